What follows belongs to an exercise in optimizing a design on an open flow for small area, a short achievable clock period and few clock cycles; a production flow would make more cautious choices. RTL that was checked went through simulation tests only; none was proved equivalent to the original. Runs are listed by start time; runs that overlapped did not see each other's results, and the first one shown may already differ from the original design. Some runs may be left out. An edit can pass the tests and still lose a function that they never use. Function not checked in run 1: the RTL went through the layout flow alone. Power is estimated from default activity; no workload was simulated.

==> flow/design.v <==
module cache(
    clk,
    proc_reset,
    proc_read,
    proc_write,
    proc_addr,
    proc_rdata,
    proc_wdata,
    proc_stall,
    mem_read,
    mem_write,
    mem_addr,
    mem_rdata,
    mem_wdata,
    mem_ready
);
    input          clk;
    input          proc_reset;
    input          proc_read, proc_write;
    input   [29:0] proc_addr;
    input   [31:0] proc_wdata;
    output         proc_stall;
    output [31:0]  proc_rdata;
    input  [127:0] mem_rdata;
    input          mem_ready;
    output         mem_read, mem_write;
    output [27:0]  mem_addr;
    output [127:0] mem_wdata;
    integer i;
    reg [127:0] data  [0:7];
    reg [24:0]  tag   [0:7];
    reg [7:0]   valid, dirty;
    reg [29:0]  addr_r;
    reg         wr_r;
    reg [31:0]  wdata_r;
    reg         cap;       
    reg         stall_r;
    reg         whit_r;    
    reg         mrd, mwr;  
    reg         mbusy;     
    reg         rdfl;      
    reg [31:0]  rdata_r;
    reg [127:0] mwdata_r;
    reg [27:0]  maddr_r;
    assign proc_stall = stall_r;
    assign proc_rdata = rdata_r;
    assign mem_read   = mrd;
    assign mem_write  = mwr;
    assign mem_addr   = maddr_r;
    assign mem_wdata  = mwdata_r;
    wire [2:0]  idx_in = proc_addr[4:2];
    wire [1:0]  off_in = proc_addr[1:0];
    wire        req_in = proc_read | proc_write;
    reg  [7:0]  match;
    always @(*) for (i = 0; i < 8; i = i + 1) match[i] = valid[i] & (tag[i] == proc_addr[29:5]);
    wire        hit_in = match[idx_in];
    wire [127:0] blk_in = data[idx_in];
    reg  [31:0] word_in;
    always @(*) case (off_in)
        2'd0: word_in = blk_in[31:0];
        2'd1: word_in = blk_in[63:32];
        2'd2: word_in = blk_in[95:64];
        default: word_in = blk_in[127:96];
    endcase
    wire [2:0]  idx_r = addr_r[4:2];
    wire [1:0]  off_r = addr_r[1:0];
    reg  [31:0] word_mem;
    always @(*) case (off_r)
        2'd0: word_mem = mem_rdata[31:0];
        2'd1: word_mem = mem_rdata[63:32];
        2'd2: word_mem = mem_rdata[95:64];
        default: word_mem = mem_rdata[127:96];
    endcase
    wire taken = !mbusy & !mem_ready & (mrd | mwr);
    wire fill  = rdfl & mem_ready;
    reg [127:0] wbus;
    always @(*) for (i = 0; i < 4; i = i + 1)
        wbus[32*i +: 32] = (rdfl & !(wr_r & off_r == i)) ? mem_rdata[32*i +: 32] : wdata_r;
    always @(posedge clk) begin
        addr_r  <= proc_addr;
        wr_r    <= proc_write;
        wdata_r <= proc_wdata;
        rdata_r <= rdfl ? word_mem : word_in;
        mwdata_r <= data[idx_r];
        if (cap)
            maddr_r <= proc_addr[29:2];
        else if (!(mrd & !taken))
            maddr_r <= {tag[idx_r], idx_r};
        whit_r <= cap & proc_write & hit_in;
    end
    always @(posedge clk) begin
        if (proc_reset) begin
            cap     <= 1'b1;
            stall_r <= 1'b1;
            mrd     <= 1'b0;
            mwr     <= 1'b0;
            mbusy   <= 1'b0;
            rdfl    <= 1'b0;
        end else begin
            cap <= !stall_r;
            if (cap)
                stall_r <= req_in & !hit_in;
            else if (!stall_r)
                stall_r <= 1'b1;
            else if (fill)
                stall_r <= 1'b0;
            mrd <= (cap & req_in & !hit_in) | (mrd & !taken);
            mwr <= (fill & dirty[idx_r]) | (mwr & !taken);
            if (mem_ready)
                mbusy <= 1'b0;
            else if (taken)
                mbusy <= 1'b1;
            if (mem_ready)
                rdfl <= 1'b0;
            else if (taken & mrd)
                rdfl <= 1'b1;
        end
    end
    always @(posedge clk) begin
        for (i = 0; i < 8; i = i + 1) begin
            if (idx_r == i) begin
                if (fill) begin
                    data[i] <= wbus;
                    tag[i]  <= addr_r[29:5];
                end else if (whit_r) begin
                    case (off_r)
                        2'd0: data[i][31:0]   <= wdata_r;
                        2'd1: data[i][63:32]  <= wdata_r;
                        2'd2: data[i][95:64]  <= wdata_r;
                        default: data[i][127:96] <= wdata_r;
                    endcase
                end
            end
        end
    end
    always @(posedge clk) begin
        if (proc_reset) begin
            valid <= 8'd0;
            dirty <= 8'd0;
        end else begin
            for (i = 0; i < 8; i = i + 1) begin
                if (idx_r == i) begin
                    if (fill) begin
                        valid[i] <= 1'b1;
                        dirty[i] <= wr_r;
                    end else if (whit_r)
                        dirty[i] <= 1'b1;
                end
            end
        end
    end
endmodule
==> flow/run.sh <==
#!/bin/bash
# synth_recipe.tcl (not shown) runs the flow's synth.tcl, then flattens the netlist and writes it again
# the make line also repeats each setting of config.mk as NAME=value (left out here)
make -C /OpenROAD-flow-scripts/flow DESIGN_CONFIG=/design/flow/config.mk WORK_HOME=/design/flow/orfs CLKGATE_MAP_FILE= SYNTH_SCRIPT=/design/flow/synth_recipe.tcl finish
==> flow/config.mk <==
export PLATFORM = sky130hd
export DESIGN_NAME = cache
export DESIGN_NICKNAME = cache
export VERILOG_FILES = /design/flow/design.v
export SDC_FILE = /design/flow/constraint.sdc
export NUM_CORES = 4
export LEC_CHECK = 0
export CAP_MARGIN = 20
export CORE_MARGIN = 2
export CORE_UTILIZATION = 40
export SLEW_MARGIN = 20
==> flow/constraint.sdc <==
create_clock -name core_clock -period 10.0 [get_ports {clk}]
set_input_delay 2.0000 -clock core_clock [delete_from_list [all_inputs] [get_ports {clk}]]
set_output_delay 2.0000 -clock core_clock [all_outputs]
set_load 0.01 [all_outputs]
==> run summary, run 1 <==
The flow ran to the end and the layout has no timing, DRC or antenna violations. The final wirelength came out at 280000 µm. The first-iteration detailed-routing DRC count is 8598.

The share of the synthesized area in compound gates (AO/OA/AOI/OAI) is 0.150. In this run the cell area of the synthesized design comes to 65900 µm². STA classifies the critical path endpoint as a flop.

Between clock sinks in the finished design, the worst skew comes to 42.7 ps. The number of clock buffers inserted by TritonCTS is 163. Setup repair after global routing left no endpoint under its margin. The average via count per standard cell is 6.66. The last weighted congestion value of the routability-driven placer is 0.933.

After routing, the total negative slack on setup checks comes to 0 ps. After synthesis, the cell types taking the most area are edfxtp_1 57%, dfxtp_1 7.5%, mux2_2 4.2%. The number of top-level design ports came out at 386. The number of nets in the final layout is 5331. The total of buffers placed on input and output ports is 385.

The worst-case headroom to the max-slew limit came out at 0.116. The number of synthesized flops with an enable pin is 1252. The number of fill cells in the layout is 14390. Relative to the synthesized area, the layout overhead comes to 17.8%. The static leakage power came out at 25.6 nW. Clock tree synthesis selected as its root buffer the cell clkbuf_16. The dominant combinational cell family by area after synthesis is compound AO/OA/AOI/OAI gates.

The length of routed met3 wiring came out at 42200 µm. The shortest clock period the worst path allows after layout is 5380 ps. The critical path contains buffers and inverters numbering 3 combined.

The count of nets left with antenna violations after detail routing is 0. The hold-critical path depth came out at 1. After layout, the worst setup slack is 4620 ps. The die area is 168000 µm². The count of standard-cell rows came out at 149. The number of buffers inserted by hold repair at cts came out at 0.

The library cell occupying the most area in the post-synthesis netlist is edfxtp_1. The number of gates on the worst path with buffers counted came out at 10. The max-slew violation count came to 0. The adder-cell area share of the yosys netlist came out at 0.

The worst-case hold slack came out at 426 ps. The clock input transition at the sequential cells of the worst setup and hold paths is 60 ps. The required time reported for the critical path endpoint came out at 10760 ps. Of the total synthesized cell area, the portion taken by AND, OR, NAND and NOR gates is 0.0491.

The share of the Yosys chip area taken by registers is 0.645. Each instance of the synthesized netlist takes up on average 13.6 µm². The maximum cell stage delay along the critical path is 930 ps. The worst-skew pair later-pin latency came out at 830 ps. Static timing analysis puts the maximum clock frequency at 0.186 GHz. At the pin with the least slew margin, the transition time is 1310 ps.

The number of cells traversed by the worst register-to-register path is 6. The vertical die dimension is 410 µm. For this configuration, the core starts out at a cell density of 0.401.

The data arrival time at the worst-slack endpoint came out at 6140 ps. The worst-case vdd ir drop came out at 0.000194 V. The number of nets handed over by synthesis was 5048. The quantity of gates resized following cts came out at 0. The footprint of the flip-flops and latches came out at 42500 µm². The H-tree generated during clock tree synthesis spans 4 levels.

The share of cells above drive strength 1 is 0.149. Detailed placement ended at an HPWL of 176000 µm. The clock drives 1498 sinks.

The via total after detailed routing came out at 49759. The via count of the first global-routing pass came out at 46748. The multi-input combinational cells in the finished layout cover a total of 21900 µm². The share of synthesized area in the top cell type comes to 0.570. Dividing the detail-routed wire length by the instance count gives 37.6 µm. The post-placement cell area came out at 72400 µm². Setup violations remaining at the end of the flow were counted as 0. In this run the deepest clock path goes through 3 buffers.

The most frequently used flop master after synthesis is edfxtp_1. The worst hold path belongs to the class flop to flop. The xor and xnor fraction of the mapped netlist area came out at 0.0260. The initial antenna violation count is 34. The number of warnings issued by yosys is 3.

In this run, distinct cell masters in the synthesized netlist total 68. In the global route stage, overall resource usage came out at 0.324. After synthesis the netlist holds a flip-flop and latch count of 1498. The classification of the worst setup path is input pin to flop. The top fanout value on the critical path came out at 55. The highest-delay cell along the critical path is buf_4. The final non-filler cell area came out at 77700 µm². In the detailed route, the total length drawn on met2 is 118000 µm. In this run the post-CTS setup repair buffer count came out at 0.

The total congestion overflow came out at 0. The most common cell in the synthesized netlist is edfxtp_1. The worst-case setup slack after placement came out at 4100 ps. The share of synthesized area spent on multiplexers is 0.0999. Power spread over the standard cell area amounts to 188 nW/µm². TritonCTS built the clock tree. The die boundary width came out at 410 µm. The first-pass GRT wire length came out at 381000 µm. The wire length on met1 came out at 105000 µm.

The cell family contributing the most delay on the critical path is compound AO/OA/AOI/OAI gates. The final count of hold timing violations came out at 0. The first-pass iteration count of the detailed router came out at 9. Walking the worst path, the cells encountered are clkbuf_8 -> buf_4 -> nor2b_4 -> buf_4 -> a22o_1 -> a221oi_1 -> a211oi_1 -> a21oi_1 -> a211o_1 -> a21oi_1.

The DRC violation count after routing came out at 0. Ranked by instance count, the synthesized netlist is headed by 1252 x edfxtp_1, 368 x nor2_1, 260 x a21oi_1, 255 x o21ai_0, 247 x mux2_2. The post-synthesis instance total is 4853. The maximum number of pins on one net before global-route repair came out at 128. The share of flip-flops with an asynchronous set or reset after synthesis is 0. The top routing layer in use is met5. Of the available clock period, the critical path in the final layout requires 0.538. The total core area is 164000 µm². The max-capacitance violation count came out at 0. The overall power of the completed layout came out at 14.6 mW. The worst setup path is launched from an input pin.
==> registers in the layout, summed over array words and instances (netlist names) <==
signal    cells
data       1024
tag         200
mwdata_r    128
rdata_r      32
wdata_r      32
addr_r       30
maddr_r      28
dirty         8
valid         8
cap           1
mbusy         1
mrd           1
mwr           1
rdfl          1
stall_r       1
whit_r        1
wr_r          1
==> kinds of logic (layout without fill, tap and decap cells) <==
kind of cell    after synthesis  after routing
other cells                   0             10
flops                      1498           1498
xor+xnor                    196            196
mux                         542            542
compound gates             1418           1418
buf+inv                     457            872
simple gates                742            742
==> report_power, final <==
| group | switching (mW) | leakage (nW) | internal [mW] | total (mW) |
|---|---|---|---|---|
| logic | 1.02 | 9.68 | 0.553 | 1.57 |
| registers | 0.113 | 13.4 | 6.90 | 7.02 |
| clock network | 2.56 | 2.59 | 3.47 | 6.04 |
==> path summary, 6_finish.rpt <==
path                                     to    startpoint  slack, ps
worst min-delay path                    cap       stall_r        430
worst max-delay path            rdata_r[10]  proc_addr[3]       4620
worst min register to register          cap       stall_r        430
worst max register to register  data[7][37]     addr_r[2]       5220
==> final cells by class <==
type,instances,share of cell area
well taps,2189,0.0353
multi-input cells,2898,0.282
diodes,10,0.000322
clock buffers,227,0.0601
inverters,54,0.00264
repair buffers,521,0.0636
clock inverters,70,0.00820
flip-flops and latches,1498,0.547
==> metal layers <==
layer / up-vias / track usage
met3: 798 / 0.118
met5: - / 0
li1: 19690 / -
met4: 10 / 0.159
met1: 24845 / 0.436
met2: 4416 / 0.461
==> cells in the final DEF, fill, tap and decap left out, types with 31 or more instances in the layout <==
cell	Yosys	routed
a211oi_1	75	75
a21oi_1	260	260
a221o_1	33	33
a221oi_1	171	171
a22o_1	100	100
a22oi_1	218	218
a31oi_1	50	45
buf_4	24	132
clkbuf_1	208	40
clkbuf_16	0	173
clkdlybuf4s50_1	0	380
dfxtp_1	246	239
edfxtp_1	1252	1252
inv_1	52	48
mux2_2	247	247
mux2i_1	227	227
mux4_2	68	68
nand2_1	185	183
nor2_1	368	315
nor2_4	0	41
nor2b_1	42	36
o21ai_0	255	254
o22ai_1	57	57
o32a_1	31	31
xnor2_1	102	102
xor2_1	94	94
==> through the flow <==
stage / instances / utilization
floorplan: 4853 / -
global placement: 7160 / 0.440
detailed placement: 7160 / 0.440
CTS: 7457 / 0.472
global route: 7459 / 0.472
finish: 7467 / 0.473
==> run 2: changes to the inputs <==
==> flow/design.v (replaced) <==
module cache(
    clk,
    proc_reset,
    proc_read,
    proc_write,
    proc_addr,
    proc_rdata,
    proc_wdata,
    proc_stall,
    mem_read,
    mem_write,
    mem_addr,
    mem_rdata,
    mem_wdata,
    mem_ready
);
    input          clk;
    input          proc_reset;
    input          proc_read, proc_write;
    input   [29:0] proc_addr;
    input   [31:0] proc_wdata;
    output         proc_stall;
    output [31:0]  proc_rdata;
    input  [127:0] mem_rdata;
    input          mem_ready;
    output         mem_read, mem_write;
    output [27:0]  mem_addr;
    output [127:0] mem_wdata;
    integer i;
    reg [127:0] data  [0:7];
    reg [24:0]  tag   [0:7];
    reg [7:0]   valid, dirty;
    reg         cap;       
    reg         stall_r;
    reg         whit_r;    
    reg         mrd, mwr;  
    reg         mbusy;     
    reg         rdfl;      
    reg [31:0]  rdata_r;
    reg [127:0] mwdata_r;
    reg [27:0]  maddr_r;
    reg [7:0]   sel_r;     
    reg [3:0]   offd_r;    
    reg         wr_r;
    assign proc_stall = stall_r;
    assign proc_rdata = rdata_r;
    assign mem_read   = mrd;
    assign mem_write  = mwr;
    assign mem_addr   = maddr_r;
    assign mem_wdata  = mwdata_r;
    wire [2:0]  idx = proc_addr[4:2];
    wire [1:0]  off = proc_addr[1:0];
    wire        req = proc_read | proc_write;
    wire [127:0] blk = data[idx];
    reg  [7:0]  match;
    always @(*) for (i = 0; i < 8; i = i + 1) match[i] = valid[i] & (tag[i] == proc_addr[29:5]);
    wire        hit = |(match & (8'd1 << idx));
    reg  [31:0] word_blk, word_mem;
    always @(*) begin
        case (off)
            2'd0: begin word_blk = blk[31:0];   word_mem = mem_rdata[31:0];   end
            2'd1: begin word_blk = blk[63:32];  word_mem = mem_rdata[63:32];  end
            2'd2: begin word_blk = blk[95:64];  word_mem = mem_rdata[95:64];  end
            default: begin word_blk = blk[127:96]; word_mem = mem_rdata[127:96]; end
        endcase
    end
    reg  [24:0] tag_old;
    reg         dirty_old;
    always @(*) begin
        tag_old = 25'd0;
        dirty_old = 1'b0;
        for (i = 0; i < 8; i = i + 1) begin
            tag_old = tag_old | (tag[i] & {25{sel_r[i]}});
            dirty_old = dirty_old | (dirty[i] & sel_r[i]);
        end
    end
    wire taken = !mbusy & !mem_ready & (mrd | mwr);
    wire fill  = rdfl & mem_ready;
    reg [127:0] wbus;
    always @(*) for (i = 0; i < 4; i = i + 1)
        wbus[32*i +: 32] = (rdfl & !(wr_r & offd_r[i])) ? mem_rdata[32*i +: 32] : proc_wdata;
    always @(posedge clk) begin
        rdata_r  <= rdfl ? word_mem : word_blk;
        mwdata_r <= blk;
        maddr_r  <= rdfl ? {tag_old, idx} : proc_addr[29:2];
        sel_r    <= 8'd1 << idx;
        offd_r   <= 4'd1 << off;
        wr_r     <= proc_write;
    end
    always @(posedge clk) begin
        if (proc_reset) begin
            cap     <= 1'b1;
            stall_r <= 1'b1;
            whit_r  <= 1'b0;
            mrd     <= 1'b0;
            mwr     <= 1'b0;
            mbusy   <= 1'b0;
            rdfl    <= 1'b0;
        end else begin
            cap    <= !stall_r;
            whit_r <= cap & proc_write & hit;
            if (cap)
                stall_r <= req & !hit;
            else if (!stall_r)
                stall_r <= 1'b1;
            else if (fill)
                stall_r <= 1'b0;
            mrd <= (cap & req & !hit) | (mrd & !taken);
            mwr <= (fill & dirty_old) | (mwr & !taken);
            if (mem_ready)
                mbusy <= 1'b0;
            else if (taken)
                mbusy <= 1'b1;
            if (mem_ready)
                rdfl <= 1'b0;
            else if (taken & mrd)
                rdfl <= 1'b1;
        end
    end
    always @(posedge clk) begin
        for (i = 0; i < 8; i = i + 1) begin
            if (sel_r[i] & (fill | (whit_r & offd_r[0]))) data[i][31:0]   <= wbus[31:0];
            if (sel_r[i] & (fill | (whit_r & offd_r[1]))) data[i][63:32]  <= wbus[63:32];
            if (sel_r[i] & (fill | (whit_r & offd_r[2]))) data[i][95:64]  <= wbus[95:64];
            if (sel_r[i] & (fill | (whit_r & offd_r[3]))) data[i][127:96] <= wbus[127:96];
            if (sel_r[i] & fill) tag[i] <= proc_addr[29:5];
        end
    end
    always @(posedge clk) begin
        if (proc_reset) begin
            valid <= 8'd0;
            dirty <= 8'd0;
        end else begin
            for (i = 0; i < 8; i = i + 1) begin
                if (sel_r[i] & fill) begin
                    valid[i] <= 1'b1;
                    dirty[i] <= wr_r;
                end else if (sel_r[i] & whit_r)
                    dirty[i] <= 1'b1;
            end
        end
    end
endmodule
==> flow/flow/run.sh (new file) <==
#!/bin/bash
# The standard ORFS layout (standard.sh), with timing repair asked to
# leave extra setup slack and the ports buffered with buf_2.
set -euo pipefail
export SETUP_SLACK_MARGIN=6.6
export BUFFER_PORTS_ARGS="-buffer_cell sky130_fd_sc_hd__buf_2"
bash standard.sh > standard.log 2>&1
==> flow/standard.sh (new file) <==
#!/bin/bash
# synth_recipe.tcl (not shown) runs the flow's synth.tcl, then flattens the netlist and writes it again
# the make line also repeats each setting of config.mk as NAME=value (left out here)
make -C /OpenROAD-flow-scripts/flow DESIGN_CONFIG=/design/flow/config.mk WORK_HOME=/design/flow/orfs CLKGATE_MAP_FILE= SYNTH_SCRIPT=/design/flow/synth_recipe.tcl "${@:-finish}"
--- a/flow/config.mk
+++ b/flow/config.mk
@@ -6,6 +6,9 @@
 export NUM_CORES = 4
 export LEC_CHECK = 0
+export ABC_AREA = 1
 export CAP_MARGIN = 20
 export CORE_MARGIN = 2
 export CORE_UTILIZATION = 40
+export CTS_CLUSTER_DIAMETER = 100
+export CTS_CLUSTER_SIZE = 24
 export SLEW_MARGIN = 20
removed: flow/run.sh
==> run 2 against run 1 <==
Register-to-register slack improved by 1300 ps. Cell area shrank 16%. Clock-buffer cell count fell by 111. Die area decreased by 13%. Sequential power fell by 3.7%. Largest power group unchanged.
==> run summary, run 2 <==
The flow ran to the end and the layout has no timing, DRC or antenna violations. The final non-filler cell area came out at 65200 µm². The via total after detailed routing came out at 41552. The worst clock skew came out at 28.3 ps.

Counting instances in the post-synthesis netlist gives the leading cell types as 1388 x nand2_1, 1224 x edfxtp_1, 468 x inv_1, 268 x nor2_1, 224 x dfxtp_1. The first detailed-routing pass took 6 iterations. Leaving out fill and tap cells, the most frequent cell in the layout is nand2_1.

Measured on the finished design, the core utilization comes to 0.460. Power comes to 11.2 mW. The first-iteration detailed-routing DRC count is 6814.

The power density over the cells came out at 171 nW/µm². The largest total area in the synthesized netlist belongs to edfxtp_1. The total overflow left after global routing is 0.

The average instance area after synthesis is 11.7 µm². The largest registers in the layout are data (1024), tag (200), mwdata_r (128). The final wirelength came out at 225000 µm. Final hold analysis gives a worst-case slack of 424 ps. The total of buffers placed on input and output ports is 385. STA puts the critical path data required time at 10380 ps. The tool flagged a number of max-cap violations equal to 0. The share of cells above drive strength 1 is 0.161.

The first-pass GRT wire length is 301000 µm. The synthesized area came out at 57200 µm². The number of nets in the final layout came out at 5467. The average via count per standard cell is 5.75. The clock input transition at the sequential cells of the worst setup and hold paths is 100 ps. The via count of the first global-routing pass is 37907. The proportion of netlist area held by the largest area contributor came out at 0.643. The path with the worst hold slack has its endpoint at cap.

The maximum number of pins on one net before global-route repair came out at 50. The final non-filler cell total is 7221. The setup-violating endpoint count in the final report came out at 0. The number of synthesized flops with an enable pin came out at 1224. Clock tree synthesis found a total of 1448 sinks. The count of standard-cell rows is 138. The smallest clock period supported by the final layout is computed as 3520 ps. The worst-case headroom to the max-slew limit came out at 0.204. Based on the critical path, the design can be clocked at up to 0.284 GHz. Of the available clock period, the critical path in the final layout requires 0.352. The average detailed-routed wire length per instance came out at 31.1 µm. The synthesized netlist contains 46 unique library cells. The startpoint identified for the worst hold timing path is stall_r. The total area inside the core boundary comes to 142000 µm².

The classification of the worst setup path is flop to flop. Setup slack on the worst reg-to-reg path comes out at 6480 ps. The worst register-to-register path ends at data[3][67]. The layout overhead on the synthesized area came out at 14.1%.

The sequential area share after synthesis is 0.722. TritonCTS built the clock tree. Setup repair after global routing could not meet its margin everywhere. The floorplan step set the die height to 382 µm.

When the netlist entered floorplanning its net count stood at 5073. The half-perimeter wire length of the detailed placement result is 139000 µm. The final total negative setup slack came out at 0 ps.

The static leakage power came out at 24.6 nW. The cell sitting at the root of the clock tree is a clkbuf_16. The post-placement cell area is 61600 µm².

The number of top-level design ports came out at 386. The data arrival time at the worst-slack endpoint came out at 3890 ps. The type of destination of the critical path is a flop.

The count of placed standard cells including taps is 7021. The post-synthesis instance total is 4878. The DRC violation count after routing came out at 0. After layout, the worst setup slack is 6480 ps. The number of buffers inserted by hold repair at cts came out at 0. The floorplan step defined a die boundary enclosing 146000 µm². TritonCTS created 72 clock buffers. The number of warnings issued by yosys is 3. The worst register-to-register path begins at rdfl.

For this configuration, the core starts out at a cell density of 0.403. The worst-case vdd ir drop is 0.000132 V. The top fanout value on the critical path is 46. After synthesis the netlist holds a flip-flop and latch count of 1448. For the pin with the worst max-slew slack, the measured transition is 1180 ps. The worst-case setup slack after placement is 4870 ps. In the layout the commonest cells are 1378 x nand2_1, 1224 x edfxtp_1, 462 x inv_1. At the end of routability-driven placement, the weighted congestion stood at 0.944.

The final count of hold timing violations came out at 0. CTS built an H-tree with a depth of 3. The most instantiated library cell after synthesis is nand2_1. The hold-critical path depth is 1.

Clock latency on the worst-skew pair, taken at its later pin, is 720 ps. The count of nets left with antenna violations after detail routing is 0. The number of cells traversed by the worst register-to-register path came out at 4.

The die is 382 µm wide. In the post-synthesis netlist, the biggest area contributors are edfxtp_1 64%, nand2_1 9.1%, dfxtp_1 7.8%. The number of flip-flops under the largest register name is 1024. The category of the worst setup path launch point is a flop. The max-slew violation count is 0. The min-delay analysis places its worst path in the category flop to flop. The most used flip-flop cell after synthesis is edfxtp_1. The maximum clock path buffer count came out at 3. In the global route stage, overall resource usage came out at 0.296. Counting flops per register, the top entry is data.

For this run, asynchronously set or reset flops after synthesis account for 0. The initial antenna violation count is 32.
## run 2: cell type report
class	instances	area [µm²]
fillers	12985	76500
repair inverters	4	35.0
repair buffers	539	3680
diodes	7	17.5
clock buffers	116	2000
well taps	1890	2360
multi-input cells	2724	13700
flip-flops and latches	1448	41300
inverters	483	1930
clock inverters	10	160
## run 2: worst max path at each step
stage | startpoint | end | slack, ps
floorplan | mem_ready | dirty[1] | 6280
global placement | proc_addr[3] | rdata_r[24] | 4910
detailed placement | proc_addr[3] | rdata_r[3] | 4870
CTS | rdfl | data[5][35] | 6530
global route | rdfl | data[3][67] | 6480
finish | rdfl | data[3][67] | 6480
## run 2: repair_timing
| item | in CTS | in global routing |
|---|---|---|
| buffers inserted | 27 | 18 |
| pin swaps | 23 | 18 |
| gates cloned | 15 | 7 |
| gates resized for setup | 165 | 68 |
| setup endpoints to repair | 492 | 284 |
## run 2: critical path, cell delays in order, from the launching register on
cell and delay, ps:
dfxtp_4 340, buf_4 650, nand2_2 660, buf_4 530, o21ai_0 870
## run 2: cells by family (layout without fill, tap and decap cells)
kind of cell,Yosys count,count (layout),synth area share
muxes,36,36,0.00709
AOI/OAI and AO/OA,695,695,0.0750
buffers and inverters,708,1152,0.0493
xor gates and xnor gates,74,74,0.0113
and+or+nand+nor,1917,1919,0.136
DFF,1448,1448,0.722
other,0,7,0
## run 2: metal layers
layer	part of all wire	track usage	vias up	routed length [µm]
met1	0.37	0.406	20325	83500
met4	0.059	0.144	28	13200
li1	-	-	17565	-
met3	0.14	0.0750	508	31100
met2	0.43	0.441	3126	96700
met5	0.00074	0	-	167
## run 2: power by group
| part | switching, mW | internal [mW] | leakage, nW |
|---|---|---|---|
| clock network | 1.99 | 1.42 | 1.03 |
| registers | 0.109 | 6.65 | 12.9 |
| logic | 0.727 | 0.278 | 10.7 |
Testbench counts for the RTL of run 2, summed over its fixed seeds: cycles 158,178.
==> run 3: changes to the inputs <==
--- a/flow/config.mk
+++ b/flow/config.mk
@@ -10,5 +10,5 @@
 export CORE_MARGIN = 2
 export CORE_UTILIZATION = 40
-export CTS_CLUSTER_DIAMETER = 100
-export CTS_CLUSTER_SIZE = 24
+export CTS_CLUSTER_DIAMETER = 60
+export CTS_CLUSTER_SIZE = 20
 export SLEW_MARGIN = 20
==> run 3 against run 2 <==
Worst setup slack got worse by 18 ps. Utilization increased by 1.2 points. Highest routed layer unchanged. Maximum frequency decreased by 0.51%. Critical path type is now input pin to flop. Synthesized cell count unchanged. Still clean on timing, DRC and antenna. Global-route usage about the same. Largest power group unchanged. Non-clock buffer count decreased by 8. Clock skew increased by 30 ps. First-iteration DRC count increased by 1.8%. Sequential share of layout area decreased by 1.5 points. Register-to-register slack about the same. Clock-buffer cell count increased by 15.
==> run summary, run 3 <==
The max-slew violation count came out at 0. Along the worst hold path, the cell count comes to 1. In this run the power density over the cells is 188 nW/µm².

In this run the power spent charging and discharging nets is 3.23 mW. For the pin with the worst max-slew slack, the measured transition is 1240 ps. Across all setup checks in the final design, the least slack found is 6470 ps. The path class of the tightest hold or removal check is flop to flop.

The end of the worst hold path is cap. Leaving out fill and tap cells, the most frequent cell in the layout is nand2_1. The layout overhead on the synthesized area came out at 17.0%. For the final routed database, the setup TNS stands at 0 ps. The last weighted congestion value of the routability-driven placer came out at 0.944. Across the routed clock network, the largest skew measured is 57.9 ps.

In this run, synthesis inferred 1224 flip-flops with an integrated enable. Of the total power, registers draw 0.538. The net count of the finished layout is 5494.

No sink is reached through more buffers than the 3 on the longest clock path. Counting flops per register, the top entry is data. Data on the critical path is required at its endpoint by 10710 ps. The half-perimeter wire length of the detailed placement result is 139000 µm. The flow ran to the end and the layout has no timing, DRC or antenna violations. By count the netlist is led by 1388 x nand2_1, 1224 x edfxtp_1, 468 x inv_1, 268 x nor2_1, 224 x dfxtp_1. The synthesis-stage register bit count came out at 1448.

For this run, the number of Yosys warnings is 3. The via count of the first global-routing pass came out at 38218. The shortest clock period the worst path allows after layout came out at 3530 ps. The proportion of netlist area held by the largest area contributor came out at 0.643. The largest total area in the synthesized netlist belongs to edfxtp_1. The total number of H-tree levels is 3. Measured in cells, the most critical reg-to-reg path has a length of 4. The startpoint of the lowest-slack register-to-register path is rdfl. The minimum setup slack among reg-to-reg paths came out at 6490 ps. The die boundary width came out at 382 µm. The fraction of power spent switching nets is 0.257. TritonCTS built the clock tree.

The worst-skew pair later-pin latency came out at 780 ps. The root buffer cell chosen for the clock tree is clkbuf_16. The number of distinct standard cells referenced by the synthesized netlist came out at 46. The worst pin sits at a relative slew slack of 0.164. The setup path with the least slack is of type input pin to flop. The number of clock buffers inserted by TritonCTS is 109. The static leakage power came out at 25.4 nW. The initial standard-cell utilization of the core came out at 0.403. The final core utilization is 0.472. The first detailed-routing pass took 6 iterations. The global routing usage summed across all routing layers came out at 0.297. The number of top-level design ports is 386. The share of total power dissipated in combinational logic is 0.080. The die covers 146000 µm². After floorplanning, the core was sized to cover 142000 µm². STA classifies the critical path startpoint as an input pin. After clock tree synthesis, the clock-pin slew on the worst setup and hold paths is 80 ps. The count of nets left with antenna violations after detail routing is 0.

Sorting the synthesized cells by area gives the leading types as edfxtp_1 64%, nand2_1 9.1%, dfxtp_1 7.8%. The startpoint identified for the worst hold timing path is stall_r. The share of total power dissipated in the clock network is 0.383. For this run, design rule violations remaining after detail routing come to 0. The first-pass GRT wire length came out at 302000 µm. The maximum number of pins on one net before global-route repair came out at 51.

The final wirelength is 225000 µm. The clock sink count is 1448. The largest registers in the layout are data (1024), tag (200), mwdata_r (128). The total nets after synthesis is 5073. The cell area that synthesis handed to floorplanning was 57200 µm². After global routing the overflow that remains totals 0. The total of buffers placed on input and output ports came out at 385. The average instance area after synthesis is 11.7 µm².

The setup-violating endpoint count in the final report came out at 0. The worst-case setup slack after placement came out at 4870 ps. The worst-case vdd ir drop is 0.000132 V.

The internal portion of total power is 9.34 mW. The capture point of the worst reg-to-reg path is data[4][51]. The final count of hold timing violations was 0.

After detailed routing, the average wire length per cell comes to 30.9 µm. The top cell types in the final layout, fill and taps aside, are 1378 x nand2_1, 1224 x edfxtp_1, 462 x inv_1. The max-capacitance violation count came out at 0. For this run, the leading register cell type out of synthesis is edfxtp_1.

The post-synthesis instance total came out at 4878. The first-iteration detailed-routing DRC count came out at 6939. Yosys instantiated no cell more often than nand2_1. The share of cells above drive strength 1 is 0.178. The top fanout value on the critical path came out at 31. The sequential area share after synthesis came out at 0.722. The number of flip-flops under the largest register name is 1024. STA classifies the critical path endpoint as a flop.

The average via count per standard cell is 5.73. The maximum clock rate came out at 0.283 GHz. The number of buffers inserted by hold repair at cts came out at 0.

From bottom edge to top edge, the die measures 382 µm. For the worst setup path, the data arrival time is 4240 ps. The initial antenna violation count is 28. Setup repair after global routing could not meet its margin everywhere.

The count of standard-cell rows came out at 138. Counting flops with an async set or reset pin after synthesis yields a share of 0. The post-route fraction of the period consumed by the critical path is 0.353. The via total after detailed routing came out at 41788.
## run 3: cell counts after synthesis
Identical to the previous run, type by type.
## run 3: per-stage QoR
| step | std cells | cell area [µm²] | hold WS (ps) | total power [mW] |
|---|---|---|---|---|
| floorplan | 4878 | 57400 | 424 | 7.23 |
| global placement | 7021 | 61600 | 399 | 7.78 |
| detailed placement | 7021 | 61600 | 403 | 7.78 |
| CTS | 7264 | 66500 | 428 | 12.5 |
| global route | 7285 | 66800 | 468 | 12.8 |
| finish | 7291 | 66900 | 417 | 12.6 |
## run 3: cells by family (layout without fill, tap and decap cells)
| family | count (synthesis) | in the layout | synth area share |
|---|---|---|---|
| XOR/XNOR | 74 | 74 | 0.0113 |
| multiplexers | 36 | 36 | 0.00709 |
| other | 0 | 6 | 0 |
| flip-flops | 1448 | 1448 | 0.722 |
| AO/OA/AOI/OAI | 695 | 695 | 0.0750 |
| AND/OR/NAND/NOR | 1917 | 1919 | 0.136 |
| buffers and inverters | 708 | 1223 | 0.0493 |
## run 3: power by group through the flow
stage	logic (mW)	registers (mW)	clock network, mW
after floorplan	0.387	6.85	0
after global placement	0.887	6.89	0
after detailed placement	0.892	6.89	0
after CTS	0.944	6.76	4.82
after global routing	1.04	6.76	5.04
final	0.999	6.76	4.81
## run 3: final cells by class
cell class	instances	area [µm²]
clock inverter	76	965
fill	12828	74900
tap	1890	2360
timing repair buffer	531	3610
multi-input combinational	2724	13600
clock buffer	131	2940
antenna	6	15.0
sequential	1448	41400
timing repair inverter	2	17.5
inverter	483	1920
## run 3: worst max-delay path by stage
| stage | startpoint | to | cells past startpoint |
|---|---|---|---|
| 5_1_grt | proc_addr[0] | rdata_r[25] | 9 |
| 6_report | proc_addr[0] | rdata_r[25] | 9 |
| 3_5_place_dp | proc_addr[3] | rdata_r[3] | 11 |
| 2_1_floorplan | mem_ready | dirty[1] | 5 |
| 3_3_place_gp | proc_addr[3] | rdata_r[24] | 11 |
| 4_1_cts | mwdata_r[10] | mem_wdata[10] | 1 |
## run 3: what timing repair did
item                                    in CTS  in global routing
cloned                                      12                  8
endpoints found under the hold margin        0                  0
endpoints found under the setup margin     505                232
buffers inserted                            24                 13
pin swaps                                   18                 16
gates resized for setup                    192                 55
## run 3: routing by layer
layer	global-route usage	wire length, µm	vias up
li1	-	-	17694
met1	0.409	85100	20511
met2	0.445	97100	3035
met3	0.0727	30400	528
met4	0.133	12300	20
met5	0	126	-
## run 3: worst max-delay path, cell delays in order
cell	delay [ps]
buf_2	90
buf_4	240
nand2_8	290
buf_8	320
buf_4	500
nor2_1	150
nor2_1	330
o21ai_2	170
nand2_1	80
==> run 4: changes to the inputs <==
--- a/flow/design.v
+++ b/flow/design.v
@@ -77,7 +77,5 @@
     wire taken = !mbusy & !mem_ready & (mrd | mwr);
     wire fill  = rdfl & mem_ready;
-    reg [127:0] wbus;
-    always @(*) for (i = 0; i < 4; i = i + 1)
-        wbus[32*i +: 32] = (rdfl & !(wr_r & offd_r[i])) ? mem_rdata[32*i +: 32] : proc_wdata;
+    wire [127:0] wbus = rdfl ? mem_rdata : {4{proc_wdata}};
     always @(posedge clk) begin
         rdata_r  <= rdfl ? word_mem : word_blk;
@@ -99,5 +97,5 @@
         end else begin
             cap    <= !stall_r;
-            whit_r <= cap & proc_write & hit;
+            whit_r <= (cap & proc_write & hit) | (fill & wr_r);
             if (cap)
                 stall_r <= req & !hit;
@@ -135,5 +133,5 @@
                 if (sel_r[i] & fill) begin
                     valid[i] <= 1'b1;
-                    dirty[i] <= wr_r;
+                    dirty[i] <= 1'b0;
                 end else if (sel_r[i] & whit_r)
                     dirty[i] <= 1'b1;
--- a/flow/config.mk
+++ b/flow/config.mk
@@ -10,5 +10,5 @@
 export CORE_MARGIN = 2
 export CORE_UTILIZATION = 40
-export CTS_CLUSTER_DIAMETER = 60
-export CTS_CLUSTER_SIZE = 20
+export CTS_CLUSTER_DIAMETER = 100
+export CTS_CLUSTER_SIZE = 24
 export SLEW_MARGIN = 20
==> run 4 against run 3 <==
Non-clock buffer count shrank 14. Via count up 0.46%. Highest routed layer unchanged. Utilization shrank 1.2 points.
==> run summary, run 4 <==
The buffer type at the clock tree root is clkbuf_16. More flip-flops sit in one register than any other, and that register is data. STA puts the critical path data required time at 10670 ps. The worst-case headroom to the max-slew limit came out at 0.210.

The top fanout value on the critical path is 54. The shortest clock period the worst path allows after layout came out at 3490 ps. The largest registers in the layout are data (1024), tag (200), mwdata_r (128). The die area is 145000 µm².

Counting every net in the synthesized netlist gives 5122. The register with the most flip-flops in the layout has 1024 of them. Compared with the post-synthesis result, the final layout area differs by 14.3%. The data arrival time at the worst-slack endpoint came out at 4160 ps. Among all flip-flop cells after synthesis, the most frequent one is edfxtp_1. Routability-driven placement finished with a final weighted congestion of 0.958. After routing the design area is 65000 µm². The count of nets left with antenna violations after detail routing came out at 0.

The number of placed instances, taps included, is 7055. The number of warnings issued by yosys came out at 3. The clock tree synthesis step divided the H-tree into 3 levels. Synthesis inferred 1448 register bits. Setup repair after global routing could not meet its margin everywhere. The worst hold path belongs to the class flop to flop. The number of top-level design ports came out at 386. The internal portion of total power is 8.39 mW.

The category of the worst setup path launch point is an input pin. At the pin with the least slew margin, the transition time is 1170 ps. The clock sink count came out at 1448. After floorplanning, the core was divided into 138 placement rows. Summed over all layers, the global routing overflow is 0.

The vertical die dimension is 381 µm. The hold-critical path depth came out at 2. The average via count per standard cell came out at 5.78. The clock tree from TritonCTS is done. Clock-pin slew was measured on the worst setup and hold paths at 100 ps. The post-route fraction of the period consumed by the critical path came out at 0.349. Synthesis produced a netlist whose cell count is 4927. The number of buffers inserted by hold repair at cts is 0. The worst setup path is captured at a flop. The worst-skew pair later-pin latency came out at 750 ps.

The number of nets in the final layout is 5503. For this run, the register share of the synthesized area comes to 0.725. The core region is 141000 µm². The post-placement cell area is 61100 µm². Port buffering added 385 buffers. The worst-case vdd ir drop came out at 0.000120 V. Measured along the x axis, the die boundary spans 381 µm. The DRC violation count after routing is 0. In the layout the commonest cells are 1664 x nand2_1, 1224 x edfxtp_1, 399 x inv_1. The maximum clock path buffer count is 3.

In the post-synthesis netlist, the cell with the most instances is nand2_1. The worst setup path is of the input pin to flop kind. The commonest cells after synthesis are 1678 x nand2_1, 1224 x edfxtp_1, 404 x inv_1, 298 x nor2_1, 224 x dfxtp_1. Counting flops with a built-in enable in the synthesized netlist gives 1224. The max-capacitance violation count came out at 0. The final count of hold timing violations is 0. The first global-routing pass estimated 306000 µm of wire. The via count of the first global-routing pass is 37763.

The logic gate share of total power is 0.091. For this design the ratio of total power to cell area is 174 nW/µm². The synthesized area came out at 56900 µm². Setup violations remaining at the end of the flow were counted as 0.

After filler insertion, the fill cell instance count of the layout stands at 12926. The via total after detailed routing is 41981. Summed over all cells, the static leakage comes to 24.5 nW.

The share of total power dissipated in the clock network is 0.310. The first-iteration detailed-routing DRC count came out at 6953. The number of cells traversed by the worst register-to-register path came out at 5.

Static timing analysis puts the maximum clock frequency at 0.286 GHz. In the post-synthesis netlist, the biggest area contributors are edfxtp_1 65%, nand2_1 11%, dfxtp_1 7.9%. Leaving out fill and tap cells, the most frequent cell in the layout is nand2_1. The final total negative setup slack came out at 0 ps. The initial standard-cell utilization of the core is 0.402. The share of total power in sequential cells came out at 0.599. The worst clock skew came out at 64.7 ps. The final non-filler cell total is 7263. Of the post-synthesis cell area, the dominant cell type holds 0.646. The share of cells above drive strength 1 came out at 0.147.

The flow ran to the end and the layout has no timing, DRC or antenna violations. The share of flip-flops with an asynchronous set or reset after synthesis is 0. The synthesized design spends more area on one cell type than any other, namely edfxtp_1. The first-pass iteration count of the detailed router came out at 6. The initial antenna violation count came out at 26. In this run the power spent charging and discharging nets is 2.91 mW.

The number of clock buffers inserted by TritonCTS came out at 73. Dividing the synthesized area by the synthesized cell count gives 11.5 µm². The half-perimeter wire length of the detailed placement result is 144000 µm. Of the total power, the share spent switching nets is 0.257.

The global routing usage summed across all routing layers is 0.304. For this block, the routed nets add up to 235000 µm of wire. The max-slew violation count is 0. The average detailed-routed wire length per instance came out at 32.4 µm. The number of distinct standard cells referenced by the synthesized netlist is 39. Entering global routing, the biggest net connects 109 pins.
==> run 4: cell count changes in the layout (fill, tap and decap cells not counted), moves of 26 or more <==
cell	before	now
clkbuf_16	120	85
nand4_1	139	113
mux2_2	36	0
a21oi_1	181	145
o2111ai_1	8	40
o21ai_1	64	26
nand2_1	1378	1664
o21ai_0	154	80
clkbuf_1	14	47
inv_1	462	399
==> run 4: layer usage <==
layer,up-vias,global-route usage,share of wire
met5,-,0,0.00068
met4,26,0.153,0.064
met3,521,0.0642,0.12
met2,3169,0.484,0.46
met1,20693,0.392,0.36
li1,17572,-,-
==> run 4: worst max-delay path: stages <==
cell	delay (ps)
buf_4	420
nand2_8	310
buf_6	420
o2111ai_2	430
nand2_1	250
nand2_1	130
==> run 4: area by class of cell <==
class	instances	area, µm²	share of cell area
Clock inverter	11	206	0.00318
Sequential cell	1448	41300	0.635
Clock buffer	123	2070	0.0318
Multi-Input combinational cell	2842	13700	0.210
Antenna cell	6	15.0	0.000231
Timing Repair Buffer	517	3570	0.0548
Inverter	419	1740	0.0267
Tap cell	1890	2360	0.0364
Timing Repair inverter	7	76.3	0.00117
==> run 4: power groups by stage <==
stage	clock (mW)	combinational, mW	sequential, mW
2_1_floorplan	0	0.380	6.86
3_3_place_gp	0	0.900	6.90
3_5_place_dp	0	0.910	6.90
4_1_cts	3.52	0.953	6.76
5_1_grt	3.70	1.05	6.77
6_report	3.51	1.02	6.77
==> run 4: path summary, 6_finish.rpt <==
path / startpoint / to / slack [ps]
worst max register to register: rdfl / data[5][126] / 6670
worst min register to register: wr_r / whit_r / 460
worst min-delay path: wr_r / whit_r / 460
worst max-delay path: proc_addr[0] / rdata_r[16] / 6510
==> run 4: per-stage QoR <==
stage	hold slack, ps	power (mW)	worst slack (ps)	util
after CTS	463	11.2	6460	0.454
after global routing	491	11.5	6570	0.460
final	463	11.3	6510	0.460
after global placement	447	7.80	4290	0.432
after floorplan	429	7.24	6390	-
after detailed placement	449	7.81	4250	0.432
==> run 4: timing repair <==
action,4_1_cts,5_1_grt
gates cloned,10,18
resized for setup,146,70
endpoints found under the setup margin,236,161
buffers inserted,7,33
pin swaps,6,17
==> run 4: cells by family (layout without fill, tap and decap cells) <==
logic type             after synthesis  after routing  synth area share
flip-flops                        1448           1448             0.725
other                                0              6                 0
buffers and inverters              639           1077            0.0451
AO/OA/AOI/OAI                      550            550            0.0638
XOR/XNOR                            69             69            0.0106
AND/OR/NAND/NOR                   2221           2223             0.156
Testbench counts for the RTL of run 4, summed over its fixed seeds: cycles 158,178.
==> run 5: changes to the inputs <==
==> flow/flow/run.sh (replaced) <==
#!/bin/bash
# The standard ORFS layout (standard.sh), with timing repair asked to
# leave extra setup slack and the ports buffered with buf_2.
set -euo pipefail
export SETUP_SLACK_MARGIN=6.75
export BUFFER_PORTS_ARGS="-buffer_cell sky130_fd_sc_hd__buf_2"
bash standard.sh > standard.log 2>&1
==> run 5 against run 4 <==
Still clean. Clock skew decreased by 4.6 ps. Critical path depth increased by 5. Clock-buffer cell count decreased by 4. Clock power about the same. Sequential power about the same. Register-to-register slack improved by 30 ps. Cell count increased by 0.59%. Die area unchanged. Synthesized cell count unchanged. Flip-flop and latch count unchanged. Largest cell class unchanged.
==> run summary, run 5 <==
Setup repair after global routing could not meet its margin everywhere. The tightest min-delay check is of the flop to flop type. The post-synthesis instance total came out at 4927.

The maximum cell stage delay along the critical path is 280 ps. The worst-case vdd ir drop came out at 0.000142 V. The die area came out at 145000 µm². The fraction of power spent switching nets is 0.256. The signal on the critical path passes through buf_8 -> nand2_2 -> nor2_4 -> buf_4 -> buf_12 -> a22oi_2 -> nand4_1 -> nand2_1 -> nand4_1 -> nand2_2 -> nand2_1. For this run the aggregate overflow at the end of global routing stands at 0. By instance count, the leading cell after synthesis is nand2_1. The initial standard-cell utilization of the core came out at 0.402. The category of the worst setup path launch point is an input pin. The register with the most flip-flops in the layout has 1024 of them.

From synthesis to final layout, the design area changed by 17.5%. The setup-violating endpoint count in the final report came out at 0. The count of buffer and inverter cells on the critical path is 3.

The highest-delay cell along the critical path is nand4_1. The share of total power in sequential cells is 0.596. Of all nets on the critical path, the largest fanout is 38.

The post-layout worst setup margin came out at 6650 ps. For this run, the detailed router's first-pass iteration total came to 6. In this run, CTS created clock tree buffers numbering 74. Once layout is complete, the utilization of the core stands at 0.473. The data arrival time at the worst-slack endpoint came out at 3990 ps. The top routing layer in use is met5. The post-route fraction of the period consumed by the critical path came out at 0.335. The most used flip-flop cell after synthesis is edfxtp_1. The floorplan step defined a core boundary enclosing 141000 µm². The flow ran to the end and the layout has no timing, DRC or antenna violations.

The register ranked first by flip-flop count is data. After detailed placement, the total cell area comes to 61400 µm². Between clock sinks in the finished design, the worst skew comes to 60.0 ps.

After legalization and detailed placement, the total HPWL measured 145000 µm. Wires add up to 239000 µm. For this design, the CTS-stage hold fixing added 0 buffers. The synthesized area is 56900 µm². TritonCTS built the clock tree.

At the pin with the least slew margin, the transition time is 1160 ps. In the final layout, the registers with the most flip-flops are data (1024), tag (200), mwdata_r (128). The die boundary width is 381 µm. Leaving out fill and tap cells, the most frequent cell in the layout is nand2_1. The maximum clock path buffer count is 3.

The via count of the first global-routing pass came out at 37907. In this run the power density over the cells is 170 nW/µm². Across the run, the number of max-cap violations was 0. After the first detailed-routing iteration, the DRC count stood at 6618.

The total nets after synthesis came out at 5122. The number of top-level design ports is 386. The worst-case hold slack came out at 437 ps.

The total of buffers placed on input and output ports came out at 385. The buffer type at the clock tree root is clkbuf_16. In the layout the commonest cells are 1660 x nand2_1, 1224 x edfxtp_1, 399 x inv_1.

The commonest cells after synthesis are 1678 x nand2_1, 1224 x edfxtp_1, 404 x inv_1, 298 x nor2_1, 224 x dfxtp_1. After synthesis the netlist holds a flip-flop and latch count of 1448. The logic gate share of total power came out at 0.095.

Summed over all instances, the cell type with the most area after synthesis is edfxtp_1. The final count of hold timing violations came to 0. The max-slew violation count is 0. Summed over all nets, the switching power comes to 2.91 mW. The count of nets left with antenna violations after detail routing is 0. The number of distinct standard cells referenced by the synthesized netlist came out at 39. Among cell families on the critical path, the largest total delay comes from simple AND/OR/NAND/NOR gates. The average instance area after synthesis came out at 11.5 µm². The proportion of netlist area held by the largest area contributor came out at 0.646. Counting flops with a built-in enable in the synthesized netlist gives 1224.

The maximum clock rate came out at 0.299 GHz. The worst-case headroom to the max-slew limit came out at 0.219. The portion of total power attributed to the clock network came out at 0.309.

The total number of H-tree levels is 3. STA classifies the critical path endpoint as a flop. The via total after detailed routing is 42164.

The final non-filler cell area came out at 66800 µm². The wire length on met1 came out at 86200 µm. The clock input transition at the sequential cells of the worst setup and hold paths is 110 ps. For this run, design rule violations remaining after detail routing come to 0. The average detailed-routed wire length per instance is 32.7 µm. The maximum number of pins on one net before global-route repair is 62. The last weighted congestion value of the routability-driven placer came out at 0.984. The initialized floorplan defines 138 standard-cell rows. The worst-skew pair later-pin latency came out at 730 ps. For this run, the post-layout net count is 5549.

The share of the Yosys chip area taken by registers is 0.725. Detailed routing placed a total of 104000 µm of wire on met2. The global routing usage summed across all routing layers is 0.316. The first-pass GRT wire length came out at 315000 µm. The vertical die dimension came out at 381 µm.

The initial antenna violation count came out at 20. The average via count per standard cell is 5.77. The analysis attributes to cell leakage a power of 25.2 nW. The internal portion of total power came out at 8.48 mW. The length of routed met3 wiring came out at 31400 µm. The number of fill cells in the layout is 12712. The tree built by TritonCTS fans out to 1448 sinks. Of all flip-flops after synthesis, the portion carrying an async set or reset was 0.

The worst-case setup slack after placement is 4350 ps. After layout, the minimum clock period comes to 3350 ps. The number of warnings issued by yosys is 3. The worst setup path is of the input pin to flop kind. The required time reported for the critical path endpoint came out at 10640 ps. By area the synthesized netlist is led by edfxtp_1 65%, nand2_1 11%, dfxtp_1 7.9%. The share of cells above drive strength 1 came out at 0.173.

Summed over all failing endpoints, the final setup total negative slack is 0 ps.
run 5: path summary, 6_finish.rpt:
path / to / startpoint / slack [ps] / cells after the start
worst max-delay path: rdata_r[12] / proc_addr[2] / 6650 / 11
worst min-delay path: cap / stall_r / 440 / 1
worst max register to register: data[0][122] / rdfl / 6700 / 5
worst min register to register: cap / stall_r / 440 / 1
run 5: logic make-up after synthesis:
group                  count (synthesis)  share of synthesized area
AND/OR/NAND/NOR                     2221                      0.156
flip-flops                          1448                      0.725
buffers and inverters                639                     0.0451
AO/OA/AOI/OAI                        550                     0.0638
XOR/XNOR                              69                     0.0106
run 5: per-stage QoR:
stage / power (mW) / cells
global placement: 7.80 / 7060
detailed placement: 7.80 / 7061
finish: 11.4 / 7306
CTS: 11.3 / 7258
global route: 11.6 / 7304
floorplan: 7.25 / 4927
run 5: final cells by class:
class / instances / area (µm²) / area share
Timing Repair Buffer: 557 / 4910 / 0.0735
Multi-Input combinational cell: 2843 / 13800 / 0.207
Antenna cell: 3 / 7.51 / 0.000112
Sequential cell: 1448 / 41600 / 0.622
Timing Repair inverter: 11 / 109 / 0.00163
Inverter: 419 / 1720 / 0.0257
Clock inverter: 16 / 229 / 0.00343
Clock buffer: 119 / 2040 / 0.0305
Tap cell: 1890 / 2360 / 0.0354
run 5: routing by layer:
| layer | up-vias | track usage |
|---|---|---|
| met4 | 26 | 0.175 |
| li1 | 17689 | - |
| met3 | 576 | 0.0863 |
| met1 | 20694 | 0.409 |
| met5 | - | 0 |
| met2 | 3179 | 0.480 |
run 5: worst reg2reg max path, stage by stage (launching register included):
cell and delay [ps]:
dfxtp_4 480, inv_4 370, buf_4 400, buf_4 670
nand2_1 520, o21ai_0 540
run 5: timing repair:
| item | 4_1_cts | 5_1_grt |
|---|---|---|
| gates cloned | 23 | 9 |
| gates resized for setup | 462 | 67 |
| setup endpoints to repair | 605 | 480 |
| buffers inserted | 39 | 33 |
| pin swaps | 25 | 17 |
run 5: power groups by stage:
stage	clock, mW	combinational, mW	sequential (mW)
global placement	0	0.889	6.91
CTS	3.53	1.03	6.79
floorplan	0	0.391	6.86
global route	3.72	1.12	6.79
finish	3.52	1.08	6.79
detailed placement	0	0.897	6.90
==> run 6: changes to the inputs <==
--- a/flow/design.v
+++ b/flow/design.v
@@ -43,4 +43,7 @@
     reg [3:0]   offd_r;    
     reg         wr_r;
+    reg         pend;      
+    reg [7:0]   selw;      
+    reg [3:0]   offdw;     
     assign proc_stall = stall_r;
     assign proc_rdata = rdata_r;
@@ -76,11 +79,19 @@
     end
     wire taken = !mbusy & !mem_ready & (mrd | mwr);
-    wire fill  = rdfl & mem_ready;
+    wire fill  = rdfl & mem_ready & !pend;    
+    wire fillw = rdfl & mem_ready & pend;     
+    wire [7:0] sel = 8'd1 << idx;
+    wire hold  = pend & (proc_write | (|(sel & selw)));
+    wire early = proc_write & !(|(dirty & sel)) & !mbusy;
     wire [127:0] wbus = rdfl ? mem_rdata : {4{proc_wdata}};
     always @(posedge clk) begin
-        rdata_r  <= rdfl ? word_mem : word_blk;
+        rdata_r  <= (rdfl & !pend) ? word_mem : word_blk;
         mwdata_r <= blk;
-        maddr_r  <= rdfl ? {tag_old, idx} : proc_addr[29:2];
-        sel_r    <= 8'd1 << idx;
+        maddr_r  <= (rdfl & !pend & !mrd) ? {tag_old, idx} : proc_addr[29:2];
+        sel_r    <= sel;
+        if (cap & req & !hit & !pend & early) begin
+            selw  <= sel;
+            offdw <= 4'd1 << off;
+        end
         offd_r   <= 4'd1 << off;
         wr_r     <= proc_write;
@@ -95,14 +106,19 @@
             mbusy   <= 1'b0;
             rdfl    <= 1'b0;
+            pend    <= 1'b0;
         end else begin
-            cap    <= !stall_r;
-            whit_r <= (cap & proc_write & hit) | (fill & wr_r);
+            cap    <= !stall_r | (cap & req & hold);
+            whit_r <= (cap & proc_write & !hold & (hit | early)) | (fill & wr_r);
             if (cap)
-                stall_r <= req & !hit;
+                stall_r <= req & (hold | (!hit & !early));
             else if (!stall_r)
                 stall_r <= 1'b1;
             else if (fill)
                 stall_r <= 1'b0;
-            mrd <= (cap & req & !hit) | (mrd & !taken);
+            mrd <= (cap & req & !hit & !hold) | (mrd & !taken);
+            if (fillw)
+                pend <= 1'b0;
+            else if (cap & req & !hit & !pend & early)
+                pend <= 1'b1;
             mwr <= (fill & dirty_old) | (mwr & !taken);
             if (mem_ready)
@@ -118,9 +134,9 @@
     always @(posedge clk) begin
         for (i = 0; i < 8; i = i + 1) begin
-            if (sel_r[i] & (fill | (whit_r & offd_r[0]))) data[i][31:0]   <= wbus[31:0];
-            if (sel_r[i] & (fill | (whit_r & offd_r[1]))) data[i][63:32]  <= wbus[63:32];
-            if (sel_r[i] & (fill | (whit_r & offd_r[2]))) data[i][95:64]  <= wbus[95:64];
-            if (sel_r[i] & (fill | (whit_r & offd_r[3]))) data[i][127:96] <= wbus[127:96];
-            if (sel_r[i] & fill) tag[i] <= proc_addr[29:5];
+            if ((sel_r[i] & (fill | (whit_r & offd_r[0]))) | (selw[i] & fillw & !offdw[0])) data[i][31:0]   <= wbus[31:0];
+            if ((sel_r[i] & (fill | (whit_r & offd_r[1]))) | (selw[i] & fillw & !offdw[1])) data[i][63:32]  <= wbus[63:32];
+            if ((sel_r[i] & (fill | (whit_r & offd_r[2]))) | (selw[i] & fillw & !offdw[2])) data[i][95:64]  <= wbus[95:64];
+            if ((sel_r[i] & (fill | (whit_r & offd_r[3]))) | (selw[i] & fillw & !offdw[3])) data[i][127:96] <= wbus[127:96];
+            if (sel_r[i] & (fill | whit_r)) tag[i] <= proc_addr[29:5];
         end
     end
@@ -134,6 +150,8 @@
                     valid[i] <= 1'b1;
                     dirty[i] <= 1'b0;
-                end else if (sel_r[i] & whit_r)
+                end else if (sel_r[i] & whit_r) begin
+                    valid[i] <= 1'b1;
                     dirty[i] <= 1'b1;
+                end
             end
         end
==> run 6 against run 5 <==
Total power up 0.52%. Worst setup slack lost 150 ps. Clock-buffer cell count unchanged. First-iteration DRC count fell by 1.5%. Synthesized cell count fell by 5.3%. Routed wire length fell by 4.9%. Die area grew 0.54%. Critical path type unchanged. Clock skew fell by 5.0 ps. Register-to-register slack hardly changed. Critical endpoint is now offdw[2]. Non-clock buffer count rose by 22.
==> run summary, run 6 <==
The run finished with no timing, DRC or antenna violations. Sorting the synthesized cells by how often they occur yields 1420 x nand2_1, 1236 x edfxtp_1, 340 x inv_1, 225 x dfxtp_1, 194 x nor2_1. Setup repair after global routing could not meet its margin everywhere. Of the total synthesized cell area, the portion taken by XOR and XNOR cells is 0.0119.

The DRC violation count after routing is 0. The worst register-to-register path ends at maddr_r[27]. The detail route stage leaves a number of antenna-violating nets equal to 0. For the worst setup path, the data arrival time is 3930 ps. The dominant combinational cell family by area after synthesis is simple AND/OR/NAND/NOR gates. The post-synthesis instance total came out at 4665. The die area came out at 146000 µm².

The proportion of netlist area held by the largest area contributor came out at 0.649. By startpoint and endpoint, the worst setup path is classified as input pin to flop. The floorplan step set the die height to 382 µm. The Yosys step of the flow raised 3 warnings. In this run the tightest slew margin relative to its limit is 0.119. The buffer type at the clock tree root is clkbuf_16. The actual slew at the worst max-slew pin came out at 1310 ps. TritonCTS built the clock tree. The number of cells traversed by the worst register-to-register path is 8. Max-cap violations in this run came to 0. Of the post-synthesis cell area, the part taken by muxes is 0. Yosys attributes the largest share of cell area to edfxtp_1 65%, nand2_1 9.3%, dfxtp_1 7.9%. The initial standard-cell utilization of the core came out at 0.404. The first-iteration detailed-routing DRC count is 6522. Once detailed placement completed, the half-perimeter wirelength came to 138000 µm. The average instance area after synthesis is 12.3 µm². The total number of H-tree levels is 3. The average detailed-routed wire length per instance came out at 32.1 µm.

The last weighted congestion value of the routability-driven placer is 0.984. For met1 alone, demand over resource in global routing was 0.397. The register with the most flip-flops in the final layout is data.

The largest total area in the synthesized netlist belongs to edfxtp_1. The final count of hold timing violations came to 0. The first-pass GRT wire length came out at 304000 µm. The total congestion overflow is 0. Setup slack on the worst reg-to-reg path comes out at 6690 ps. Of the cells placed in the final design, the portion with a size suffix greater than 1 is 0.212. The most instantiated library cell after synthesis is nand2_1.

The maximum number of pins on one net before global-route repair is 59. The sequential area share after synthesis came out at 0.728. The max-slew violation count came to 0.

In the layout the commonest cells are 1374 x nand2_1, 1236 x edfxtp_1, 327 x inv_1. The category of the worst setup path launch point is an input pin. The critical path endpoint is offdw[2]. Derived from the worst setup path, the maximum achievable clock frequency is 0.286 GHz.

The synthesized area came out at 57200 µm². Setup violations remaining at the end of the flow were counted as 0. The clock drives 1461 sinks. Summed over all cells, the static leakage comes to 24.5 nW.

The routing usage on met3 came out at 0.0668. The worst-skew pair later-pin latency is 720 ps. The largest registers in the layout are data (1024), tag (200), mwdata_r (128). The worst-case vdd ir drop came out at 0.000146 V.

The type of destination of the critical path is a flop. Among all flip-flop cells after synthesis, the most frequent one is edfxtp_1. The power density over the cells is 168 nW/µm². STA puts the critical path data required time at 10430 ps. The number of synthesized flops with an enable pin came out at 1236. The number of distinct standard cells referenced by the synthesized netlist came out at 47.

The average via count per standard cell came out at 5.86. The library cell used most frequently in the layout, excluding fill and tap cells, is nand2_1. The first-pass iteration count of the detailed router came out at 8. Between clock sinks in the finished design, the worst skew comes to 55.0 ps. The post-route fraction of the period consumed by the critical path came out at 0.350.

For this run, the total global-route usage over all layers was measured as 0.300. The clock passes through at most 3 buffers. The total core area came out at 142000 µm². The count of placed standard cells including taps came out at 6808. The top fanout value on the critical path came out at 8. Wires add up to 227000 µm. The number of nets in the final layout came out at 5307. The overall power of the completed layout is 11.5 mW. The clock input transition at the sequential cells of the worst setup and hold paths is 100 ps. The layout has 12486 filler cells.

Summing over every cut layer, the via total after detailed routing is 41380. The share of the synthesized area in compound gates (AO/OA/AOI/OAI) came out at 0.0768. The number of top-level design ports came out at 386.

Tracing the worst setup path back leads to its startpoint at proc_addr[6]. The via count of the first global-routing pass came out at 37952. From synthesis to final layout, the design area changed by 18.8%. The number of nets in the synthesized netlist is 4860. The area of the multi-input gates came out at 14500 µm². Row generation in the floorplan step produced 138 rows.

The met2 track demand over resource in global routing came out at 0.471. After global routing, the most crowded layer is met2. The worst register-to-register path begins at rdfl.

The share of flip-flops with an asynchronous set or reset after synthesis came out at 0. Counting flops and latches in the post-synthesis netlist gives 1461. The final total negative setup slack is 0 ps. The shortest clock period the worst path allows after layout is 3500 ps. The hold-critical path depth is 2. The total of buffers placed on input and output ports is 385.

The die boundary width is 382 µm. Of the total synthesized cell area, the portion taken by full adders, half adders and majority gates is 0. The number of buffers inserted by hold repair at cts is 0. The finished layout holds 7066 standard cells, fillers aside. Of the total synthesized cell area, the portion taken by AND, OR, NAND and NOR gates is 0.139. The initial antenna violation count is 17. The number of flip-flops under the largest register name came out at 1024.

The path class of the tightest hold or removal check is flop to flop. The footprint of the flip-flops and latches came out at 42000 µm². The number of clock buffers inserted by TritonCTS came out at 72.
[run 6: cell count changes in the layout (fill, tap and decap cells not counted), moves of 32 or more]
cell       change
a21oi_1       -73
a221oi_2      +73
and3_1        +49
inv_1         -72
nand2_1      -286
nor2_1        -79
o2111ai_1     -32
o21ai_0       +66
o22ai_1       +33
o22ai_4       +32
[run 6: cell type report]
| cell class | instances | share of cell area |
|---|---|---|
| Clock buffer | 119 | 0.0295 |
| Antenna cell | 8 | 0.000295 |
| Inverter | 359 | 0.0224 |
| Clock inverter | 11 | 0.00215 |
| Tap cell | 1890 | 0.0348 |
| Multi-Input combinational cell | 2629 | 0.213 |
| Timing Repair inverter | 10 | 0.00136 |
| Timing Repair Buffer | 579 | 0.0787 |
| Sequential cell | 1461 | 0.617 |
[run 6: worst min-delay path by stage]
stage | slack, ps | startpoint | end
2_1_floorplan | 430 | wr_r | whit_r
4_1_cts | 450 | wr_r | whit_r
3_3_place_gp | 440 | wr_r | whit_r
5_1_grt | 490 | stall_r | cap
6_report | 450 | wr_r | whit_r
3_5_place_dp | 440 | wr_r | whit_r
[run 6: cell families (layout without fill, tap and decap cells)]
logic type	count (synthesis)	after routing
AND/OR/NAND/NOR	1932	1938
flip-flops	1461	1461
XOR/XNOR	78	78
AO/OA/AOI/OAI	613	613
buffers and inverters	581	1078
other	0	8
[run 6: worst max-delay path: stages]
cell        delay [ps]
buf_12              80
clkinvlp_4         160
o211ai_1           320
nor2_1             130
nand2_1            150
nor2_1              60
nand2_1             70
nand2_2             80
nor2_4             160
nand2_2             80
nor2_4             120
nand2_2            100
nor2_4             160
buf_6              120
buf_12             110
[run 6: where the power goes]
part	switching [mW]	internal, mW
logic	0.786	0.376
registers	0.135	6.75
clock network	1.99	1.41
total	2.91	8.54
[run 6: metrics by stage]
step	utilization	hold WS, ps	worst slack (ps)	area [µm²]
2_1_floorplan	-	430	6310	58300
3_3_place_gp	0.436	435	4680	61900
3_5_place_dp	0.436	438	4630	61900
4_1_cts	0.473	445	6590	67100
5_1_grt	0.479	487	6510	68000
6_report	0.479	450	6500	68000
[run 6: timing repair]
action,in CTS,in global routing
hold endpoints to repair,0,0
cloned,29,9
resized for setup,548,117
endpoints found under the setup margin,1575,885
pin swaps,34,50
buffers inserted,55,24
[run 6: per-layer routing]
layer	part of all wire	routed length [µm]
met5	0.00082	186
met4	0.055	12600
met3	0.12	27400
met2	0.45	103000
met1	0.37	83900
Testbench counts for the RTL of run 6, summed over its fixed seeds: cycles 155,519.
==> run 7: changes to the inputs <==
==> flow/flow/run.sh (replaced) <==
#!/bin/bash
# The standard ORFS layout (standard.sh), with timing repair asked to
# leave extra setup slack and the ports buffered with buf_2.
set -euo pipefail
export SETUP_SLACK_MARGIN=6.85
export BUFFER_PORTS_ARGS="-buffer_cell sky130_fd_sc_hd__buf_2"
bash standard.sh > standard.log 2>&1
--- a/flow/config.mk
+++ b/flow/config.mk
@@ -10,5 +10,5 @@
 export CORE_MARGIN = 2
 export CORE_UTILIZATION = 40
-export CTS_CLUSTER_DIAMETER = 100
-export CTS_CLUSTER_SIZE = 24
+export CTS_CLUSTER_DIAMETER = 90
+export CTS_CLUSTER_SIZE = 22
 export SLEW_MARGIN = 20
==> run 7 against run 6 <==
Flip-flop and latch count stayed put. Still clean. Clock-buffer cell count is 14 higher. Largest power group unchanged. Total power is 2.3% higher. Synthesized area stayed put. Die area stayed put. First-iteration DRC count is 8.0% lower. Critical path type is now flop to primary output. Non-clock buffer count is 21 higher. Utilization is 0.75 points higher. Maximum frequency is 4.4% higher. Cell count is 0.65% higher. Combinational power hardly changed. Cell area is 1.6% higher.
==> run summary, run 7 <==
The worst-case vdd ir drop is 0.000134 V. The final total negative setup slack is 0 ps. The first-pass GRT wire length is 304000 µm. In the final layout, the share of cells above drive strength 1 is 0.223.

The maximum clock path buffer count is 3. Among all flip-flop cells after synthesis, the most frequent one is edfxtp_1. The total core area came out at 142000 µm². The register with the most flip-flops in the layout has 1024 of them. The via count of the first global-routing pass is 38151. The count of standard-cell rows came out at 138. The worst-case headroom to the max-slew limit came out at 0.161. After clock tree synthesis, the clock-pin slew on the worst setup and hold paths is 100 ps. TritonCTS built the clock tree. The most frequent standard cell in the layout excluding fill and tap cells is nand2_1. In the synthesized netlist, the cells that appear most often are 1420 x nand2_1, 1236 x edfxtp_1, 340 x inv_1, 225 x dfxtp_1, 194 x nor2_1. The final non-filler cell area is 69000 µm². The final core utilization is 0.487. On the critical path, the stage with the largest delay is an instance of dfxtp_4. The total overflow left after global routing is 0. Summing all placed instances gives a cell area of 61900 µm². The shortest clock period the worst path allows after layout came out at 3350 ps. Dividing the detail-routed via count by the number of cells gives 5.82. The first-iteration detailed-routing DRC count is 6000. The power density over the cells came out at 170 nW/µm². STA classifies the critical path startpoint as a flop.

The initial standard-cell utilization of the core came out at 0.404. The number of top-level design ports came out at 386. The actual slew at the worst max-slew pin is 1250 ps. The worst hold path begins at wr_r. The worst register-to-register path begins at sel_r[4]. The worst path meets setup with 6650 ps of slack. The die boundary width came out at 382 µm. The layout overhead on the synthesized area is 20.7%. The top fanout value on the critical path is 1. The minimum setup slack among reg-to-reg paths is 6930 ps. The last weighted congestion value of the routability-driven placer is 0.960. The maximum cell stage delay along the critical path came out at 460 ps. The family with the most delay on the worst path is flip-flops. Counting flops and latches in the post-synthesis netlist gives 1461. The library cell occupying the most area in the post-synthesis netlist is edfxtp_1. The clock sink count came out at 1461. Counting flops per register, the top entry is data. The maximum number of pins on one net before global-route repair came out at 65. The most critical setup path has its startpoint at mwdata_r[7].

The count of buffer and inverter cells on the critical path came out at 1. Across every metal layer, demand over resource in global routing totals 0.300. The first TritonRoute pass finished after 6 iterations. Yosys printed 3 warnings. The vertical die dimension came out at 382 µm.

The via total after detailed routing came out at 41371. The post-route fraction of the period consumed by the critical path is 0.335. The number of clock buffers inserted by TritonCTS is 78. The run finished with no timing, DRC or antenna violations. The worst-skew pair later-pin latency is 760 ps. Once detailed placement completed, the half-perimeter wirelength came to 135000 µm. In the layout the commonest cells are 1390 x nand2_1, 1236 x edfxtp_1, 326 x inv_1.

The number of buffers inserted by hold repair at cts is 0. The DRC violation count after routing is 0. The data arrival time at the worst-slack endpoint is 1350 ps.

For the worst setup path, the data required time is 8000 ps. The synthesized area came out at 57200 µm². The completed layout was analyzed and its total power is 11.7 mW.

The max-slew violation count came out at 0. The largest registers in the layout are data (1024), tag (200), mwdata_r (128). The setup-violating endpoint count in the final report came out at 0.

The cell sitting at the root of the clock tree is a clkbuf_16. The type of the worst min-delay path is flop to flop. Setup repair after global routing could not meet its margin everywhere. The analysis attributes to cell leakage a power of 24.9 nW. Once detail routing completed, the nets flagged for antenna violations numbered 0. The proportion of netlist area held by the largest area contributor is 0.649.

The average detailed-routed wire length per instance came out at 32.2 µm. By instance count, the leading cell after synthesis is nand2_1. The average instance area after synthesis is 12.3 µm². The initial antenna violation count came out at 20.

The number of nets in the final layout came out at 5339. The critical path is of the flop to primary output type. On the final layout, the worst clock skew is 45.4 ps.

The total number of H-tree levels came out at 3. The share of flip-flops with an asynchronous set or reset after synthesis is 0. The max-capacitance violation count came out at 0. The total of buffers placed on input and output ports is 385.

Based on the critical path, the design can be clocked at up to 0.298 GHz. The die area came out at 146000 µm². Yosys mapped a number of flops with a built-in enable equal to 1236. The sequential area share after synthesis came out at 0.728. STA classifies the critical path endpoint as a primary output. The total nets after synthesis came out at 4860. The number of distinct standard cells referenced by the synthesized netlist is 47. The critical path goes through buf_6.

The final count of hold timing violations came out at 0. The final wirelength came out at 229000 µm. Prior to clock tree synthesis, the placed netlist has a worst setup slack of 4750 ps.

Synthesis handed over a netlist of 4665 instances. Sorting the synthesized cells by area gives the leading types as edfxtp_1 65%, nand2_1 9.3%, dfxtp_1 7.9%.
==> run 7: cell counts after synthesis <==
Identical to the previous run, type by type.
==> run 7: worst paths after layout <==
kind                                endpoint  cells past startpoint
worst max register to register    tag[4][24]                      3
worst min register to register        whit_r                      2
worst min-delay path                  whit_r                      2
worst max-delay path            mem_wdata[7]                      1
==> run 7: layer usage <==
layer	wire [µm]	share of wire	track usage
met3	30100	0.13	0.0838
met5	164	0.00072	0
met4	14000	0.061	0.144
met1	82700	0.36	0.392
met2	102000	0.44	0.463
==> run 7: report_power, final <==
group | switching (mW) | internal, mW
clock | 2.05 | 1.59
combinational | 0.781 | 0.404
sequential | 0.137 | 6.75
total | 2.97 | 8.74
==> run 7: metrics by stage <==
stage / std cells / hold WS (ps)
after global placement: 6802 / 438
after detailed placement: 6805 / 441
final: 7112 / 455
after global routing: 7102 / 485
after floorplan: 4665 / 430
after CTS: 7059 / 453
==> run 7: kinds of logic after synthesis <==
logic type,count (synthesis),share of synthesized area
simple gates,1932,0.139
compound gates,613,0.0768
buf+inv,581,0.0452
flops,1461,0.728
xor+xnor,78,0.0119
==> run 7: repair_timing <==
action                                  in CTS  in global routing
endpoints found under the setup margin    1678               1249
buffers inserted                            74                 27
pin swaps                                   35                 35
gates cloned                                34                 12
gates resized for setup                    621                199
==> run 7: final cells by class <==
type | count | area (µm²)
antenna | 12 | 30.0
clock buffer | 133 | 2220
clock inverter | 13 | 235
fill | 12350 | 72700
inverter | 359 | 1550
multi-input combinational | 2630 | 14500
sequential | 1461 | 42000
tap | 1890 | 2360
timing repair buffer | 600 | 6000
timing repair inverter | 14 | 143
==> run 8: changes to the inputs <==
--- a/flow/config.mk
+++ b/flow/config.mk
@@ -9,5 +9,5 @@
 export CAP_MARGIN = 20
 export CORE_MARGIN = 2
-export CORE_UTILIZATION = 40
+export CORE_UTILIZATION = 60
 export CTS_CLUSTER_DIAMETER = 90
 export CTS_CLUSTER_SIZE = 22
==> run 8 against run 7 <==
Total power decreased by 0.87%. Critical path type is now input pin to flop. Worst setup slack got worse by 68 ps. Still clean on timing, DRC and antenna. Worst hold slack gained 12 ps. Synthesized area did not move. Cell count shrank 7.8%. Combinational power increased by 7%. Clock skew fell by 19 ps. Clock-buffer cell count decreased by 1. Clock power fell by 5%. Non-clock buffer count grew 77. Sequential power barely moved. Routed wire length down 0.86%. Largest power group unchanged. Largest cell class unchanged.
==> run summary, run 8 <==
The average via count per standard cell is 6.50. The number of fill cells in the layout came out at 6206. Along the worst path, the maximum fanout reaches 14. The initial antenna violation count came to 14. The maximum number of pins on one net before global-route repair is 65. After detailed routing, the number of remaining DRC violations is 0.

The largest registers in the layout are data (1024), tag (200), mwdata_r (128). Counting every net in the synthesized netlist gives 4860. The layout overhead on the synthesized area is 22.5%. The vertical die dimension came out at 313 µm. The die area came out at 97800 µm². For this run, the register share of the synthesized area comes to 0.728. The smallest clock period supported by the final layout is computed as 3420 ps. The top routing layer in use is met5. Among all cell types in the netlist, the one instantiated most often is nand2_1. The clock sink count came out at 1461. For this block, the initial DRC count from the detailed router was 7325. The last weighted congestion value of the routability-driven placer is 1.01.

The total core area is 94700 µm². The maximum clock rate came out at 0.293 GHz. The register with the most flip-flops in the final layout is data.

The placed instances occupy a cell area of 61100 µm². In this run the power density over the cells is 166 nW/µm². The share of flip-flops with an asynchronous set or reset after synthesis is 0. The first global-routing pass estimated 294000 µm of wire. The detailed-routed wire length on met2 came out at 100000 µm. The most frequent standard cell in the layout excluding fill and tap cells is nand2_1. The worst-case vdd ir drop came out at 0.000200 V.

Global routing finished with a remaining overflow of 0. The post-route fraction of the period consumed by the critical path is 0.342. After synthesis the netlist holds a flip-flop and latch count of 1461. The library cells used most frequently in the layout, excluding fill and tap cells, are 1322 x nand2_1, 1236 x edfxtp_1, 323 x inv_1. The type of the worst min-delay path is flop to flop.

The synthesized area is 57200 µm². The finished cells cover 70100 µm². Setup repair after global routing could not meet its margin everywhere. Once detailed placement completed, the half-perimeter wirelength came to 127000 µm. The most frequently used flop master after synthesis is edfxtp_1. The number of flip-flops under the largest register name is 1024. The static leakage power is 25.8 nW. STA classifies the critical path endpoint as a flop. The final total negative setup slack came out at 0 ps. Summed over all layers, the routed wires come to 227000 µm. The minimum setup slack among reg-to-reg paths came out at 6820 ps. The number of clock buffers inserted by TritonCTS came out at 77. The actual slew at the worst max-slew pin is 1180 ps. Clock tree synthesis selected as its root buffer the cell clkbuf_16. The average instance in the mapped netlist occupies 12.3 µm². The post-synthesis instance total is 4665. The max-capacitance violation count came out at 0. The number of distinct standard cells referenced by the synthesized netlist came out at 47. The flow ran to the end and the layout has no timing, DRC or antenna violations. The number of synthesized flops with an enable pin is 1236. The first-pass iteration count of the detailed router came out at 6. The total number of H-tree levels is 3. The number of nets in the final layout came out at 5416. STA puts the critical path data required time at 10400 ps. The worst pin sits at a relative slew slack of 0.205.

The share of synthesized area in the top cell type comes to 0.649. The wire length on met1 is 74400 µm. The share of cells above drive strength 1 came out at 0.255. The via count of the first global-routing pass came out at 38617. The worst-skew pair later-pin latency came out at 700 ps. In the final routed layout, each cell accounts on average for 34.6 µm. After floorplanning, the core was divided into 113 placement rows. The count of nets left with antenna violations once routing finished came out at 0. The global routing usage summed across all routing layers came out at 0.435. The final count of hold timing violations came out at 0. The clock input transition at the sequential cells of the worst setup and hold paths came out at 90 ps. The critical path is of the input pin to flop type.

The number of warnings issued by yosys came out at 3. The max-slew violation count was 0. The initial standard-cell utilization of the core is 0.604. The via total after detailed routing is 42634. STA classifies the critical path startpoint as an input pin. Hold repair after CTS inserted 0 buffers. Setup violations remaining at the end of the flow were counted as 0. In this run the deepest clock path goes through 3 buffers. The library cell occupying the most area in the post-synthesis netlist is edfxtp_1.

The total of buffers placed on input and output ports is 385. The die is 313 µm wide. In the synthesized netlist, the cells that appear most often are 1420 x nand2_1, 1236 x edfxtp_1, 340 x inv_1, 225 x dfxtp_1, 194 x nor2_1. Yosys attributes the largest share of cell area to edfxtp_1 65%, nand2_1 9.3%, dfxtp_1 7.9%. The data arrival time at the worst-slack endpoint is 3820 ps. The number of top-level design ports came out at 386.

The worst clock skew came out at 26.1 ps. TritonCTS built the clock tree. The length of routed met3 wiring is 32000 µm.
## run 8: stage by stage
step	hold WS [ps]	power, mW	cells	setup WS [ps]	util
final	467	11.6	6556	6580	0.740
after CTS	465	11.4	6422	6630	0.707
after floorplan	430	7.39	4665	6310	-
after global placement	434	7.88	6186	5000	0.645
after global routing	477	11.8	6546	6520	0.739
after detailed placement	447	7.88	6187	4980	0.645
## run 8: cell type report
type                       count  area, µm²  share of cell area
clock inverter                 6       78.8             0.00113
inverter                     359       1550              0.0222
timing repair inverter        18        226             0.00323
clock buffer                 132       2180              0.0311
timing repair buffer         677       7320               0.104
sequential                  1461      42000               0.599
antenna                       11       27.5            0.000393
multi-input combinational   2627      15100               0.216
tap                         1265       1580              0.0226
## run 8: report_power, final
| part | total [mW] | internal [mW] | switching, mW |
|---|---|---|---|
| Clock | 3.47 | 1.53 | 1.94 |
| Combinational | 1.27 | 0.455 | 0.814 |
| Sequential | 6.87 | 6.75 | 0.125 |
| Total | 11.6 | 8.73 | 2.88 |
## run 8: final timing paths
| kind | start | to | depth (start not counted) |
|---|---|---|---|
| worst max-delay path | proc_addr[28] | selw[2] | 15 |
| worst min-delay path | wr_r | whit_r | 2 |
| worst max register to register | rdfl | data[1][42] | 6 |
| worst min register to register | wr_r | whit_r | 2 |
## run 8: routing by layer
layer / vias to the layer above / GRT usage
li1: 17530 / -
met1: 20471 / 0.569
met2: 3797 / 0.664
met3: 824 / 0.0963
met4: 12 / 0.283
met5: - / 0
## run 8: critical path: stages
cell and delay (ps):
buf_8 130, clkinvlp_4 220, nor2_2 160, nor3_1 60, nand3_1 170, nor2_1 80
nand2_1 70, nand2_1 80, nor2_4 140, nand2_2 80, nor2_4 140, nand2_2 100
nor2_4 150, buf_6 120, buf_12 110
## run 8: repair_timing
item | in CTS | in global routing
setup endpoints to repair | 1720 | 1155
cloned | 34 | 31
buffers inserted | 63 | 90
gates resized for setup | 642 | 383
pin swaps | 41 | 156
## run 8: kinds of logic after synthesis
kind of cell / count (synthesis) / share of synthesized area
AO/OA/AOI/OAI: 613 / 0.0768
XOR/XNOR: 78 / 0.0119
buffers and inverters: 581 / 0.0452
flip-flops: 1461 / 0.728
AND/OR/NAND/NOR: 1932 / 0.139
==> run 9: changes to the inputs <==
--- a/flow/config.mk
+++ b/flow/config.mk
@@ -9,6 +9,7 @@
 export CAP_MARGIN = 20
 export CORE_MARGIN = 2
-export CORE_UTILIZATION = 60
+export CORE_UTILIZATION = 40
 export CTS_CLUSTER_DIAMETER = 90
 export CTS_CLUSTER_SIZE = 22
 export SLEW_MARGIN = 20
+export TNS_END_PERCENT = 30
==> run 9 against run 8 <==
Still clean on timing, DRC and antenna. First-iteration DRC count decreased by 11%. Worst setup slack better by 13 ps. Via count shrank 3.0%. Non-clock buffer count down 58. Synthesized cell count unchanged. Maximum frequency grew 0.38%. Sequential share of layout area is 1.4 points higher. Cell area fell by 2.3%. Die area up 49%. Combinational power is 6% lower. Sequential power barely moved. Clock-buffer cell count up 3. Largest cell class unchanged.
==> run summary, run 9 <==
The synthesized design spends more area on one cell type than any other, namely edfxtp_1. The worst-case headroom to the max-slew limit is 0.182. In the layout the commonest cells are 1376 x nand2_1, 1236 x edfxtp_1, 331 x inv_1.

The global routing usage summed across all routing layers came out at 0.305. In this run the number of H-tree levels came out at 3. The clock tree from TritonCTS is done. Walking the worst path, the cells encountered are buf_12 -> clkinvlp_4 -> buf_6 -> o211ai_1 -> nor2_1 -> nand2_1 -> nor2_1 -> nand2_1 -> nand2_2 -> nor2_4 -> nand2_2 -> nor2_4 -> nand2_2 -> nor2_4 -> buf_6 -> buf_12. The shortest clock period the worst path allows after layout is 3410 ps. Static timing analysis puts the maximum clock frequency at 0.294 GHz. The via count of the first global-routing pass is 38431. The classification of the worst setup path is input pin to flop. The actual slew at the worst max-slew pin came out at 1210 ps. The max-slew violation count is 0. The startpoint identified for the worst hold timing path is wr_r. Of the available clock period, the critical path in the final layout requires 0.341.

The number of clock buffers inserted by TritonCTS came out at 78. Sorting the synthesized cells by how often they occur yields 1420 x nand2_1, 1236 x edfxtp_1, 340 x inv_1, 225 x dfxtp_1, 194 x nor2_1. The share of total power in sequential cells came out at 0.589. The data arrival time at the worst-slack endpoint is 3840 ps. The average via count per standard cell came out at 5.80. The maximum clock path buffer count is 3. The register with the most flip-flops in the layout has 1024 of them. The layout overhead on the synthesized area is 19.7%. For hold timing, the worst endpoint is whit_r.

The power density over the cells is 170 nW/µm². The clock input transition at the sequential cells of the worst setup and hold paths is 100 ps. The number of warnings issued by yosys is 3. The average detailed-routed wire length per instance is 32.4 µm.

The share of total power dissipated in the clock network is 0.309. The final wirelength is 231000 µm. The worst setup path is captured at a flop.

The number of top-level design ports came out at 386. For this run, the share of the core covered by cells in the final layout is 0.483. Entering global routing, the biggest net connects 44 pins. Setup repair after global routing could not meet its margin everywhere. The share of the Yosys chip area taken by registers is 0.728. In this run the mean area of a mapped cell was 12.3 µm². The total nets after synthesis came out at 4860.

The initial antenna violation count is 15. The count of nets left with antenna violations once routing finished came out at 0. The worst setup path is launched from an input pin. The die is 382 µm wide. The endpoint identified for the worst register-to-register timing path is tag[7][24].

The count of standard-cell rows is 138. The total congestion overflow came out at 0. STA puts the critical path data required time at 10430 ps. The DRC violation count after routing came out at 0. The congestion estimate from routability-driven global placement came to 0.992. The synthesized area is 57200 µm².

The number of nets in the final layout is 5354. For this block, the via count after detailed routing is 41334. Among all stages on the critical path, the largest delay is contributed by o211ai_1. The worst-case hold slack came out at 470 ps. The net switching component of the power is 2.98 mW. The vertical die dimension came out at 382 µm. After synthesis, the share of flip-flops with an asynchronous set or reset is 0. The footprint of the flip-flops and latches came out at 41900 µm².

The minimum setup slack among reg-to-reg paths is 6950 ps. The max-capacitance violation count came out at 0. The proportion of netlist area held by the largest area contributor is 0.649. The most common cell in the synthesized netlist is nand2_1.

The total core area came out at 142000 µm². Of the cells placed in the final design, the portion with a size suffix greater than 1 is 0.216. The floorplan step defined a die boundary enclosing 146000 µm². The startpoint of the lowest-slack register-to-register path is sel_r[7]. The most frequently used flop master after synthesis is edfxtp_1. Fill cells in the final layout number 12551. In this design, the stage delay of the slowest critical-path cell is 250 ps. The worst-skew pair later-pin latency is 750 ps. The initial utilization of the core area, before any placement, comes to 0.404. The final count of hold timing violations was 0. The setup-violating endpoint count in the final report came out at 0.

The internal portion of total power came out at 8.69 mW. On the final layout, the worst clock skew is 66.4 ps. The area of the multi-input gates came out at 14300 µm².

In the final layout, the registers with the most flip-flops are data (1024), tag (200), mwdata_r (128). The library cell used most frequently in the layout, excluding fill and tap cells, is nand2_1. The final total negative setup slack came out at 0 ps. Counting cells, the worst reg-to-reg path comes to 3. Counting flops and latches in the post-synthesis netlist gives 1461. The first-iteration detailed-routing DRC count came out at 6519.

For this design the static power due to leakage is 24.9 nW. Before antenna repair, the detailed router went through 8 iterations. The first-pass GRT wire length is 308000 µm. The flow ran to the end and the layout has no timing, DRC or antenna violations. The min-delay analysis places its worst path in the category flop to flop. The number of synthesized flops with an enable pin is 1236. The clock sink count is 1461. data holds more flip-flops than any other register. The hold-critical path depth is 2. The logic gate share of total power is 0.102.

Once detailed placement completed, the half-perimeter wirelength came to 139000 µm. Of the total power, the share spent switching nets is 0.255. The worst-case vdd ir drop is 0.000132 V. The tree is rooted in a clkbuf_16. The top fanout value on the critical path came out at 7. Yosys attributes the largest share of cell area to edfxtp_1 65%, nand2_1 9.3%, dfxtp_1 7.9%.

The number of distinct standard cells referenced by the synthesized netlist came out at 47. The count of buffers added on input and output ports is 385. The post-synthesis instance total is 4665.
==> run 9: cell count changes in the layout (fill, tap and decap cells not counted), sizes merged <==
cell      change
clkinv        -6
diode         -5
bufinv        -1
nor2          +3
clkbuf        -8
inv           +2
bufbuf        +1
buf          -48
clkinvlp      +2
==> run 9: final cells by class <==
| cell class | count | share of cell area |
|---|---|---|
| Multi-Input combinational cell | 2630 | 0.209 |
| Clock buffer | 135 | 0.0322 |
| Inverter | 359 | 0.0221 |
| Timing Repair inverter | 10 | 0.00163 |
| Tap cell | 1890 | 0.0345 |
| Sequential cell | 1461 | 0.613 |
| Timing Repair Buffer | 619 | 0.0845 |
| Clock inverter | 11 | 0.00278 |
| Antenna cell | 6 | 0.000219 |
==> run 9: power by group through the flow <==
| stage | sequential (mW) | combinational [mW] | clock, mW |
|---|---|---|---|
| after floorplan | 6.95 | 0.425 | 0 |
| after global placement | 6.99 | 0.935 | 0 |
| after detailed placement | 6.98 | 0.945 | 0 |
| after CTS | 6.85 | 1.07 | 3.61 |
| after global routing | 6.88 | 1.23 | 3.80 |
| final | 6.88 | 1.19 | 3.60 |
==> run 9: logic make-up after synthesis <==
family	after synthesis	share of synthesized area
DFF	1461	0.728
buffers and inverters	581	0.0452
and+or+nand+nor	1932	0.139
AOI/OAI and AO/OA	613	0.0768
xor gates and xnor gates	78	0.0119
==> run 9: worst max-delay path by stage <==
stage | from | endpoint | slack, ps | cells after the start
6_report | proc_addr[6] | selw[7] | 6590 | 16
5_1_grt | proc_addr[6] | selw[2] | 6540 | 16
4_1_cts | mwdata_r[98] | mem_wdata[98] | 6500 | 1
3_5_place_dp | proc_addr[4] | rdata_r[3] | 4710 | 10
3_3_place_gp | proc_addr[4] | rdata_r[3] | 4760 | 10
2_1_floorplan | mem_ready | data[4][0] | 6310 | 4
==> run 9: what timing repair did <==
item	4_1_cts	5_1_grt
buffers inserted	105	13
gates cloned	32	8
hold buffers	0	0
pin swaps	51	22
endpoints found under the hold margin	0	0
endpoints found under the setup margin	1614	722
resized for setup	302	433
==> run 9: worst max-delay path, delay by kind of cell <==
kind,cells,cell delay [ps]
simple gates,10,940
buf+inv,5,630
compound gates,1,250
==> run 9: metrics by stage <==
| step | setup WS [ps] | std cells | power (mW) | instance area, µm² |
|---|---|---|---|---|
| floorplan | 6310 | 4665 | 7.37 | 57800 |
| global placement | 4760 | 6806 | 7.92 | 61600 |
| detailed placement | 4710 | 6809 | 7.93 | 61600 |
| CTS | 6500 | 7092 | 11.5 | 66700 |
| global route | 6540 | 7115 | 11.9 | 68500 |
| finish | 6590 | 7121 | 11.7 | 68500 |
==> run 9: per-layer routing <==
metal / GRT usage / wire, µm / vias to the layer above / part of all wire
li1: - / - / 17372 / -
met1: 0.386 / 81200 / 20510 / 0.35
met2: 0.474 / 105000 / 2971 / 0.45
met3: 0.0833 / 29500 / 465 / 0.13
met4: 0.173 / 15100 / 16 / 0.066
met5: 0 / 94 / - / 0.00041
==> run 10: changes to the inputs <==
--- a/flow/config.mk
+++ b/flow/config.mk
@@ -7,9 +7,8 @@
 export LEC_CHECK = 0
 export ABC_AREA = 1
-export CAP_MARGIN = 20
+export CAP_MARGIN = 10
 export CORE_MARGIN = 2
 export CORE_UTILIZATION = 40
 export CTS_CLUSTER_DIAMETER = 90
 export CTS_CLUSTER_SIZE = 22
-export SLEW_MARGIN = 20
-export TNS_END_PERCENT = 30
+export SLEW_MARGIN = 10
==> run 10 against run 9 <==
Flip-flop and latch count unchanged. Critical path depth decreased by 15. Maximum frequency increased by 2.0%. Critical path type is now flop to primary output. Clock power increased by 3%. Via count increased by 1.8%. Sequential power about the same. Worst setup slack improved by 68 ps. Worst hold slack got worse by 17 ps. Clock-buffer cell count decreased by 3. First-iteration DRC count decreased by 4.4%. Global-route usage decreased by 0.18 points.
==> run summary, run 10 <==
The last weighted congestion value of the routability-driven placer is 0.960. The required time reported for the critical path endpoint came out at 8000 ps. The routed design could run at a clock period as short as 3340 ps. Of the cells placed in the final design, the portion with a size suffix greater than 1 is 0.249. The post-placement cell area is 61800 µm². The synthesized design spends more area on one cell type than any other, namely edfxtp_1. The register ranked first by flip-flop count is data. The half-perimeter wire length of the detailed placement result is 136000 µm.

In this run the remaining antenna-violating nets after routing total 0. The total number of H-tree levels is 3. TritonCTS created 79 clock buffers.

The static leakage power came out at 25.6 nW. The count of buffer and inverter cells on the critical path came out at 1. The via count of the first global-routing pass came out at 38567.

The total of buffers placed on input and output ports is 385. The DRC violation count after routing came out at 0. The final count of hold timing violations is 0. The final non-filler cell area came out at 70400 µm². The number of warnings issued by yosys is 3. The commonest cells after synthesis are 1420 x nand2_1, 1236 x edfxtp_1, 340 x inv_1, 225 x dfxtp_1, 194 x nor2_1.

For this run, the register share of the synthesized area comes to 0.728. Of the post-synthesis cell area, the part taken by muxes is 0. The maximum clock rate is 0.300 GHz. The power density over the cells came out at 168 nW/µm². The actual slew at the worst max-slew pin is 1310 ps. The adder-cell area share of the yosys netlist came out at 0.

The data arrival time at the worst-slack endpoint is 1340 ps. The synthesized area came out at 57200 µm². The register with the most flip-flops in the layout has 1024 of them. STA classifies the critical path endpoint as a primary output. The total core area came out at 142000 µm².

The cell sitting at the root of the clock tree is a clkbuf_16. The final total negative setup slack came out at 0 ps. The die covers 146000 µm². The clock passes through at most 3 buffers. The number of nets in the final layout is 5407. The count of standard-cell rows came out at 138.

The worst-case headroom to the max-slew limit is 0.118. The family with the most delay on the worst path is flip-flops. The die boundary width came out at 382 µm.

The total nets after synthesis came out at 4860. By area, the combinational part of the netlist is dominated by simple AND/OR/NAND/NOR gates. The proportion of netlist area held by the largest area contributor is 0.649. The worst setup path is launched from a flop. The maximum number of pins on one net before global-route repair is 65. Setup repair after global routing could not meet its margin everywhere. The tightest min-delay check is of the flop to flop type.

The number of buffers inserted by hold repair at cts came out at 0. The maximum cell stage delay along the critical path is 450 ps. The average detailed-routed wire length per instance is 32.3 µm.

The synthesis-stage register bit count came out at 1461. The final layout contains routed wiring with a total length of 232000 µm. In the global route stage, overall resource usage came out at 0.304.

The first-iteration detailed-routing DRC count is 6232. The first global-routing pass estimated 307000 µm of wire. Across the run, the number of max-cap violations was 0. Clock skew on the completed layout was measured at 45.2 ps. The run finished with no timing, DRC or antenna violations. After synthesis, the cell types taking the most area are edfxtp_1 65%, nand2_1 9.3%, dfxtp_1 7.9%. The share of the synthesized area in compound gates (AO/OA/AOI/OAI) came out at 0.0768. In the post-synthesis netlist, the cell with the most instances is nand2_1. For this design the top-level I/O count stands at 386. The clock input transition at the sequential cells of the worst setup and hold paths came out at 100 ps. The overall power of the completed layout is 11.8 mW. The post-synthesis instance total came out at 4665. The vertical die dimension came out at 382 µm.

The library cell used most frequently in the layout, excluding fill and tap cells, is nand2_1. The top cell types in the final layout, fill and taps aside, are 1348 x nand2_1, 1236 x edfxtp_1, 325 x inv_1. The average via count per standard cell is 5.86. Setup violations remaining at the end of the flow were counted as 0.

The share of flip-flops with an asynchronous set or reset after synthesis came out at 0. The minimum setup slack among reg-to-reg paths came out at 6830 ps. The top fanout value on the critical path came out at 1.

The xor and xnor fraction of the mapped netlist area came out at 0.0119. In the final layout, the registers with the most flip-flops are data (1024), tag (200), mwdata_r (128). The most used flip-flop cell after synthesis is edfxtp_1. The area share of and/or/nand/nor cells after synthesis is 0.139. Before antenna repair, the detailed router went through 6 iterations. The layout overhead on the synthesized area is 23.1%. Summed over all layers, the global routing overflow is 0. The worst-case IR drop observed on VDD is 0.000139 V.

The highest-delay cell along the critical path is dfxtp_4. The average instance in the mapped netlist occupies 12.3 µm². The worst-case hold slack came out at 454 ps. Counting distinct cell types in the post-synthesis netlist gives 47.

The max-slew violation count came out at 0. The initial standard-cell utilization of the core is 0.404. In the finished design, the share of the clock period the worst path needs comes to 0.334. The initial antenna violation count came out at 23. The signal on the critical path passes through buf_6. The clock sink count is 1461. The via total after detailed routing is 42081. TritonCTS built the clock tree. The worst-skew pair later-pin latency is 740 ps. Yosys mapped a number of flops with a built-in enable equal to 1236.

The critical path is of the flop to primary output type.
==> run 10: cell types whose count changed in the layout (fill, tap and decap cells not counted), moves of 28 or more <==
cell and delta:
buf_12 +40, buf_2 -51, buf_6 +40, dfxtp_1 -39, nand2_1 -28, nand2_2 +28
==> run 10: layer usage <==
metal	part of all wire	global-route usage	up-vias
met5	0.00031	0	-
met4	0.063	0.152	12
met3	0.13	0.0730	543
met2	0.45	0.469	3256
met1	0.36	0.400	20747
li1	-	-	17523
==> run 10: final cells by class <==
| type | instances | area [µm²] |
|---|---|---|
| well taps | 1890 | 2360 |
| multi-input cells | 2631 | 14800 |
| diodes | 15 | 37.5 |
| fillers | 12264 | 71300 |
| clock inverters | 12 | 229 |
| flip-flops and latches | 1461 | 42000 |
| repair inverters | 15 | 144 |
| inverters | 359 | 1530 |
| clock buffers | 132 | 2230 |
| repair buffers | 665 | 7060 |
==> run 10: final timing paths <==
| check | from | endpoint | depth (start not counted) |
|---|---|---|---|
| setup / recovery | mwdata_r[7] | mem_wdata[7] | 1 |
| hold / removal | wr_r | whit_r | 2 |
| setup reg to reg | rdfl | maddr_r[17] | 9 |
| hold reg to reg | wr_r | whit_r | 2 |
==> run 10: cell families (layout without fill, tap and decap cells) <==
| logic type | after synthesis | count (layout) |
|---|---|---|
| simple gates | 1932 | 1940 |
| flops | 1461 | 1461 |
| compound gates | 613 | 613 |
| buf+inv | 581 | 1183 |
| xor+xnor | 78 | 78 |
| other cells | 0 | 15 |
==> run 10: what timing repair did <==
| action | CTS | global route |
|---|---|---|
| cloned | 37 | 21 |
| pin swaps | 54 | 109 |
| endpoints found under the setup margin | 1676 | 1007 |
| resized for setup | 694 | 262 |
| hold endpoints to repair | 0 | 0 |
| buffers inserted | 96 | 64 |
==> run 10: through the flow <==
step,instances,setup WS (ps),utilization
after floorplan,4665,6310,-
after global placement,6802,4870,0.436
after detailed placement,6803,4740,0.436
after CTS,7080,6640,0.482
after global routing,7166,6610,0.497
final,7180,6660,0.497
==> run 10: power breakdown <==
part           internal [mW]  total, mW  switching, mW  leakage (nW)
clock                   1.62       3.69           2.07          1.17
sequential              6.75       6.89          0.140          13.1
combinational          0.441       1.24          0.801          11.4
total                   8.81       11.8           3.01          25.6
==> run 11: changes to the inputs <==
--- a/flow/config.mk
+++ b/flow/config.mk
@@ -7,8 +7,9 @@
 export LEC_CHECK = 0
 export ABC_AREA = 1
-export CAP_MARGIN = 10
+export CAP_MARGIN = 20
 export CORE_MARGIN = 2
 export CORE_UTILIZATION = 40
 export CTS_CLUSTER_DIAMETER = 90
 export CTS_CLUSTER_SIZE = 22
-export SLEW_MARGIN = 10
+export PLACE_DENSITY = 0.5
+export SLEW_MARGIN = 20
==> run 11 against run 10 <==
Die area unchanged. Sequential share of layout area is 0.37 points higher. Largest cell class unchanged. Clock power shrank 4%. Flip-flop and latch count unchanged. Utilization shrank 0.31 points. Critical path depth up 14.
==> run summary, run 11 <==
The flow ran to the end and the layout has no timing, DRC or antenna violations. The largest registers in the layout are data (1024), tag (200), mwdata_r (128). The total number of H-tree levels came out at 3. The final count of hold timing violations came out at 0.

The die boundary width is 382 µm. Dividing the final minimum period by the clock period gives 0.344. The category of the worst setup path launch point is an input pin. The data arrival time at the worst-slack endpoint is 3870 ps. For this block, the routed nets add up to 242000 µm of wire.

Clock skew on the completed layout was measured at 47.5 ps. The initial standard-cell utilization of the core is 0.404. The library cells used most frequently in the layout, excluding fill and tap cells, are 1325 x nand2_1, 1236 x edfxtp_1, 326 x inv_1. In the routed layout, each cell is associated on average with a via count of 5.73. The worst-case setup slack after placement came out at 4930 ps. The first-iteration detailed-routing DRC count is 5378.

Dividing the detail-routed wire length by the instance count gives 33.9 µm. The maximum clock rate came out at 0.291 GHz. The cell that appears most often on the critical path is nand2_2.

In this run the remaining antenna-violating nets after routing total 0. The overall power of the completed layout is 11.7 mW. The share of flip-flops with an asynchronous set or reset after synthesis is 0.

A synthesized cell averages 12.3 µm². The number of warnings issued by yosys came out at 3. The tree is rooted in a clkbuf_16. In this run the number of cells on the critical path is 15. The clock tree from TritonCTS is done. The via total after detailed routing came out at 40941. The routing usage on met3 came out at 0.0621. The worst setup path is of the input pin to flop kind. The total nets after synthesis is 4860. For this design, the sink count on the clock tree is 1461. The commonest cells after synthesis are 1420 x nand2_1, 1236 x edfxtp_1, 340 x inv_1, 225 x dfxtp_1, 194 x nor2_1. The synthesized area is 57200 µm². The worst-case headroom to the max-slew limit came out at 0.190. The first-pass GRT wire length is 321000 µm.

The layer flagged by global routing as most heavily used is met2. The worst-case vdd ir drop is 0.000126 V. The worst register-to-register path begins at sel_r[7]. Before antenna repair, the detailed router went through 6 iterations.

The number of flip-flops under the largest register name came out at 1024. The count of standard-cell rows came out at 138. The proportion of netlist area held by the largest area contributor came out at 0.649. The top fanout value on the critical path came out at 7. The critical path goes through buf_12 -> clkinvlp_4 -> o211ai_1 -> nor2_1 -> nand2_2 -> nor2_1 -> nand2_1 -> nand2_2 -> nor2_4 -> nand2_2 -> nor2_4 -> nand2_2 -> nor2_4 -> buf_6 -> buf_12. The global routing usage summed across all routing layers is 0.320. In this run the static leakage power is 25.5 nW. The via count of the first global-routing pass came out at 38215. For this run, global-route usage on met1 was measured as 0.422. The initial antenna violation count came out at 18. Setup repair after global routing could not meet its margin everywhere. The actual slew at the worst max-slew pin is 1200 ps. Counting flops per register, the top entry is data. The maximum cell stage delay along the critical path came out at 340 ps. Summed over all layers, the global routing overflow is 0. The congestion estimate from routability-driven global placement came to 0.926. On the critical path the largest part of the delay comes from simple AND/OR/NAND/NOR gates. The synthesis-stage register bit count is 1461. The setup-violating endpoint count in the final report came out at 0. The total of buffers placed on input and output ports is 385. Setup total negative slack on the finished layout was measured at 0 ps. The required time reported for the critical path endpoint came out at 10430 ps. The maximum number of pins on one net before global-route repair came out at 64. Measured in cells, the most critical reg-to-reg path has a length of 3. The number of fill cells in the layout is 12625. Counting flops with a built-in enable in the synthesized netlist gives 1236. The launching element of the worst setup path is proc_addr[6].

In the final layout, the share of cells above drive strength 1 is 0.245. In this run the critical register-to-register path is captured at data[7][110]. The worst-skew pair later-pin latency is 740 ps. For this run, the leading register cell type out of synthesis is edfxtp_1. For this design, the slowest cell found on the critical path is o211ai_1. The die area came out at 146000 µm². The total core area came out at 142000 µm². The power density over the cells is 167 nW/µm². For this run, design rule violations remaining after detail routing come to 0. The most frequent standard cell in the layout excluding fill and tap cells is nand2_1. The layout overhead on the synthesized area came out at 22.4%. The tightest min-delay check is of the flop to flop type.

TritonCTS created 77 clock buffers. The vertical die dimension came out at 382 µm. Across the run, the number of max-cap violations was 0. In the synthesized netlist, the number of instances is 4665. The half-perimeter wire length of the detailed placement result came out at 143000 µm. After synthesis, the netlist uses 47 different library cells.

The library cell occupying the most area in the post-synthesis netlist is edfxtp_1. The sequential area share after synthesis is 0.728. The number of nets in the final layout is 5385.

Clock-pin slew was measured on the worst setup and hold paths at 90 ps. The minimum setup slack among reg-to-reg paths came out at 6910 ps. By area the synthesized netlist is led by edfxtp_1 65%, nand2_1 9.3%, dfxtp_1 7.9%. The shortest clock period the worst path allows after layout is 3440 ps. The critical path endpoint is selw[7]. The post-layout worst setup margin came out at 6560 ps. The max-slew violation count came out at 0. The worst setup path is captured at a flop. The count of buffer and inverter cells on the critical path came out at 4. By instance count, the leading cell after synthesis is nand2_1. In this run the count of I/O pins placed on the die edge is 386. Counting along the longest clock path gives a buffer depth of 3. The met2 track demand over resource in global routing came out at 0.514.
run 11: cell counts after synthesis:
No cell type changed its count.
run 11: stage by stage:
step	hold WS [ps]	utilization	instance area, µm²	cells
6_report	470	0.494	70000	7151
5_1_grt	496	0.494	70000	7142
4_1_cts	472	0.481	68200	7066
3_5_place_dp	430	0.437	61900	6813
3_3_place_gp	417	0.436	61900	6810
2_1_floorplan	430	-	58300	4665
run 11: area by class of cell:
cell class | count | area, µm² | share of cell area
repair buffers | 654 | 6940 | 0.0991
multi-input cells | 2628 | 14800 | 0.211
repair inverters | 9 | 96.3 | 0.00138
flip-flops and latches | 1461 | 42000 | 0.600
clock inverters | 9 | 131 | 0.00188
clock buffers | 132 | 2130 | 0.0305
inverters | 359 | 1510 | 0.0216
well taps | 1890 | 2360 | 0.0338
diodes | 9 | 22.5 | 0.000322
run 11: where the power goes:
| part | total, mW | switching, mW | internal (mW) |
|---|---|---|---|
| Clock | 3.56 | 2.05 | 1.51 |
| Sequential | 6.89 | 0.144 | 6.75 |
| Combinational | 1.24 | 0.804 | 0.438 |
run 11: kinds of logic (layout without fill, tap and decap cells):
kind of cell    count (synthesis)  count (layout)  synth area share
compound gates                613             613            0.0768
xor+xnor                       78              78            0.0119
buf+inv                       581            1163            0.0452
flops                        1461            1461             0.728
other cells                     0               9                 0
simple gates                 1932            1937             0.139
run 11: timing repair:
action,4_1_cts,5_1_grt
setup endpoints to repair,1936,1296
cloned,36,15
pin swaps,53,108
resized for setup,688,221
hold buffers,0,0
setup buffers,76,60
run 11: worst min path at each step:
| stage | to | start | depth (start not counted) |
|---|---|---|---|
| after floorplan | whit_r | wr_r | 2 |
| after global placement | cap | stall_r | 1 |
| after detailed placement | cap | stall_r | 1 |
| after CTS | mwdata_r[43] | data[0][43] | 2 |
| after global routing | mwdata_r[66] | data[0][66] | 1 |
| final | mwdata_r[66] | data[0][66] | 1 |
run 11: routing by layer:
metal | routed length [µm] | vias to the layer above
li1 | - | 17457
met1 | 94500 | 20694
met2 | 113000 | 2374
met3 | 22100 | 408
met4 | 12800 | 8
met5 | 55 | -
==> run 12: changes to the inputs <==
==> flow/flow/run.sh (replaced) <==
#!/bin/bash
# The standard ORFS layout (standard.sh), with timing repair asked to
# leave extra setup slack and the ports buffered with buf_4.
set -euo pipefail
export SETUP_SLACK_MARGIN=6.85
export BUFFER_PORTS_ARGS="-buffer_cell sky130_fd_sc_hd__buf_4"
bash standard.sh > standard.log 2>&1
--- a/flow/config.mk
+++ b/flow/config.mk
@@ -12,4 +12,3 @@
 export CTS_CLUSTER_DIAMETER = 90
 export CTS_CLUSTER_SIZE = 22
-export PLACE_DENSITY = 0.5
 export SLEW_MARGIN = 20
==> run 12 against run 11 <==
Die area unchanged. Maximum frequency is 0.47% higher. Total power grew 0.70%. Highest routed layer unchanged.
==> run summary, run 12 <==
The flow ran to the end and the layout has no timing, DRC or antenna violations. The number of clock buffers inserted by TritonCTS came out at 78. Yosys mapped a number of flops with a built-in enable equal to 1236. The top fanout value on the critical path came out at 6.

The static leakage power is 25.7 nW. The worst min-delay path startpoint is wr_r. For the worst setup path, the data required time is 10450 ps. The worst setup path is captured at a flop. The post-synthesis instance total is 4665. The floorplan step defined a die boundary enclosing 146000 µm². The setup-violating endpoint count in the final report came out at 0.

The total number of H-tree levels came out at 3. The max-slew violation count is 0. The max-capacitance violation count is 0. The die boundary width came out at 382 µm. The final count of hold timing violations came to 0.

Traced cell by cell, the critical path runs through buf_12 -> clkinvlp_4 -> buf_4 -> o211ai_1 -> nor2_1 -> nand2_2 -> nor2_2 -> nand2_1 -> nand2_1 -> nor2_2 -> nand2_1 -> nor2_2 -> nand2_2 -> nor2_4 -> buf_6 -> buf_12. Sorting the synthesized cells by how often they occur yields 1420 x nand2_1, 1236 x edfxtp_1, 340 x inv_1, 225 x dfxtp_1, 194 x nor2_1. In the layout the commonest cells are 1343 x nand2_1, 1236 x edfxtp_1, 325 x inv_1. edfxtp_1 takes more of the synthesized area than any other cell.

The post-route fraction of the period consumed by the critical path is 0.342. The layout overhead on the synthesized area came out at 23.9%. The count of standard-cell rows is 138. The most frequently used flop master after synthesis is edfxtp_1. The worst clock skew came out at 57.2 ps. The post-layout worst setup margin came out at 6580 ps. The initial standard-cell utilization of the core is 0.404.

The clock tree from TritonCTS is done. The worst setup path is launched from an input pin. The initial antenna violation count is 15. Once layout is complete, the utilization of the core stands at 0.500. The first global-routing pass estimated 309000 µm of wire. In the post-synthesis netlist, the cell with the most instances is nand2_1. The post-placement cell area came out at 62900 µm².

The average detailed-routed wire length per instance came out at 32.5 µm. The vertical die dimension came out at 382 µm. The register ranked first by flip-flop count is data. The synthesized area came out at 57200 µm². For this block, the routed nets add up to 233000 µm of wire. The worst-case vdd ir drop came out at 0.000151 V.

The actual slew at the worst max-slew pin came out at 1210 ps. Broken down by cell family, the worst path's largest delay share belongs to simple AND/OR/NAND/NOR gates. Summing over every cut layer, the via total after detailed routing is 41757.

By area the synthesized netlist is led by edfxtp_1 65%, nand2_1 9.3%, dfxtp_1 7.9%. The count of nets left with antenna violations after detail routing is 0. For this run, the slowest stage of the critical path takes 210 ps. The worst-case headroom to the max-slew limit came out at 0.191. The clock input transition at the sequential cells of the worst setup and hold paths came out at 100 ps. The maximum number of pins on one net before global-route repair is 71.

The first-iteration detailed-routing DRC count came out at 5998. In the final layout, the registers with the most flip-flops are data (1024), tag (200), mwdata_r (128). The average instance area after synthesis is 12.3 µm². For this design the ratio of total power to cell area is 166 nW/µm². The shortest clock period the worst path allows after layout is 3420 ps.

During placement, the flow inserted port buffers numbering 385. The startpoint of the lowest-slack register-to-register path is rdfl. Detailed placement finished with a half-perimeter wire length of 136000 µm.

The maximum clock path buffer count came out at 3. The number of top-level design ports is 386. The number of warnings issued by yosys came out at 3. After synthesis, the netlist uses 47 different library cells. Timing would allow up to 0.292 GHz. The total congestion overflow is 0. The last weighted congestion value of the routability-driven placer is 0.943.

Setup repair after global routing could not meet its margin everywhere. The via count of the first global-routing pass is 38489. For this run, design rule violations remaining after detail routing come to 0. The buffer type at the clock tree root is clkbuf_16. Synthesis inferred 1461 register bits. The total nets after synthesis is 4860. The total core area came out at 142000 µm². The global routing usage summed across all routing layers is 0.305. The worst-skew pair later-pin latency is 740 ps. The final non-filler cell area came out at 70900 µm². Of the synthesized area, sequential elements account for 0.728.

The type of the worst min-delay path is flop to flop. The most frequent standard cell in the layout excluding fill and tap cells is nand2_1. The first-pass iteration count of the detailed router is 8. The proportion of netlist area held by the largest area contributor is 0.649. Timing analysis after detailed placement gives a worst setup slack of 4650 ps. The net count of the finished layout is 5399.

By startpoint and endpoint, the worst setup path is classified as input pin to flop. The register with the most flip-flops in the layout has 1024 of them. The data arrival time at the worst-slack endpoint is 3870 ps.

The slowest stage of the critical path belongs to the cell o211ai_1. The average via count per standard cell came out at 5.83. The number of buffers and inverters on the critical path is 5. The clock sink count is 1461. The critical path starts at proc_addr[6]. Counting flops with an async set or reset pin after synthesis yields a share of 0. The share of cells above drive strength 1 came out at 0.251. Summed over all failing endpoints, the final setup total negative slack is 0 ps.
==> run 12: area by class of cell <==
| class | instances | area (µm²) |
|---|---|---|
| fill | 12273 | 70900 |
| sequential | 1461 | 42100 |
| multi-input combinational | 2632 | 14900 |
| timing repair buffer | 659 | 7430 |
| tap | 1890 | 2360 |
| clock buffer | 135 | 2250 |
| inverter | 359 | 1540 |
| clock inverter | 10 | 144 |
| timing repair inverter | 13 | 143 |
| antenna | 2 | 5.00 |
==> run 12: final timing paths <==
check	end	slack [ps]	depth (start not counted)
worst min register to register	whit_r	460	2
worst max register to register	data[5][78]	6980	5
worst max-delay path	offdw[3]	6580	16
worst min-delay path	whit_r	460	2
==> run 12: what timing repair did <==
action                                  in CTS  in global routing
pin swaps                                   46                117
gates cloned                                38                 17
endpoints found under the setup margin    1687               1118
gates resized for setup                    693                225
hold buffers                                 0                  0
buffers inserted                            95                 53
==> run 12: metal layers <==
metal  global-route usage  vias up  routed length (µm)
li1                     -    17485                   -
met5                    0        -                 128
met4                0.158       20               13700
met3               0.0854      533               28100
met1                0.388    20792               84600
met2                0.477     2927              106000
==> run 12: cell families after synthesis <==
logic type | after synthesis | synth area share
DFF | 1461 | 0.728
buffers and inverters | 581 | 0.0452
xor gates and xnor gates | 78 | 0.0119
AOI/OAI and AO/OA | 613 | 0.0768
and+or+nand+nor | 1932 | 0.139
==> run 12: metrics by stage <==
stage | power, mW | cells | hold WS [ps]
4_1_cts | 11.7 | 7087 | 458
3_5_place_dp | 8.00 | 6809 | 444
6_report | 11.8 | 7161 | 459
5_1_grt | 12.0 | 7159 | 491
3_3_place_gp | 8.00 | 6808 | 439
2_1_floorplan | 7.39 | 4665 | 430
==> run 12: worst min-delay path: stages (launching register included) <==
cell     delay, ps
dfxtp_1        310
nand2_1         50
a21oi_1         60
==> run 12: power by group <==
group | internal [mW] | switching, mW
Clock | 1.57 | 2.03
Combinational | 0.470 | 0.815
Sequential | 6.75 | 0.137
Total | 8.80 | 2.98
==> run 13: changes to the inputs <==
==> flow/design.v: back to that of run 4 <==
==> flow/flow/run.sh (replaced) <==
#!/bin/bash
# The standard ORFS layout (standard.sh), with timing repair asked to
# leave extra setup slack and the ports buffered with buf_2.
set -euo pipefail
export SETUP_SLACK_MARGIN=6.85
export BUFFER_PORTS_ARGS="-buffer_cell sky130_fd_sc_hd__buf_2"
bash standard.sh > standard.log 2>&1
==> run 13 against run 12 <==
Still clean. First-iteration DRC count rose by 30%. Via count rose by 3.7%. Combinational power barely moved. Worst hold slack improved by 5.6 ps.
==> run summary, run 13 <==
The run finished with no timing, DRC or antenna violations. The largest registers in the layout are data (1024), tag (200), mwdata_r (128). The total core area came out at 141000 µm².

The actual slew at the worst max-slew pin is 1220 ps. The initial antenna violation count is 24. The signal on the critical path passes through buf_16 -> inv_4 -> nand3_4 -> inv_16 -> buf_16 -> buf_12 -> clkbuf_16 -> a21oi_2 -> inv_1 -> nor2_1 -> nand4_1 -> nand2_2 -> nand2_1 -> nor2_2 -> o21ai_1. The worst-case headroom to the max-slew limit came out at 0.183.

The max-capacitance violation count came out at 0. The share of flip-flops with an asynchronous set or reset after synthesis came out at 0. The via total after detailed routing came out at 43301. 386 I/O pins were placed.

The final count of hold timing violations was 0. The maximum clock rate came out at 0.299 GHz. The startpoint identified for the worst hold timing path is wr_r. In this design, the stage delay of the slowest critical-path cell is 260 ps. Of the cells placed in the final design, the portion with a size suffix greater than 1 is 0.215. The data arrival time at the worst-slack endpoint came out at 3990 ps. The largest individual stage delay along the critical path comes from the cell nand4_1.

The total nets after synthesis is 5122. The number of warnings issued by yosys is 3. The global routing usage summed across all routing layers came out at 0.326. The worst setup path is launched from an input pin. The synthesized area came out at 56900 µm². The top fanout value on the critical path came out at 10. Of the post-synthesis cell area, the dominant cell type holds 0.646.

In this design, the critical path's most frequently occurring cell is buf_16. Excluding fillers, the count of instances in the completed layout stands at 7413. The vertical die dimension is 381 µm. The worst register-to-register path has a depth of 4. The static leakage power came out at 26.2 nW. The maximum number of pins on one net before global-route repair is 66. The max-slew violation count came to 0. The via count of the first global-routing pass came out at 38895. Counting flops and latches in the post-synthesis netlist gives 1448.

In this run the number of H-tree levels came out at 3. The worst hold path passes through 2 cells. The first-iteration detailed-routing DRC count is 7820.

For this design the ratio of total power to cell area is 169 nW/µm². The maximum clock path buffer count came out at 3. CTS placed an instance of clkbuf_16 at the clock tree root. The average detailed-routed wire length per instance came out at 33.4 µm.

The critical path is of the input pin to flop type. The library cell occupying the most area in the post-synthesis netlist is edfxtp_1. The worst-skew pair later-pin latency came out at 750 ps. The die area is 145000 µm². The register with the most flip-flops in the final layout is data. The average instance in the mapped netlist occupies 11.5 µm².

The overall power of the completed layout is 11.7 mW. The sequential area share after synthesis came out at 0.725. The worst-case hold slack came out at 465 ps. The register with the most flip-flops in the layout has 1024 of them. The most used flip-flop cell after synthesis is edfxtp_1.

Detailed placement finished with a half-perimeter wire length of 148000 µm. The total congestion overflow came out at 0. The number of synthesized flops with an enable pin is 1224. For the final routed database, the setup TNS stands at 0 ps. The clock tree from TritonCTS is done. The type of the worst min-delay path is flop to flop. The total of buffers placed on input and output ports came out at 385. The worst-case IR drop observed on VDD is 0.000135 V. Setup repair after global routing could not meet its margin everywhere. The number of distinct standard cells referenced by the synthesized netlist is 39.

In this run the horizontal extent of the chip is 381 µm. The post-route fraction of the period consumed by the critical path came out at 0.335. The required time reported for the critical path endpoint is 10640 ps. In this run the critical register-to-register path is launched from rdfl. Leaving out fill and tap cells, the most frequent cell in the layout is nand2_1. The DRC violation count after routing is 0. Counting instances in the post-synthesis netlist gives the leading cell types as 1678 x nand2_1, 1224 x edfxtp_1, 404 x inv_1, 298 x nor2_1, 224 x dfxtp_1.

The shortest clock period the worst path allows after layout is 3350 ps. The number of buffers inserted by hold repair at cts came out at 0. The first-pass iteration count of the detailed router came out at 8. The number of clock buffers inserted by TritonCTS came out at 79.

Setup violations remaining at the end of the flow were counted as 0. The first global-routing pass estimated 325000 µm of wire. The layout overhead on the synthesized area came out at 21.6%. Yosys attributes the largest share of cell area to edfxtp_1 65%, nand2_1 11%, dfxtp_1 7.9%. The clock sink count is 1448. The count of nets left with antenna violations after detail routing came out at 0. For hold timing, the worst endpoint is whit_r. The initial standard-cell utilization of the core is 0.402. The endpoint identified for the worst register-to-register timing path is data[6][120]. Across all register-to-register paths, the minimum setup slack is 6820 ps. The most instantiated library cell after synthesis is nand2_1. The library cells used most frequently in the layout, excluding fill and tap cells, are 1631 x nand2_1, 1224 x edfxtp_1, 395 x inv_1. The worst-case setup slack after placement is 4680 ps. The last weighted congestion value of the routability-driven placer came out at 0.976. The type of destination of the critical path is a flop. The net count of the finished layout is 5647. The post-synthesis instance total came out at 4927. The worst clock skew came out at 42.6 ps.

The post-layout worst setup margin came out at 6650 ps. The final wirelength came out at 248000 µm. The average via count per standard cell is 5.84. The initialized floorplan defines 138 standard-cell rows. The clock input transition at the sequential cells of the worst setup and hold paths came out at 90 ps. The number of placed instances, taps included, is 7071.
-- run 13: how the worst max path moves through the flow --
stage / startpoint / end / slack [ps] / depth (start not counted)
after floorplan: mem_ready / data[4][0] / 6420 / 5
after global placement: proc_addr[4] / rdata_r[24] / 4680 / 12
after detailed placement: proc_addr[4] / rdata_r[24] / 4680 / 12
after CTS: mwdata_r[93] / mem_wdata[93] / 6670 / 1
after global routing: mwdata_r[93] / mem_wdata[93] / 6660 / 1
final: proc_addr[2] / rdata_r[20] / 6650 / 15
-- run 13: worst max-delay path, delay by kind of cell --
kind	cells	cell delay, ps
simple gates	6	970
buf+inv	7	750
compound gates	2	180
-- run 13: metal layers --
metal  global-route usage  vias up  routed length, µm
li1                     -    17896                  -
met1                0.417    21065              85900
met2                0.503     3561             109000
met3               0.0782      757              32600
met4                0.201       22              20100
met5                    0        -                134
-- run 13: timing repair --
item,4_1_cts,5_1_grt
buffers inserted,67,73
cloned,39,11
pin swaps,52,96
endpoints found under the setup margin,879,450
gates resized for setup,571,199
-- run 13: logic make-up after synthesis --
| group | after synthesis | synth area share |
|---|---|---|
| flip-flops | 1448 | 0.725 |
| AND/OR/NAND/NOR | 2221 | 0.156 |
| AO/OA/AOI/OAI | 550 | 0.0638 |
| XOR/XNOR | 69 | 0.0106 |
| buffers and inverters | 639 | 0.0451 |
-- run 13: layout make-up --
type | count | area, µm²
clock buffers | 132 | 2210
inverters | 419 | 1700
flip-flops and latches | 1448 | 41600
repair buffers | 656 | 6680
diodes | 7 | 17.5
fillers | 12500 | 72200
well taps | 1890 | 2360
multi-input cells | 2842 | 14300
clock inverters | 13 | 196
repair inverters | 6 | 55.1
-- run 13: power breakdown --
group | leakage, nW | switching, mW | internal [mW]
Clock | 1.14 | 2.07 | 1.56
Combinational | 12.1 | 0.824 | 0.421
Sequential | 12.9 | 0.119 | 6.67
Total | 26.2 | 3.02 | 8.65
-- run 13: stage by stage --
stage | util | instance area (µm²)
2_1_floorplan | - | 57800
3_3_place_gp | 0.435 | 61600
3_5_place_dp | 0.435 | 61600
4_1_cts | 0.478 | 67500
5_1_grt | 0.489 | 69200
6_report | 0.489 | 69200
Testbench counts for the RTL of run 13, summed over its fixed seeds: cycles 158,178.

[afterwards: timing with drivers on the ports]
The results above use ideal ports. As a check the final layouts listed here were re-extracted and re-timed, cells and wires unchanged. Step 1: set_driving_cell puts a clkbuf_16 on clk and a buf_2 on each other input, an assumption about the parent block. Step 2 moves the port delays by t, midway between the first and last clock arrival at a register: inputs arrive t later, outputs are due t later. That takes back most of the time a late clock gives input paths. Slacks: ideal ports / drivers / drivers and shift; pairs: ideal ports / drivers.
| run | shift t [ns] | setup slack, ns | worst data-port slew with drivers (ns) | pins driven straight from the clock port |
|---|---|---|---|---|
| run 1 | 0.891 | 4.618 / 4.665 / 3.774 | 0.07 | 1 |
| run 2 | 0.791 | 6.485 / 6.485 / 5.791 | 0.22 | 1 |
| run 3 | 0.835 | 6.467 / 6.493 / 5.688 | 0.22 | 1 |
| run 4 | 0.791 | 6.509 / 6.519 / 5.746 | 0.26 | 1 |
| run 5 | 0.779 | 6.654 / 6.600 / 5.906 | 0.18 | 1 |
| run 6 | 0.783 | 6.502 / 6.513 / 5.730 | 0.17 | 1 |
| run 7 | 0.818 | 6.649 / 6.568 / 5.953 | 0.23 | 1 |
| run 8 | 0.763 | 6.581 / 6.602 / 5.839 | 0.19 | 1 |
| run 9 | 0.802 | 6.594 / 6.576 / 5.811 | 0.22 | 1 |
| run 10 | 0.798 | 6.662 / 6.580 / 5.847 | 0.25 | 1 |
| run 11 | 0.808 | 6.563 / 6.585 / 5.777 | 0.22 | 1 |
| run 12 | 0.793 | 6.579 / 6.595 / 5.802 | 0.24 | 1 |
| run 13 | 0.799 | 6.653 / 6.600 / 5.843 | 0.18 | 1 |
After both steps setup and hold are still met in every run listed. For run 1, which loses most, drivers alone change the setup slack by +0.047 ns; drivers and shift together by -0.844 ns.
